Context: an optimization exercise on an open-source flow, tuned for small area. The choices shown serve that exercise and are no tape-out recipe.
The RTL was checked by simulation tests, not by an equivalence proof against the original design.
The runs stand in the order in which they began. Some may have run side by side, so a run need not build on the results above it, and the first need not be the original design.
Some runs may be left out. An edit can pass the tests and still lose a function that they never use.
The clock cells of runs 9 to 13 come from the design's own scripts or RTL, not from TritonCTS.
The clock input has no modelled driver; a real chip could not lean on it and would need a root buffer or a full tree.
Power is estimated from default activity; no workload was simulated.

## flow/config.mk

```make
export PLATFORM = sky130hd
export DESIGN_NAME = spi_oled
export DESIGN_NICKNAME = spi_oled
export VERILOG_FILES = /design/flow/design.v
export SDC_FILE = /design/flow/constraint.sdc
export NUM_CORES = 4
export LEC_CHECK = 0
export CAP_MARGIN = 20
export CORE_MARGIN = 2
export CORE_UTILIZATION = 40
export SLEW_MARGIN = 20
export SYNTH_MEMORY_MAX_BITS = 16384
```

## flow/design.v

```verilog
module reverse_vector #( parameter
  WIDTH = 8
)(
  input [(WIDTH-1):0] in,
  output logic [(WIDTH-1):0] out
);
  integer i;
  always_comb begin
    for (i = 0; i < WIDTH ; i++) begin : gen_reverse
      out[i] = in[(WIDTH-1)-i];
    end  
  end  
endmodule
module edge_detect #(
  parameter [7:0] WIDTH = 1,                  
  parameter [0:0] REGISTER_OUTPUTS = 1'b0     
)(
  input clk,
  input anrst,
  input [WIDTH-1:0] in,
  output logic [WIDTH-1:0] rising,
  output logic [WIDTH-1:0] falling,
  output logic [WIDTH-1:0] both
);
logic [WIDTH-1:0] in_d;
always_ff @(posedge clk or negedge anrst) begin
  if ( ~anrst ) begin
    in_d[WIDTH-1:0] <= '0;
  end else begin
    in_d[WIDTH-1:0] <= in[WIDTH-1:0];
  end
end
logic [WIDTH-1:0] rising_comb;
logic [WIDTH-1:0] falling_comb;
logic [WIDTH-1:0] both_comb;
always_comb begin
  rising_comb[WIDTH-1:0] = {WIDTH{anrst}} & (in[WIDTH-1:0] & ~in_d[WIDTH-1:0]);
  falling_comb[WIDTH-1:0] = {WIDTH{anrst}} & (~in[WIDTH-1:0] & in_d[WIDTH-1:0]);
  both_comb[WIDTH-1:0] = {WIDTH{anrst}} & (rising_comb[WIDTH-1:0] | falling_comb[WIDTH-1:0]);
end
generate
  if( REGISTER_OUTPUTS==1'b0 ) begin
    always_comb begin
      rising[WIDTH-1:0] = rising_comb[WIDTH-1:0];
      falling[WIDTH-1:0] = falling_comb[WIDTH-1:0];
      both[WIDTH-1:0] = both_comb[WIDTH-1:0];
    end  
  end else begin
    always_ff @(posedge clk or negedge anrst) begin
      if( ~anrst ) begin
        rising[WIDTH-1:0] <= '0;
        falling[WIDTH-1:0] <= '0;
        both[WIDTH-1:0] <= '0;
      end else begin
        rising[WIDTH-1:0] <= rising_comb[WIDTH-1:0];
        falling[WIDTH-1:0] <= falling_comb[WIDTH-1:0];
        both[WIDTH-1:0] <= both_comb[WIDTH-1:0];
      end  
    end  
  end  
endgenerate
endmodule
module spi_master #(
  parameter CPOL = 0,                   
  parameter FREE_RUNNING_SPI_CLK = 0,   
  parameter [5:0] MOSI_DATA_WIDTH = 8,  
  parameter WRITE_MSB_FIRST = 1,        
  parameter [5:0] MISO_DATA_WIDTH = 8,  
  parameter READ_MSB_FIRST = 1          
)(
  input clk,                      
  input nrst,                     
  input spi_clk,                  
  input spi_wr_cmd,               
  input spi_rd_cmd,               
  output logic spi_busy,          
  input [MOSI_DATA_WIDTH-1:0] mosi_data,             
  output logic [MISO_DATA_WIDTH-1:0] miso_data,      
  output logic clk_pin,           
  output logic ncs_pin,       
  output logic mosi_pin,      
  output logic oe_pin,        
  input miso_pin,                 
  input			recv_dc,
  output	logic	spi_dc
);
localparam WRITE_SEQ_START = 2;
localparam WRITE_SEQ_END = WRITE_SEQ_START+2*MOSI_DATA_WIDTH;
localparam READ_SEQ_START = WRITE_SEQ_END;
localparam READ_SEQ_END = READ_SEQ_START+2*MISO_DATA_WIDTH;
logic spi_clk_rise;
logic spi_clk_fall;
edge_detect ed_spi_clk (
  .clk( clk ),
  .anrst( nrst ),
  .in( spi_clk ),
  .rising( spi_clk_rise ),
  .falling( spi_clk_fall ),
  .both(  )
);
logic spi_wr_cmd_rise;
logic spi_rd_cmd_rise;
edge_detect ed_cmds [1:0] (
  .clk( {2{clk}} ),
  .anrst( {2{nrst}} ),
  .in( {spi_wr_cmd,spi_rd_cmd} ),
  .rising( {spi_wr_cmd_rise,spi_rd_cmd_rise} ),
  .falling(  ),
  .both(  )
);
always@(posedge clk)
	if(~nrst)
		spi_dc <= 1'b0;
	else if(spi_wr_cmd)
		spi_dc <= recv_dc;
logic [MOSI_DATA_WIDTH-1:0] mosi_data_rev;
reverse_vector #(
  .WIDTH( MOSI_DATA_WIDTH )
) reverse_mosi_data (
  .in( mosi_data[MOSI_DATA_WIDTH-1:0] ),
  .out( mosi_data_rev[MOSI_DATA_WIDTH-1:0] )
);
logic clk_pin_before_inversion;                   
logic [7:0] sequence_cntr;
logic rd_nwr;                                 
logic [MOSI_DATA_WIDTH-1:0] mosi_data_buf;    
logic [MISO_DATA_WIDTH-1:0] miso_data_buf;    
always_ff @(posedge clk) begin
  if( ~nrst ) begin
    clk_pin_before_inversion <= CPOL;
    ncs_pin <= 1'b1;
    mosi_pin <= 1'b0;
    oe_pin <= 1'b0;
    sequence_cntr[7:0] <= 0;
    rd_nwr <= 0;
    mosi_data_buf[MOSI_DATA_WIDTH-1:0] <= 0;
    miso_data_buf[MISO_DATA_WIDTH-1:0] <= 0;
  end else begin
    if( FREE_RUNNING_SPI_CLK ) begin
      if ( spi_clk_rise ) begin
        clk_pin_before_inversion <= 1'b1;
      end
      if( spi_clk_fall ) begin
        clk_pin_before_inversion <= 1'b0;
      end
    end else begin   
      if ( ~ncs_pin ) begin
        if ( spi_clk_rise ) begin
          clk_pin_before_inversion <= 1'b1;
        end
        if( spi_clk_fall ) begin
          clk_pin_before_inversion <= 1'b0;
        end
      end else begin  
        clk_pin_before_inversion <= CPOL;
      end
    end  
    if( sequence_cntr[7:0]==0 && (spi_wr_cmd_rise || spi_rd_cmd_rise) ) begin
      if( spi_rd_cmd_rise ) begin
        rd_nwr <= 1'b1;
      end else begin
        rd_nwr <= 1'b0;
      end
      if( WRITE_MSB_FIRST ) begin
        mosi_data_buf[MOSI_DATA_WIDTH-1:0] <= mosi_data_rev[MOSI_DATA_WIDTH-1:0];
      end else begin
        mosi_data_buf[MOSI_DATA_WIDTH-1:0] <= mosi_data[MOSI_DATA_WIDTH-1:0];
      end
      sequence_cntr[7:0] <= sequence_cntr[7:0] + 1'b1;
    end
    if( sequence_cntr[7:0]==1 && spi_clk_rise ) begin
      ncs_pin <= 1'b0;
      oe_pin <= 1'b1;
      sequence_cntr[7:0] <= sequence_cntr[7:0] + 1'b1;
    end
    if( sequence_cntr[7:0]>=WRITE_SEQ_START && sequence_cntr[7:0]<WRITE_SEQ_END ) begin
      if ( spi_clk_rise ) begin
        sequence_cntr[7:0] <= sequence_cntr[7:0] + 1'b1;
      end
      if( spi_clk_fall ) begin
        mosi_pin <= mosi_data_buf[0];
        mosi_data_buf[MOSI_DATA_WIDTH-1:0] <= {1'b0,mosi_data_buf[MOSI_DATA_WIDTH-1:1]};
        sequence_cntr[7:0] <= sequence_cntr[7:0] + 1'b1;
      end
    end
    if( ~rd_nwr ) begin
      if( sequence_cntr[7:0]==WRITE_SEQ_END && spi_clk_fall ) begin
        ncs_pin <= 1'b1;
        mosi_pin <= 1'b0;
        oe_pin <= 1'b0;
        sequence_cntr[7:0] <= 0;
      end
    end else begin
      if( sequence_cntr[7:0]==WRITE_SEQ_END && spi_clk_fall ) begin
        mosi_pin <= 1'b0;
        oe_pin <= 1'b0;
        sequence_cntr[7:0] <= sequence_cntr[7:0] + 1'b1;
      end
      if( sequence_cntr[7:0]>=READ_SEQ_START && sequence_cntr[7:0]<READ_SEQ_END ) begin
          if ( spi_clk_rise ) begin
            miso_data_buf[MISO_DATA_WIDTH-1:0] <= {miso_pin,miso_data_buf[MOSI_DATA_WIDTH-1:1]};
            sequence_cntr[7:0] <= sequence_cntr[7:0] + 1'b1;
          end
          if( spi_clk_fall ) begin
            sequence_cntr[7:0] <= sequence_cntr[7:0] + 1'b1;
          end
      end
      if( sequence_cntr[7:0]==READ_SEQ_END && spi_clk_fall ) begin
          ncs_pin <= 1'b1;
          mosi_pin <= 1'b0;
          oe_pin <= 1'b0;
          sequence_cntr[7:0] <= 0;
      end
    end  
  end  
end  
logic [MISO_DATA_WIDTH-1:0] miso_data_buf_rev;
reverse_vector #(
  .WIDTH( MISO_DATA_WIDTH )
) reverse_miso_data (
  .in( miso_data_buf[MISO_DATA_WIDTH-1:0] ),
  .out( miso_data_buf_rev[MISO_DATA_WIDTH-1:0] )
);
always_comb begin
  if( CPOL ) begin
    clk_pin = ~clk_pin_before_inversion;
  end else begin
    clk_pin = clk_pin_before_inversion;
  end
  if( READ_MSB_FIRST ) begin
    miso_data[MISO_DATA_WIDTH-1:0] = miso_data_buf_rev[MISO_DATA_WIDTH-1:0];
  end else begin
    miso_data[MISO_DATA_WIDTH-1:0] = miso_data_buf[MISO_DATA_WIDTH-1:0];
  end
  spi_busy = (sequence_cntr[7:0] != 0);
end
endmodule
module myram(
	input		clk,
	input [9:0]	read_addr,
	output reg [7:0]	read_data
);
reg	[7:0]	memory	[1023:0];
initial $readmemh("xin.hex", memory);
always@(posedge clk)  	
	read_data<= memory[read_addr];
endmodule
module ssd1306_ctrl#(
	parameter CLK_FRE = 50
	) (
	input 			  clk,rst_n,
	output [9:0] read_addr,
	input  [7:0] read_data,
	output reg		  oled_rst,		 
	input 			  send_busy ,	
	output reg 		  send_en,
	output reg  	  send_dc,
	output reg [ 7:0] send_data
);
parameter	state_RESET = 3'd0,
				state_INIT  = 3'd1,
				state_WRITE = 3'd2,
				state_BUSY  = 3'd3;
parameter	DELAY_100MS = 5_000;
parameter OLED_CMD    = 0;			 
parameter OLED_DAT    = 1;			 
parameter	NUM_CMD_INIT = 27;	 
parameter	NUM_PAGR = 8;			 
parameter	NUM_PAGE_SEG = 128;	 
parameter	NUM_CMD_ADDR = 3;		 
localparam [27*8-1:0] init_cmd = {
	 8'hAE, 
	 8'h00, 
	 8'h10, 
	 8'h40, 
	 8'h81, 
	 8'hFF, 
	 8'hA1, 
	 8'hC8, 
	 8'hA6, 
	 8'hA8, 
	 8'h3f, 
	 8'hD3, 
	 8'h00, 
	 8'hd5, 
	 8'h80, 
	 8'hD9, 
	 8'hF1, 
	 8'hDA, 
	 8'h12, 
	 8'hDB, 
	 8'h40, 
	 8'h20, 
	 8'h02, 
	 8'h8D, 
	 8'h14, 
	 8'hA4, 
	 8'hAF }; 
localparam [3*8-1:0] set_cmd 	 = {8'hb0,8'h00,8'h10};  
reg	[2:0]		state_main,state_sub;
reg	[2:0]		state_save;
reg	[23:0]	cnt_delay;
reg	[10:0]	send_cnt;
reg	[2:0]		page_cnt;
assign read_addr = {page_cnt[2:0],send_cnt[6:0]};
always@(posedge clk or negedge rst_n) begin
	if(!rst_n)begin
		state_main <= 0;
		state_sub  <= 0;
		state_save <= 0;
		cnt_delay  <= 0;
		oled_rst   <= 0;
		send_en    <= 0;
		send_dc    <= 0;
		send_data  <= 0;
		send_cnt   <= 0;
		page_cnt   <= 0;
	end
	else case(state_main)
		state_RESET:
			case(state_sub)
				3'd0:
					if(cnt_delay == DELAY_100MS)begin
						oled_rst <= 'b0;
						cnt_delay <= 'd0;
						state_sub ++;
					end
					else begin 
						oled_rst <= 'b1;
						cnt_delay ++;
					end
				3'd1:
					if(cnt_delay == DELAY_100MS)begin
						oled_rst <= 'b1;
						cnt_delay <= 'd0;
						state_sub ++;
					end
					else  
						cnt_delay ++;
				3'd2:
					if(cnt_delay == DELAY_100MS)begin
						cnt_delay <= 'd0;
						state_sub <= 0;
						send_cnt <= 0;
						state_main ++;
					end
					else begin 
						cnt_delay ++;
					end
			endcase
		state_INIT:
			if(send_cnt == NUM_CMD_INIT) begin
				send_cnt <= 'd0;
				send_en  <= 'b0;
				state_main ++;
			end
			else if(!send_busy) begin	 
				send_en <= 'b1;
				send_dc <= OLED_CMD;
				send_data <= init_cmd[(NUM_CMD_INIT- 1 -send_cnt)*8 +: 8];
				send_cnt ++;
				state_save <= state_main;
				state_main <= state_BUSY;
			end
			else
				send_en <= 'b0;
		state_WRITE:
			case(state_sub)
				3'd0:		 
					if (send_cnt == NUM_CMD_ADDR) begin 
						send_en <= 0;
						send_cnt <=0;
						if(page_cnt == NUM_PAGR)begin 
							send_cnt <= 0;
							page_cnt <= 0;
							state_main ++;
							state_sub <= 0;
						end
						else
							state_sub ++;
					end
					else if(!send_busy) begin
						send_en <= 'b1;
						send_dc <= OLED_CMD;
						send_data <= (send_cnt=='d0) ? set_cmd[(NUM_CMD_ADDR- 1 -send_cnt)*8 +: 8] + page_cnt
						: set_cmd[(NUM_CMD_ADDR- 1 -send_cnt)*8 +: 8];
						send_cnt ++;
						state_save <= state_main;
						state_main <= state_BUSY;
					end
					else
						send_en <= 'b0;
				3'd1:		 
					if(send_cnt==NUM_PAGE_SEG) begin
						send_cnt <= 'd0;
						send_en  <= 'b0;
						page_cnt ++;
						state_sub <= 0;
					end
					else if(!send_busy) begin
						send_en <= 'b1;
						send_dc <= OLED_DAT;
						send_data <= read_data;
						send_cnt ++;
						state_save <= state_main;
						state_main <= state_BUSY;
					end
					else
						send_en <= 'b0;
			endcase
		state_BUSY:			 
			if(send_busy) state_main <= state_save;
		default : begin
			state_main <= 'd0;
			state_sub  <= 'd0;
		end
	endcase
end
endmodule
module spi_oled(
	input  clk,     
	input  rst_n,
	output oled_cs,		 
	output oled_sck,		 
	output oled_rst,		 
	output oled_dc,		 
	output oled_mosi		 
);
parameter 	CLK_FRE = 50;  
parameter 	SPI_FRE = 100;  
wire [9:0] read_addr;
wire [7:0] read_data;
myram myram_m0(
	.clk 	 	(clk			),
	.read_addr 	(read_addr		),
	.read_data 	(read_data		)
	);
wire send_busy,send_en,send_dc;
wire [7:0] send_data,recv_data;
ssd1306_ctrl#(
	.CLK_FRE (CLK_FRE	 )
	) 
ssd1306_ctrl_u0(
	.clk 	  		(clk 		),
	.rst_n 			(rst_n 		),
	.read_addr 		(read_addr	),
	.read_data 		(read_data	),
	.oled_rst 		(oled_rst 	),
	.send_busy	  	(send_busy 	),
	.send_en   		(send_en 	),
	.send_dc   		(send_dc 	),
	.send_data 		(send_data 	)
	);
parameter CLK_DIV = CLK_FRE * 50 / SPI_FRE;
reg [9:0] clk_delay;
reg spi_clk;
always@(posedge clk) clk_delay <= (!rst_n || clk_delay == CLK_DIV)? 0 : clk_delay + 'd1;
always@(posedge clk) spi_clk <= rst_n && clk_delay >= CLK_DIV / 2;
  spi_master #(
    .CPOL(0),                     
    .FREE_RUNNING_SPI_CLK(0),     
    .MOSI_DATA_WIDTH(8),          
    .WRITE_MSB_FIRST(1),          
    .MISO_DATA_WIDTH(8),          
    .READ_MSB_FIRST(1)            
  ) my_spi_master (
    .clk(clk),                    
    .nrst(rst_n),                  
    .spi_clk(spi_clk),            
    .spi_wr_cmd(send_en),      
    .spi_rd_cmd(1'b0),   
    .spi_busy(send_busy),          
    .mosi_data(send_data),        
    .miso_data(),        
    .clk_pin(oled_sck),            
    .ncs_pin(oled_cs),            
    .mosi_pin(oled_mosi),          
    .oe_pin(),              
    .miso_pin(1'b0),       
	 .recv_dc(send_dc),
	 .spi_dc(oled_dc)
  );
endmodule
```

## flow/xin.hex

```
00
00
00
00
00
00
00
00
00
00
00
00
00
00
00
00
00
00
00
00
00
00
00
00
00
00
00
00
00
00
00
00
00
00
00
00
00
00
00
00
00
00
00
00
00
00
00
00
00
00
00
00
00
00
00
00
00
00
00
00
00
00
00
00
00
00
00
00
00
00
00
00
00
00
00
00
00
00
00
00
00
00
00
00
00
00
00
00
00
00
00
00
00
00
00
00
00
00
00
00
00
00
00
00
00
00
00
00
00
00
00
00
00
00
00
00
00
00
00
00
00
00
00
00
00
00
00
00
00
00
00
00
00
00
00
00
00
00
00
00
00
00
00
00
00
00
00
00
00
00
00
00
00
00
00
80
C0
E0
F0
F0
F8
F8
FC
FC
FC
FC
FE
FE
FE
FE
FE
FE
FE
FC
FC
FC
FC
F8
F8
F0
F0
E0
E0
C0
80
00
00
00
00
00
80
C0
E0
E0
F0
F0
F8
F8
FC
FC
FC
FC
FC
FE
FE
FE
FE
FE
FE
FC
FC
FC
FC
F8
F8
F0
F0
E0
C0
80
00
00
00
00
00
00
00
00
00
00
00
00
00
00
00
00
00
00
00
00
00
00
00
00
00
00
00
00
00
00
00
00
00
00
00
00
00
00
00
00
00
00
00
00
00
00
00
00
00
00
00
00
00
00
00
00
00
00
00
00
E0
FC
FF
FF
FF
FF
FF
FF
FF
FF
FF
FF
FF
FF
FF
FF
FF
FF
FF
FF
FF
FF
FF
FF
FF
FF
FF
FF
FF
FF
FF
FF
FF
FF
FE
FC
FE
FF
FF
FF
FF
FF
FF
FF
FF
FF
FF
FF
FF
FF
FF
FF
FF
FF
FF
FF
FF
FF
FF
FF
FF
FF
FF
FF
FF
FF
FF
FF
FF
FC
E0
00
00
00
00
00
00
00
00
00
00
00
00
00
00
00
00
00
00
00
00
00
00
00
00
00
00
00
00
00
00
00
00
00
00
00
00
00
00
00
00
00
00
00
00
00
00
00
00
00
00
00
00
00
00
00
00
00
07
3F
FF
FF
FF
FF
FF
FF
FF
FF
FF
FF
FF
FF
FF
FF
FF
FF
FF
FF
FF
FF
FF
FF
FF
FF
FF
FF
FF
FF
FF
FF
FF
FF
FF
FF
FF
FF
FF
FF
FF
FF
FF
FF
FF
FF
FF
FF
FF
FF
FF
FF
FF
FF
FF
FF
FF
FF
FF
FF
FF
FF
FF
FF
FF
FF
FF
FF
FF
3F
07
00
00
00
00
00
00
00
00
00
00
00
00
00
00
00
00
00
00
00
00
00
00
00
00
00
00
00
00
00
00
00
00
00
00
00
00
00
00
00
00
00
00
00
00
00
00
00
00
00
00
00
00
00
00
00
00
00
00
00
00
03
07
0F
3F
7F
FF
FF
FF
FF
FF
FF
FF
FF
FF
FF
FF
FF
FF
FF
FF
FF
FF
FF
FF
FF
FF
FF
FF
FF
FF
FF
FF
FF
FF
FF
FF
FF
FF
FF
FF
FF
FF
FF
FF
FF
FF
FF
FF
FF
FF
FF
FF
FF
FF
FF
FF
FF
FF
FF
FF
7F
3F
1F
07
03
00
00
00
00
00
00
00
00
00
00
00
00
00
00
00
00
00
00
00
00
00
00
00
00
00
00
00
00
00
00
00
00
00
00
00
00
00
00
00
00
00
00
00
00
00
00
00
00
00
00
00
00
00
00
00
00
00
00
00
00
00
00
00
00
00
00
00
00
00
01
03
07
0F
0F
1F
3F
3F
7F
FF
FF
FF
FF
FF
FF
FF
FF
FF
FF
FF
FF
FF
FF
FF
FF
FF
FF
FF
FF
FF
FF
FF
FF
FF
FF
FF
FF
FF
FF
FF
FF
FF
FF
FF
7F
3F
3F
1F
0F
0F
07
03
01
00
00
00
00
00
00
00
00
00
00
00
00
00
00
00
00
00
00
00
00
00
00
00
00
00
00
00
00
00
00
00
00
00
00
00
00
00
00
00
00
00
00
00
00
00
00
00
00
00
00
00
00
00
00
00
00
00
00
00
00
00
00
00
00
00
00
00
00
00
00
00
00
00
00
00
00
00
00
00
00
00
00
00
00
00
00
01
01
03
03
07
07
0F
0F
1F
1F
1F
3F
3F
3F
7F
7F
7F
7F
3F
3F
1F
1F
1F
0F
0F
07
07
03
03
01
01
00
00
00
00
00
00
00
00
00
00
00
00
00
00
00
00
00
00
00
00
00
00
00
00
00
00
00
00
00
00
00
00
00
00
00
00
00
00
00
00
00
00
00
00
00
00
00
00
00
00
00
00
00
00
00
00
00
00
00
00
00
00
00
00
00
00
00
00
00
00
00
00
00
00
00
00
00
00
00
00
00
00
00
00
00
00
00
00
00
00
00
00
00
00
00
00
00
00
00
00
00
00
00
00
00
00
00
00
00
00
00
00
00
00
00
00
00
00
00
00
00
00
00
00
00
00
00
00
00
00
00
00
00
00
00
00
00
00
00
00
00
00
00
00
00
00
00
00
00
00
00
00
00
00
00
00
00
00
00
00
00
00
00
00
00
00
00
00
00
00
00
00
00
00
00
00
00
00
00
00
00
```

## flow/constraint.sdc

```tcl
create_clock -name core_clock -period 10.0 [get_ports {clk}]
set_input_delay 2.0000 -clock core_clock [delete_from_list [all_inputs] [get_ports {clk}]]
set_output_delay 2.0000 -clock core_clock [all_outputs]
set_load 0.01 [all_outputs]
```

## flow/run.sh

```bash
#!/bin/bash
# synth_recipe.tcl (not shown) runs the flow's synth.tcl, then flattens the netlist and writes it again
# the make line also repeats each setting of config.mk as NAME=value (left out here)
make -C /OpenROAD-flow-scripts/flow DESIGN_CONFIG=/design/flow/config.mk WORK_HOME=/design/flow/orfs CLKGATE_MAP_FILE= SYNTH_SCRIPT=/design/flow/synth_recipe.tcl finish
```

==> impl_metrics.ini, run 1 <==
[status]
status = timing/DRC/antenna clean

[placement]
number_of_port_buffers = 6
gp_congestion = 0.9329
hpwlAfterDp_um = 11480

[synthesis]
post_synth_num_cell_types = 73
count_of_state_elements_after_synthesis = 99
ys_async_sr_fraction_pct = 60.61
netlist.area_leader.share_pct = 23.29
synth_warnings = 6
synth_edf_count = 0
synth_cells = 797
synth_area_leader_cell = sky130_fd_sc_hd__dfrtp_1
netlist_top_cells_area = sky130_fd_sc_hd__dfrtp_1, sky130_fd_sc_hd__dfxtp_1, sky130_fd_sc_hd__ha_1, sky130_fd_sc_hd__nand2_1, sky130_fd_sc_hd__o21ai_0
post_synth_instance_area_sq_um = 6446
postSynth.topFlopCell = sky130_fd_sc_hd__dfrtp_1
ys_seq_area_share_pct = 35.40
syn_area_per_cell_sq_um = 8.088
mappedNetlistNets = 827

[worst_setup_path]
worst_path_max_delay_cell = sky130_fd_sc_hd__nand4_1
worst-path-max-fanout = 70
timing.reg2reg.worst_path_depth = 8
reg2reg_to = ssd1306_ctrl_u0.send_data[4]
worst_setup_end_kind = register
path_common_cell = sky130_fd_sc_hd__nand4_1
worst_setup_path_start_kind = input port
critical_path.startpoint = rst_n
cp.required_ns = 10.21
timing.reg2reg.setup_slack_ns = 6.36
rr_startpoint = ssd1306_ctrl_u0.send_cnt[0]
crit_path_cell_trace = buf_2 > buf_4 > nor4b_1 > nand4_1 > nand3_1 > nand4_1 > xor2_1 > nor2_1
timing.critical_path.slowest_cell_delay_ns = 0.71
worst-endpoint-arrival_ns = 4.99
criticalPathCategory = in -> reg
crit_end = my_spi_master.sequence_cntr[3]

[clock_network]
clk_root_buffer_cell = sky130_fd_sc_hd__clkbuf_16
cts_tree = yes
cts.sinks = 99
cts_repair_resize_count = 0
htree_num_levels = 3
cts_buffer_depth = 2
clk_latency_ns = 0.35
cts_made_buffers = 9
cts.hold.buffers_added = 0
cts_setup_buffers = 0
clkSlewWorstSetupHoldPaths_ns = 0.07

[finish]
seqCellArea_sq_um = 2282
drive_above_1_share_pct = 4.645
diodes = 0
fillers = 1559
multiInputGateArea_sq_um = 3860
finish.net_count = 800
syn2layout_area_growth_pct = 7.085

[timing]
hold_viol_final = 0
fin_clk_skew_ns = 0.005547
report.final.slew_viol_count = 0
final.min_clock_period_ns = 4.775
min_period_over_period_pct = 47.75
worst_slew_pin_slew_ns = 1.045
fin_tns_setup_ns = 0
grt_setup_unrepaired = false
max_freq_mhz = 209.4
max_slew_margin_pct = 30.16
setup_viol = 0

[routing]
drt_first_pass_iters = 7
drt-initial-drc-count = 592
detailroute.via_count = 5918
detail-route-antenna-nets = 0
drc = 0
routed_via_density = 5.972
detail_route.wl_per_cell_um = 16.44
route.final.wire_length_um = 16300

[floorplanning]
io_pins = 7
die_h_um = 130.9
floorplan.core_area_sq_um = 15830
die-area_sq_um = 17150
initial_util_pct = 40.73
core.rowCount = 46
floorplan.die.width_um = 130.9

[worst_hold_path]
timing.hold.worst.class = reg -> reg
holdPathStages = 0

[global_route]
gr-usage-all-layers_pct = 19.41
antenna_found_initial = 0
vias_in_the_first_global_route = 5474
grt_pass1_wl_um = 26810
largest_net_degree_at_the_start_of_global_routing = 71
grt_overflow_total = 0

[run]
max_cap_viols = 0
==> per-stage QoR <==
| step | cell area (sq um) | std cells | util (%) | hold slack, ns | setup slack [ns] |
|---|---|---|---|---|---|
| floorplan | 6446 | 797 | - | 0.3546 | 6.302 |
| finish | 6903 | 991 | 43.61 | 0.3892 | 5.225 |
| CTS | 6895 | 991 | 43.57 | 0.3875 | 5.170 |
| global placement | 6610 | 975 | 41.76 | 0.3785 | 4.966 |
| global route | 6903 | 991 | 43.61 | 0.4100 | 4.782 |
| detailed placement | 6610 | 975 | 41.76 | 0.3770 | 4.804 |
==> critical path, delay by kind of cell <==
| kind | cells | cell delay [ns] |
|---|---|---|
| and+or+nand+nor | 5 | 2.07 |
| buffers and inverters | 2 | 0.71 |
| xor gates and xnor gates | 1 | 0.18 |
==> area by class of cell <==
class	count	area share, %
multi-input cells	620	55.92
repair buffers	12	1.450
clock inverters	7	0.8700
well taps	216	3.915
clock buffers	9	3.263
inverters	28	1.523
flip-flops and latches	99	33.06
==> cells in the mapped netlist (7+ instances only) <==
cell / count
sky130_fd_sc_hd__a21oi_1: 43
sky130_fd_sc_hd__a22oi_1: 9
sky130_fd_sc_hd__a311oi_1: 9
sky130_fd_sc_hd__a31oi_1: 7
sky130_fd_sc_hd__and2_1: 7
sky130_fd_sc_hd__and3_1: 13
sky130_fd_sc_hd__clkbuf_1: 38
sky130_fd_sc_hd__dfrtp_1: 60
sky130_fd_sc_hd__dfxtp_1: 39
sky130_fd_sc_hd__ha_1: 28
sky130_fd_sc_hd__inv_1: 25
sky130_fd_sc_hd__nand2_1: 89
sky130_fd_sc_hd__nand2b_1: 13
sky130_fd_sc_hd__nand3_1: 26
sky130_fd_sc_hd__nand4_1: 16
sky130_fd_sc_hd__nor2_1: 77
sky130_fd_sc_hd__nor2b_1: 15
sky130_fd_sc_hd__nor3_1: 19
sky130_fd_sc_hd__nor4_1: 12
sky130_fd_sc_hd__o211ai_1: 9
sky130_fd_sc_hd__o21ai_0: 63
sky130_fd_sc_hd__o221ai_1: 7
sky130_fd_sc_hd__or3_1: 13
sky130_fd_sc_hd__xnor2_1: 24
sky130_fd_sc_hd__xor2_1: 20
==> logic make-up (layout without fill, tap and decap cells) <==
logic type,count (synthesis),in the layout,share of synthesized area [%]
simple gates,328,328,25.41
compound gates,211,211,21.51
flops,99,99,35.40
buf+inv,78,56,4.833
xor+xnor,44,44,5.978
fa+ha+maj,29,29,5.590
mux,8,8,1.281
==> layer usage <==
layer / global-route usage [%] / wire (um) / share of wire [%] / up-vias
met1: 26.47 / 7487 / 46 / 2839
met5: 0 / 0 / 0 / -
met2: 29.93 / 7477 / 46 / 218
li1: - / - / - / 2818
met4: 8.198 / 445 / 2.7 / 0
met3: 4.031 / 884 / 5.4 / 43
==> worst min path at each step <==
stage,from,endpoint
after floorplan,spi_clk,my_spi_master.ed_spi_clk.in_d
after global placement,spi_clk,my_spi_master.ed_spi_clk.in_d
after detailed placement,spi_clk,my_spi_master.ed_spi_clk.in_d
after CTS,spi_clk,my_spi_master.ed_spi_clk.in_d
after global routing,spi_clk,my_spi_master.ed_spi_clk.in_d
final,spi_clk,my_spi_master.ed_spi_clk.in_d
==> flip-flops by register name, summed over array words and instances, names as in the netlist, 3 cells and up <==
register,cells
ssd1306_ctrl_u0.page_cnt,3
ssd1306_ctrl_u0.state_save,3
ssd1306_ctrl_u0.send_cnt,11
ssd1306_ctrl_u0.cnt_delay,24
my_spi_master.sequence_cntr,8
ssd1306_ctrl_u0.send_data,8
clk_delay,10
ssd1306_ctrl_u0.state_sub,3
myram_m0.read_data,8
my_spi_master.mosi_data_buf,8
ssd1306_ctrl_u0.state_main,3
==> layout by cell type (no fill, tap or decap), types with 6 or more instances in the layout <==
| cell | n |
|---|---|
| sky130_fd_sc_hd__xor2_1 | 20 |
| sky130_fd_sc_hd__nor3_1 | 19 |
| sky130_fd_sc_hd__a21oi_1 | 43 |
| sky130_fd_sc_hd__and3_1 | 13 |
| sky130_fd_sc_hd__nand2_1 | 89 |
| sky130_fd_sc_hd__nand4_1 | 16 |
| sky130_fd_sc_hd__nor2b_1 | 15 |
| sky130_fd_sc_hd__o31ai_1 | 6 |
| sky130_fd_sc_hd__inv_1 | 25 |
| sky130_fd_sc_hd__nand3_1 | 26 |
| sky130_fd_sc_hd__o211ai_1 | 9 |
| sky130_fd_sc_hd__a22oi_1 | 9 |
| sky130_fd_sc_hd__a32oi_1 | 6 |
| sky130_fd_sc_hd__dfrtp_1 | 60 |
| sky130_fd_sc_hd__mux2i_1 | 6 |
| sky130_fd_sc_hd__and2_1 | 7 |
| sky130_fd_sc_hd__buf_4 | 6 |
| sky130_fd_sc_hd__xnor2_1 | 24 |
| sky130_fd_sc_hd__dfxtp_1 | 39 |
| sky130_fd_sc_hd__a31oi_1 | 7 |
| sky130_fd_sc_hd__nand2b_1 | 13 |
| sky130_fd_sc_hd__or3_1 | 13 |
| sky130_fd_sc_hd__o21ai_0 | 63 |
| sky130_fd_sc_hd__nor4_1 | 12 |
| sky130_fd_sc_hd__clkbuf_16 | 9 |
| sky130_fd_sc_hd__ha_1 | 28 |
| sky130_fd_sc_hd__a311oi_1 | 9 |
| sky130_fd_sc_hd__nor2_1 | 77 |
| sky130_fd_sc_hd__o221ai_1 | 7 |
Power of run 1 is not shown: the default activity estimate is doubtful for this run.
==> inputs of run 2 (changes only) <==
==> flow/design.v (replaced) <==
module spi_oled(
	input  clk,
	input  rst_n,
	output oled_cs,
	output oled_sck,
	output oled_rst,
	output oled_dc,
	output oled_mosi
);
reg [4:0] dv;
reg [3:0] sl;
reg [7:0] q;
reg [2:0] pg;
reg       rst_q;
wire gap    = sl[3];
wire dv_end = dv[4] & dv[3] & dv[0];           
wire q_inc  = gap & (dv == 5'd1);
wire su     = q[7] & ~(q[6] & q[5] & (|q[4:1]));  
wire win    = (q > 8'hB7 && q < 8'hCC) ||
              (q == 8'hB7 && ((sl == 4'd6 && dv >= 5'd6) || sl < 4'd6 || (gap && dv < 5'd2))) ||
              (q == 8'hCC && ((gap && dv >= 5'd2) || (!gap && sl > 4'd3) || (sl == 4'd3 && dv <= 5'd14)));
always @(posedge clk) begin
	if (!rst_n) begin
		dv    <= 5'd24;
		sl    <= 4'd1;
		q     <= 8'hA1;
		pg    <= 3'd0;
		rst_q <= 1'b0;
	end else begin
		dv <= dv_end ? 5'd0 : dv + 5'd1;
		if (dv_end) sl <= (sl == 4'd0) ? 4'd8 : sl - 4'd1;
		if (q_inc) begin
			if (q == 8'h7F) begin
				q  <= 8'hFD;
				pg <= pg + 3'd1;
			end else
				q <= q + 8'd1;
		end
		rst_q <= ~win;
	end
end
reg [7:0] cmd;
always @(*) begin
	case (q[4:0])
		5'd2: cmd = 8'hAE;
		5'd3: cmd = 8'h00;
		5'd4: cmd = 8'h10;
		5'd5: cmd = 8'h40;
		5'd6: cmd = 8'h81;
		5'd7: cmd = 8'hFF;
		5'd8: cmd = 8'hA1;
		5'd9: cmd = 8'hC8;
		5'd10: cmd = 8'hA6;
		5'd11: cmd = 8'hA8;
		5'd12: cmd = 8'h3F;
		5'd13: cmd = 8'hD3;
		5'd14: cmd = 8'h00;
		5'd15: cmd = 8'hD5;
		5'd16: cmd = 8'h80;
		5'd17: cmd = 8'hD9;
		5'd18: cmd = 8'hF1;
		5'd19: cmd = 8'hDA;
		5'd20: cmd = 8'h12;
		5'd21: cmd = 8'hDB;
		5'd22: cmd = 8'h40;
		5'd23: cmd = 8'h20;
		5'd24: cmd = 8'h02;
		5'd25: cmd = 8'h8D;
		5'd26: cmd = 8'h14;
		5'd27: cmd = 8'hA4;
		5'd28: cmd = 8'hAF;
		5'd29: cmd = {5'b10110, pg};
		5'd30: cmd = 8'h00;
		5'd31: cmd = 8'h10;
		default: cmd = 8'h00;
	endcase
end
localparam [767:0] TOPS = 768'b111111111111111111111111111111111111111111111111111111111111111111111111111111111111111111111111111111111111111111111111111111111111111111111111111111111111111111111111111111111111111111111111111111010101010010010000001111001110001101001100001100001011001011001010001010001010001010001001001001001001001001001001001001001010001010001010001010001010001011001011001100001100001101001101001110001111010000010001010010010001010000001111001110001101001101001100001100001011001011001010001010001010001010001001001001001001001001001001001001001001001010001010001010001010001011001011001100001100001101001110001111010000010010010101111111111111111111111111111111111111111111111111111111111111111111111111111111111111111111111111111111111111111111111111111111111111111111111111;
localparam [767:0] BOTS = 768'b000000000000000000000000000000000000000000000000000000000000000000000000000000000000000000000000000000000000000000000000000000000000000000000000000000000000000000000000000000000000000000000000000000011010011101011111100001100010100100100101100110100111101000101001101010101011101011101100101101101101101110101111101111110000110000110001110001110010110010110011110011110100110100110100110101110101110110110110110110110110110101110101110101110100110100110100110011110011110010110010110001110001110000110000101111101111101110101101101101101100101011101011101010101001101000100111100110100101100011100010100001011111011101011010000000000000000000000000000000000000000000000000000000000000000000000000000000000000000000000000000000000000000000000000000000000000000000000000;
wire [5:0] top = TOPS[q[6:0]*6 +: 6];
wire [5:0] bot = BOTS[q[6:0]*6 +: 6];
wire [5:0] row = {pg, sl[2:0]};
wire pix = (row >= top) && (row <= bot);
wire bit_out = q[7] ? cmd[sl[2:0]] : pix;
assign oled_cs   = su | (gap & ~(dv[4] | (dv[3] & dv[2])));
assign oled_sck  = ~su & ~gap & (dv[4] | (dv[3] & dv[2]));
assign oled_mosi = ~su & ~gap & bit_out;
assign oled_dc   = ~q[7];
assign oled_rst  = rst_q;
endmodule
removed: flow/xin.hex
==> run 2 against run 1 <==
Area after synthesis decreased by 53%. Die area shrank 52%. First-iteration DRC count is 58% lower. Maximum frequency decreased by 27%. Via count fell by 47%. Global-route usage up 2.9 points. Final cell count shrank 50%. Register-to-register slack improved by 1.3 ns. Still clean. Critical path depth up 5. Sequential share of layout area is 19 points lower. Critical endpoint is now oled_mosi. Hold slack improved by 0.17 ns. Clock-buffer cell count decreased by 5.
==> impl_metrics.ini, run 2 <==
[status]
status = timing/DRC/antenna clean

[timing]
hold_viol_final = 0
max_freq_mhz = 152.7
final.min_clock_period_ns = 6.550
grt_setup_unrepaired = false
setup_viol = 0
min_period_over_period_pct = 65.50
report.final.slew_viol_count = 0
fin_clk_skew_ns = 0.002351
worst_slew_pin_slew_ns = 0.8487
fin_tns_setup_ns = 0
max_slew_margin_pct = 43.34

[power]
combinationalPowerShare_pct = 9.7
p_sw_share_pct = 24.82
power_frac_clock_pct = 33.8
totalPowerFinal_uw = 161.9
switchingPower_uw = 40.18
worst_ir_drop_vdd_v = 0.00007208
power.density_cell_area_nw_per_um2 = 52.76
power_report.internal_total_uw = 121.7
sequentialPowerShare_pct = 56.5
power.leakage_nw = 1.170

[clock_network]
cts_tree = yes
clk_root_buffer_cell = sky130_fd_sc_hd__clkbuf_8
cts_buffer_depth = 2
clk_latency_ns = 0.26
cts_repair_resize_count = 0
htree_num_levels = 1
cts_made_buffers = 3
cts.hold.buffers_added = 0
cts.sinks = 21
cts_setup_buffers = 0
clkSlewWorstSetupHoldPaths_ns = 0.07

[global_route]
grtUsageMet1_pct = 31.89
global_route.usage.met3_pct = 3.422
grt_use_met2_pct = 34.33
antenna_found_initial = 0
vias_in_the_first_global_route = 2860
grt_pass1_wl_um = 15120
largest_net_degree_at_the_start_of_global_routing = 62
grt_most_used_layer = met2
grt_overflow_total = 0
gr-usage-all-layers_pct = 22.30

[placement]
number_of_port_buffers = 6
hpwlAfterDp_um = 6305
gp_congestion = 0.8894

[run]
max_cap_viols = 0

[worst_setup_path]
criticalPathCategory = reg -> out
worst-path-max-fanout = 19
worst_setup_path_start_kind = register
worst-endpoint-arrival_ns = 4.55
cp.required_ns = 8.00
worst_setup_end_kind = output port

[floorplanning]
initial_util_pct = 41.40
die-area_sq_um = 8217
io_pins = 7
floorplan.core_area_sq_um = 7253
die_h_um = 90.65
core.rowCount = 31
floorplan.die.width_um = 90.65

[synthesis]
synth_cells = 423
synth_warnings = 1
netlist_top_cells_area = sky130_fd_sc_hd__ha_1, sky130_fd_sc_hd__dfxtp_1, sky130_fd_sc_hd__a21oi_1, sky130_fd_sc_hd__nor2_1, sky130_fd_sc_hd__o21ai_0
ys_seq_area_share_pct = 14.00
synth_compound_area_share_pct = 32.38
post_synth_num_cell_types = 65
mappedNetlistNets = 459
ys_async_sr_fraction_pct = 0
count_of_state_elements_after_synthesis = 21
synth_edf_count = 0
synth_top_family_by_area = compound AO/OA/AOI/OAI gates
synth_common_cells = sky130_fd_sc_hd__a21oi_1, sky130_fd_sc_hd__nor2_1, sky130_fd_sc_hd__ha_1
synth_area_leader_cell = sky130_fd_sc_hd__ha_1
post_synth_instance_area_sq_um = 3003
postSynth.topFlopCell = sky130_fd_sc_hd__dfxtp_1
netlist.area_leader.share_pct = 14.17
yosys.area_share.adder_pct = 14.17
syn_area_per_cell_sq_um = 7.099
xor_xnor_share_of_the_synthesized_area_pct = 2.042
synth_simple_gate_area_share_pct = 22.67
synth.mux.area_fraction_pct = 6.750

[worst_hold_path]
timing.hold.worst.class = reg -> reg

[routing]
detailroute.via_count = 3138
route.final.wire_length_um = 9189
routed_via_density = 6.352
drt-initial-drc-count = 246
detail-route-antenna-nets = 0
drc = 0
detail_route.wl_per_cell_um = 18.60
drt_first_pass_iters = 5

[finish]
fillers = 758
final_cell_mix = sky130_fd_sc_hd__nor2_1, sky130_fd_sc_hd__a21oi_1, sky130_fd_sc_hd__ha_1, sky130_fd_sc_hd__o21ai_0, sky130_fd_sc_hd__nand2_1
syn2layout_area_growth_pct = 2.208
largest_reg_flops = 8
reg.largest.list = q x8, dv x5, sl x4
finish.net_count = 432
register_bank_with_the_most_flops = q
drive_above_1_share_pct = 5.063
diodes = 0
## run 2: cell families after synthesis
family                   after synthesis
AO/OA/AOI/OAI                        151
buffers and inverters                 55
multiplexers                          15
AND/OR/NAND/NOR                      140
flip-flops                            21
XOR/XNOR                               7
adder cells (fa/ha/maj)               34
## run 2: final cells by class
type / count / area [sq um] / area share [%]
Timing Repair Buffer: 9 / 82.58 / 2.691
Clock buffer: 4 / 45.04 / 1.468
Sequential cell: 21 / 422.9 / 13.78
Inverter: 14 / 52.55 / 1.712
Multi-Input combinational cell: 347 / 2342 / 76.31
Tap cell: 99 / 123.9 / 4.036
## run 2: worst max-delay path, cell delays in order (launching register included)
cell	delay, ns
sky130_fd_sc_hd__dfxtp_1	0.64
sky130_fd_sc_hd__ha_1	0.69
sky130_fd_sc_hd__inv_1	0.30
sky130_fd_sc_hd__ha_1	0.30
sky130_fd_sc_hd__mux4_2	0.47
sky130_fd_sc_hd__a211oi_1	0.26
sky130_fd_sc_hd__a21oi_1	0.07
sky130_fd_sc_hd__ha_1	0.32
sky130_fd_sc_hd__o21a_1	0.11
sky130_fd_sc_hd__o21a_1	0.16
sky130_fd_sc_hd__o21ai_0	0.15
sky130_fd_sc_hd__a21oi_1	0.10
sky130_fd_sc_hd__o32ai_1	0.13
sky130_fd_sc_hd__clkdlybuf4s50_1	0.59
## run 2: power groups by stage
stage	clock, mW	combinational, mW	sequential (mW)
global route	0.0608	0.0179	0.0921
CTS	0.0569	0.0156	0.0913
detailed placement	0	0.0155	0.0933
floorplan	0	0.0146	0.0896
finish	0.0547	0.0157	0.0915
global placement	0	0.0153	0.0932
## run 2: worst paths after layout
| kind | startpoint | endpoint | slack (ns) | cells past startpoint |
|---|---|---|---|---|
| setup / recovery | q[1] | oled_mosi | 3.45 | 13 |
| hold / removal | dv[0] | dv[0] | 0.56 | 1 |
| setup reg to reg | q[1] | pg[0] | 7.61 | 6 |
| hold reg to reg | dv[0] | dv[0] | 0.56 | 1 |
## run 2: layer usage
layer / vias to the layer above / wire [um]
li1: 1514 / -
met1: 1429 / 4163
met2: 167 / 4032
met3: 28 / 690
met4: 0 / 302
met5: - / 0
## run 2: metrics by stage
stage	instances	util [%]	setup WS (ns)	hold slack, ns	area, sq um
floorplan	423	-	4.741	0.4862	3003
global placement	490	41.69	3.961	0.5348	3024
detailed placement	490	41.69	3.782	0.5388	3024
CTS	494	42.32	3.456	0.5697	3069
global route	494	42.32	3.127	0.6123	3069
finish	494	42.32	3.450	0.5634	3069
==> inputs of run 3 (changes only) <==
==> flow/flow/run.sh (new file) <==
#!/bin/bash
set -e
bash standard.sh > standard.log 2>&1
==> flow/standard.sh (new file) <==
#!/bin/bash
# synth_recipe.tcl (not shown) runs the flow's synth.tcl, then flattens the netlist and writes it again
# the make line also repeats each setting of config.mk as NAME=value (left out here)
make -C /OpenROAD-flow-scripts/flow DESIGN_CONFIG=/design/flow/config.mk WORK_HOME=/design/flow/orfs CLKGATE_MAP_FILE= SYNTH_SCRIPT=/design/flow/synth_recipe.tcl "${@:-finish}"
removed: flow/run.sh
==> run 3 against run 2 <==
Area after synthesis unchanged. Final cell count unchanged. Setup slack stayed put. Non-clock buffer count did not move. Synthesized cell count unchanged. Largest cell class unchanged. Global-route usage stayed put. Via count unchanged. Core utilization did not move.
==> impl_metrics.ini, run 3 <==
[finish]
drive_above_1_share_pct = 5.063
diodes = 0
syn2layout_area_growth_pct = 2.208
postLayoutCoreUtil_pct = 42.32
largest_reg_flops = 8
finish.net_count = 432
reg.largest.list = q x8, dv x5, sl x4
register_bank_with_the_most_flops = q
final_cell_mix = sky130_fd_sc_hd__nor2_1, sky130_fd_sc_hd__a21oi_1, sky130_fd_sc_hd__ha_1, sky130_fd_sc_hd__o21ai_0, sky130_fd_sc_hd__nand2_1

[global_route]
antenna_found_initial = 0
largest_net_degree_at_the_start_of_global_routing = 62
vias_in_the_first_global_route = 2860
grt_pass1_wl_um = 15120
grt_overflow_total = 0
gr-usage-all-layers_pct = 22.30

[clock_network]
cts_setup_buffers = 0
cts_made_buffers = 3
cts_tree = yes
cts_buffer_depth = 2
htree_num_levels = 1
clkSlewWorstSetupHoldPaths_ns = 0.07
clk_latency_ns = 0.26
cts.hold.buffers_added = 0
cts.sinks = 21
clk_root_buffer_cell = sky130_fd_sc_hd__clkbuf_8
cts_repair_resize_count = 0

[worst_setup_path]
timing.critical_path.slowest_cell_delay_ns = 0.69
criticalPathCategory = reg -> out
worst_setup_end_kind = output port
worst-path-max-fanout = 19
path_common_cell = sky130_fd_sc_hd__ha_1
cp.required_ns = 8.00
worst_path_max_delay_cell = sky130_fd_sc_hd__ha_1
worst-endpoint-arrival_ns = 4.55
crit_path_cell_trace = ha_1 > inv_1 > ha_1 > mux4_2 > a211oi_1 > a21oi_1 > ha_1 > o21a_1 > o21a_1 > o21ai_0 > a21oi_1 > o32ai_1 > clkdlybuf4s50_1
path_buf_inv = 2
worst_setup_path_start_kind = register
timing.critical_path.max_delay_family = adder cells

[routing]
route.final.wire_length_um = 9189
routed_via_density = 6.352
detailroute.via_count = 3138
drt_first_pass_iters = 5
detail-route-antenna-nets = 0
detail_route.wl_per_cell_um = 18.60
drc = 0
drt-initial-drc-count = 246

[floorplanning]
floorplan.die.width_um = 90.65
core.rowCount = 31
die_h_um = 90.65
floorplan.core_area_sq_um = 7253
die-area_sq_um = 8217
initial_util_pct = 41.40
io_pins = 7

[synthesis]
synth_warnings = 1
ys_seq_area_share_pct = 14.00
synth_cells = 423
syn_area_per_cell_sq_um = 7.099
netlist.area_leader.share_pct = 14.17
ys_async_sr_fraction_pct = 0
postSynth.topFlopCell = sky130_fd_sc_hd__dfxtp_1
mappedNetlistNets = 459
count_of_state_elements_after_synthesis = 21
synth_common_cells = sky130_fd_sc_hd__a21oi_1, sky130_fd_sc_hd__nor2_1, sky130_fd_sc_hd__ha_1
post_synth_instance_area_sq_um = 3003
synth_edf_count = 0
netlist_top_cells_area = sky130_fd_sc_hd__ha_1, sky130_fd_sc_hd__dfxtp_1, sky130_fd_sc_hd__a21oi_1, sky130_fd_sc_hd__nor2_1, sky130_fd_sc_hd__o21ai_0
post_synth_num_cell_types = 65
synth_area_leader_cell = sky130_fd_sc_hd__ha_1

[status]
status = timing/DRC/antenna clean

[power]
power.density_cell_area_nw_per_um2 = 52.76
power_report.internal_total_uw = 121.7
combinationalPowerShare_pct = 9.7
switchingPower_uw = 40.18
p_sw_share_pct = 24.82
sequentialPowerShare_pct = 56.5
power_frac_clock_pct = 33.8
power.leakage_nw = 1.170
worst_ir_drop_vdd_v = 0.00007208

[timing]
grt_setup_unrepaired = false
setup_viol = 0
worst_slew_pin_slew_ns = 0.8487
report.final.slew_viol_count = 0
hold_viol_final = 0
min_period_over_period_pct = 65.50
fin_tns_setup_ns = 0
max_freq_mhz = 152.7
fin_clk_skew_ns = 0.002351
final.setup.worst_slack_ns = 3.450
final.min_clock_period_ns = 6.550
max_slew_margin_pct = 43.34

[placement]
gp_congestion = 0.8894
number_of_port_buffers = 6
hpwlAfterDp_um = 6305
dpl_worst_slack_ns = 3.782

[run]
max_cap_viols = 0

[worst_hold_path]
timing.hold.worst.class = reg -> reg
## run 3: layer usage
layer / routed length (um) / global-route usage (%) / share of wire (%) / vias to the layer above
met1: 4163 / 31.89 / 45 / 1429
met4: 302 / 6.923 / 3.3 / 0
li1: - / - / - / 1514
met5: 0 / 0 / 0 / -
met2: 4032 / 34.33 / 44 / 167
met3: 690 / 3.422 / 7.5 / 28
## run 3: power by group through the flow
| stage | registers [mW] | clock network, mW | logic [mW] |
|---|---|---|---|
| 2_1_floorplan | 0.0896 | 0 | 0.0146 |
| 3_3_place_gp | 0.0932 | 0 | 0.0153 |
| 5_1_grt | 0.0921 | 0.0608 | 0.0179 |
| 4_1_cts | 0.0913 | 0.0569 | 0.0156 |
| 3_5_place_dp | 0.0933 | 0 | 0.0155 |
| 6_report | 0.0915 | 0.0547 | 0.0157 |
## run 3: worst paths after layout
check	slack, ns	cells past startpoint	end	start
setup reg to reg	7.61	6	pg[0]	q[1]
hold reg to reg	0.56	1	dv[0]	dv[0]
hold / removal	0.56	1	dv[0]	dv[0]
setup / recovery	3.45	13	oled_mosi	q[1]
## run 3: area by class of cell
cell class,count,area [sq um]
inverter,14,52.55
sequential,21,422.9
tap,99,123.9
multi-input combinational,347,2342
fill,758,4184
clock buffer,4,45.04
timing repair buffer,9,82.58
## run 3: logic make-up after synthesis
logic type | synth area share (%)
AO/OA/AOI/OAI | 32.38
AND/OR/NAND/NOR | 22.67
multiplexers | 6.750
buffers and inverters | 8.000
flip-flops | 14.00
XOR/XNOR | 2.042
adder cells (fa/ha/maj) | 14.17
## run 3: metrics by stage
step           hold slack [ns]  cell area, sq um  power, mW  cells
6_report                0.5634              3069     0.1619    494
3_3_place_gp            0.5348              3024     0.1085    490
5_1_grt                 0.6123              3069     0.1708    494
3_5_place_dp            0.5388              3024     0.1088    490
4_1_cts                 0.5697              3069     0.1639    494
2_1_floorplan           0.4862              3003     0.1042    423
==> inputs of run 4 (changes only) <==
==> flow/flow/run.sh (replaced) <==
#!/bin/bash
# Layout flow: the standard synthesis, then the combinational logic between the
# (untouched) flip-flops is re-optimised for area with ABC's deepsyn and checked
# equivalent, then the standard ORFS flow continues from the new netlist.
set -euo pipefail
W=$PWD
R=$W/orfs/results/$FLOW_PLATFORM/spi_oled/base
YOSYS=$(command -v yosys || echo "$FLOW_HOME/../tools/install/yosys/bin/yosys")
LIB=$FLOW_HOME/platforms/$FLOW_PLATFORM/lib/sky130_fd_sc_hd__tt_025C_1v80.lib

# 1. standard synthesis (same registers, names and cell types as the standard flow's)
bash standard.sh "$R/1_2_yosys.v" > $W/flow_synth.log 2>&1
cp "$R/1_2_yosys.v" "$W/1_2_yosys.standard.v"

# 2. area re-optimisation of the logic between the flip-flops
DU=""
for c in $(cat $W/flow/dont_use.txt); do DU="$DU -dont_use $c"; done
for f in post check; do
  sed -e "s#@LIB@#$LIB#g" -e "s#@IN@#$W/1_2_yosys.standard.v#g" -e "s#@OUT@#$W/1_2_yosys.post.v#g" \
      -e "s#@DU@#$DU#g" -e "s#@ABC@#$W/flow/deep.abc#g" $W/flow/$f.ys > $W/$f.ys
done
if "$YOSYS" -s $W/post.ys > $W/flow_post_synth.log 2>&1 && \
   "$YOSYS" -s $W/check.ys > $W/flow_post_check.log 2>&1; then
  cp $W/1_2_yosys.post.v "$R/1_2_yosys.v"
  touch "$R/1_2_yosys.v"
else
  echo "post-synthesis optimisation failed; keeping the standard netlist"
fi

# 3. the rest of the standard flow, from the new netlist
bash standard.sh > $W/flow_layout.log 2>&1
==> flow/flow/check.ys (new file) <==
# the new netlist must be well formed and do what the standard synthesis does
read_liberty -lib @LIB@
read_verilog @OUT@
hierarchy -top spi_oled
check -assert
design -reset
read_liberty -ignore_miss_func @LIB@
read_verilog @IN@
rename spi_oled gold
read_verilog @OUT@
rename spi_oled gate
flatten gold gate
delete t:$scopeinfo
opt_clean
rename -hide w:_*
opt_clean
equiv_make gold gate equiv
hierarchy -top equiv
equiv_simple -seq 2
equiv_induct
equiv_status -assert
==> flow/flow/deep.abc (new file) <==
strash
&get -n
&deepsyn -T 60
&put
&get -n
&dch -f
&nf -R 1000
&put
topo
==> flow/flow/dont_use.txt (new file) <==
sky130_fd_sc_hd__lpflow_bleeder_1 sky130_fd_sc_hd__lpflow_clkbufkapwr_1 sky130_fd_sc_hd__lpflow_clkbufkapwr_16 sky130_fd_sc_hd__lpflow_clkbufkapwr_2 sky130_fd_sc_hd__lpflow_clkbufkapwr_4 sky130_fd_sc_hd__lpflow_clkbufkapwr_8 sky130_fd_sc_hd__lpflow_clkinvkapwr_1 sky130_fd_sc_hd__lpflow_clkinvkapwr_16 sky130_fd_sc_hd__lpflow_clkinvkapwr_2 sky130_fd_sc_hd__lpflow_clkinvkapwr_4 sky130_fd_sc_hd__lpflow_clkinvkapwr_8 sky130_fd_sc_hd__lpflow_decapkapwr_12 sky130_fd_sc_hd__lpflow_decapkapwr_3 sky130_fd_sc_hd__lpflow_decapkapwr_4 sky130_fd_sc_hd__lpflow_decapkapwr_6 sky130_fd_sc_hd__lpflow_decapkapwr_8 sky130_fd_sc_hd__lpflow_inputiso0n_1 sky130_fd_sc_hd__lpflow_inputiso0p_1 sky130_fd_sc_hd__lpflow_inputiso1n_1 sky130_fd_sc_hd__lpflow_inputiso1p_1 sky130_fd_sc_hd__lpflow_inputisolatch_1 sky130_fd_sc_hd__lpflow_isobufsrc_1 sky130_fd_sc_hd__lpflow_isobufsrc_16 sky130_fd_sc_hd__lpflow_isobufsrc_2 sky130_fd_sc_hd__lpflow_isobufsrc_4 sky130_fd_sc_hd__lpflow_isobufsrc_8 sky130_fd_sc_hd__lpflow_isobufsrckapwr_16 sky130_fd_sc_hd__lpflow_lsbuf_lh_hl_isowell_tap_1 sky130_fd_sc_hd__lpflow_lsbuf_lh_hl_isowell_tap_2 sky130_fd_sc_hd__lpflow_lsbuf_lh_hl_isowell_tap_4 sky130_fd_sc_hd__lpflow_lsbuf_lh_isowell_4 sky130_fd_sc_hd__lpflow_lsbuf_lh_isowell_tap_1 sky130_fd_sc_hd__lpflow_lsbuf_lh_isowell_tap_2 sky130_fd_sc_hd__lpflow_lsbuf_lh_isowell_tap_4 sky130_fd_sc_hd__probe_p_8 sky130_fd_sc_hd__probec_p_8 
==> flow/flow/post.ys (new file) <==
read_liberty -ignore_miss_func @LIB@
read_verilog @IN@
hierarchy -top spi_oled
setattr -mod -set keep_hierarchy 1 sky130_fd_sc_hd__df*
flatten
delete t:$scopeinfo
opt -purge
abc -script @ABC@ -liberty @LIB@ @DU@
opt_clean -purge
hilomap -singleton -hicell sky130_fd_sc_hd__conb_1 HI -locell sky130_fd_sc_hd__conb_1 LO
insbuf -buf sky130_fd_sc_hd__buf_1 A X
select -module spi_oled
stat -liberty @LIB@
write_verilog -noattr -nohex -nodec -selected @OUT@
==> run 4 against run 3 <==
Power up 0.28%. Register-to-register slack worse by 0.62 ns. Core utilization up 4.2 points. Final cell count down 35%. Routed wire length down 39%. Area after synthesis down 43%. Combinational power down 11%. Maximum frequency up 4.4%. Synthesized cell count down 38%. Critical endpoint unchanged. Largest cell class unchanged. Largest power group unchanged. Highest routed layer unchanged.
==> impl_metrics.ini, run 4 <==
[timing]
hold_viol_final = 0
max_freq_mhz = 159.4
fin_tns_setup_ns = 0
report.final.slew_viol_count = 0
fin_clk_skew_ns = 0.001635
min_period_over_period_pct = 62.75
grt_setup_unrepaired = false
max_slew_margin_pct = 45.47
final.min_clock_period_ns = 6.275
setup_viol = 0
worst_slew_pin_slew_ns = 0.8168

[synthesis]
mappedNetlistNets = 264
synth_cells = 262
synth_warnings = 1
post_synth_instance_area_sq_um = 1719
syn_area_per_cell_sq_um = 6.562

[clock_network]
cts_buffer_depth = 2
cts_tree = yes
cts_setup_buffers = 0
clkSlewWorstSetupHoldPaths_ns = 0.08
cts.hold.buffers_added = 0
cts_made_buffers = 3
clk_latency_ns = 0.26
cts.sinks = 21
htree_num_levels = 1
clk_root_buffer_cell = sky130_fd_sc_hd__clkbuf_8
cts_repair_resize_count = 0

[routing]
drc = 0
routed_via_density = 6.661
detail_route.wl_per_cell_um = 17.42
route.final.wire_length_um = 5610
detail-route-antenna-nets = 0
detailroute.via_count = 2145
drt_first_pass_iters = 5
drt-initial-drc-count = 368

[floorplanning]
core.rowCount = 23
die_h_um = 69.56
die-area_sq_um = 4839
initial_util_pct = 42.37
io_pins = 7
floorplan.core_area_sq_um = 4058
floorplan.die.width_um = 69.56

[placement]
number_of_port_buffers = 6
hpwlAfterDp_um = 3919
gp_congestion = 0.9668

[worst_setup_path]
crit_path_cell_trace = and2_0 > o21ai_0 > and3_1 > o21ai_0 > xor2_1 > a311oi_1 > o21ai_0 > a2111oi_0 > nor4b_1 > nand2_1 > a21oi_1 > clkdlybuf4s50_1
crit_end = oled_mosi
worst-endpoint-arrival_ns = 4.27
path_common_cell = sky130_fd_sc_hd__o21ai_0
timing.reg2reg.worst_path_depth = 8
criticalPathCategory = reg -> out
rr_startpoint = q[3]
worst_setup_path_start_kind = register
worst-path-max-fanout = 23
worst_path_max_delay_cell = sky130_fd_sc_hd__dfxtp_1
reg2reg_to = pg[1]
critical_path.startpoint = q[3]
worst_setup_end_kind = output port
timing.critical_path.slowest_cell_delay_ns = 0.81
timing.reg2reg.setup_slack_ns = 6.99
cp.required_ns = 8.00

[finish]
fillers = 420
layout_commonest_cell = sky130_fd_sc_hd__nand2_1
final_cell_mix = sky130_fd_sc_hd__nand2_1, sky130_fd_sc_hd__o21ai_0, sky130_fd_sc_hd__nor2_1, sky130_fd_sc_hd__a21oi_1, sky130_fd_sc_hd__dfxtp_1
largest_reg_flops = 8
reg.largest.list = q x8, dv x5, sl x4
postLayoutCoreUtil_pct = 46.50
syn2layout_area_growth_pct = 9.753
drive_above_1_share_pct = 1.103
finish.net_count = 275
diodes = 0
register_bank_with_the_most_flops = q

[run]
max_cap_viols = 0

[worst_hold_path]
timing.hold.worst.class = reg -> reg

[power]
worst_ir_drop_vdd_v = 0.00005913
power.leakage_nw = 0.6265
power.density_cell_area_nw_per_um2 = 86.06

[global_route]
largest_net_degree_at_the_start_of_global_routing = 25
grt_pass1_wl_um = 9177
vias_in_the_first_global_route = 1864
antenna_found_initial = 0
grt_overflow_total = 0
gr-usage-all-layers_pct = 23.13

[status]
status = timing/DRC/antenna clean
==> run 4: final cells by class <==
class | count | area, sq um | area share, %
repair buffers | 6 | 60.06 | 3.183
inverters | 8 | 30.03 | 1.592
flip-flops and latches | 21 | 420.4 | 22.28
clock buffers | 4 | 45.04 | 2.387
multi-input cells | 233 | 1269 | 67.24
well taps | 50 | 62.56 | 3.316
==> run 4: power by group <==
part / total [mW] / switching, mW / internal (mW) / leakage, nW
logic: 0.0140 / 0.00744 / 0.00652 / 0.433
clock network: 0.0569 / 0.0284 / 0.0285 / 0.0228
registers: 0.0916 / 0.00513 / 0.0864 / 0.171
==> run 4: metrics by stage <==
step	cells	total power, mW	cell area, sq um	setup slack (ns)	hold WS, ns
6_report	322	0.1624	1887	3.725	0.5342
5_1_grt	322	0.1709	1887	3.513	0.5918
4_1_cts	322	0.1648	1887	3.905	0.5397
3_5_place_dp	318	0.1072	1842	4.205	0.5172
3_3_place_gp	318	0.1072	1842	4.045	0.5101
2_1_floorplan	262	0.1021	1719	5.345	0.4743
==> run 4: worst min-delay path by stage <==
| stage | start | end | slack [ns] | cells past startpoint |
|---|---|---|---|---|
| 2_1_floorplan | dv[0] | dv[0] | 0.47 | 1 |
| 3_3_place_gp | dv[0] | dv[0] | 0.51 | 1 |
| 3_5_place_dp | dv[0] | dv[0] | 0.52 | 1 |
| 4_1_cts | dv[0] | dv[0] | 0.54 | 1 |
| 5_1_grt | dv[0] | dv[0] | 0.59 | 1 |
| 6_report | dv[0] | dv[0] | 0.53 | 1 |
==> run 4: metal layers <==
metal  routed length [um]  track usage, %  vias up
met5                    0               0        -
met4                  228           11.98        0
met3                  539           4.506       28
met2                 2377           33.76      145
met1                 2465           32.11      949
li1                     -               -     1023
==> run 4: worst max-delay path, delay by kind of cell (launching register included) <==
kind,cells,cell delay (ns)
buffers and inverters,1,0.55
AO/OA/AOI/OAI,6,0.94
AND/OR/NAND/NOR,4,1.34
flip-flops,1,0.81
XOR/XNOR,1,0.37
==> inputs of run 5 (changes only) <==
==> flow/design.v (replaced) <==
module spi_oled(
	input  clk,
	input  rst_n,
	output oled_cs,
	output oled_sck,
	output oled_rst,
	output oled_dc,
	output oled_mosi
);
reg [4:0] dv;
reg [3:0] sl;
reg [7:0] q;
reg [2:0] pg;
reg       rst_q;
wire gap    = sl[3];
wire dv_end = dv[4] & dv[3] & dv[0];           
wire q_inc  = gap & (dv == 5'd1);
wire su     = (q >= 8'hA6) && (q < 8'hE7);
wire data   = (q >= 8'h05) && (q <= 8'h84);
wire win    = (q > 8'hBC && q < 8'hD1) ||
              (q == 8'hBC && ((sl == 4'd6 && dv >= 5'd6) || sl < 4'd6 || (gap && dv < 5'd2))) ||
              (q == 8'hD1 && ((gap && dv >= 5'd2) || (!gap && sl > 4'd3) || (sl == 4'd3 && dv <= 5'd14)));
always @(posedge clk) begin
	if (!rst_n) begin
		dv    <= 5'd24;
		sl    <= 4'd1;
		q     <= 8'hA6;
		pg    <= 3'd0;
		rst_q <= 1'b0;
	end else begin
		dv <= dv_end ? 5'd0 : dv + 5'd1;
		if (dv_end) sl <= (sl == 4'd0) ? 4'd8 : sl - 4'd1;
		if (q_inc) begin
			if (q == 8'h84) begin
				q  <= 8'h02;
				pg <= pg + 3'd1;
			end else
				q <= q + 8'd1;
		end
		rst_q <= ~win;
	end
end
localparam [255:0] CMDS = 256'b0001010010001101000000100010000001000000110110110001001011011010111100011101100110000000110101010000000011010011001111111010100010100110110010001010000111111111100000010100000000010000000000001010111000000000000000000001000000000000101100001010111110100100;
wire [7:0] cmd  = CMDS[q[4:0]*8 +: 8] | ((q[4:0] == 5'd2) ? {5'd0, pg} : 8'd0);
localparam [383:0] LO = 384'b111111111111111111111111111111111111111111111111111111000000000000000000000000000000000000000000000000000000000000000000000000000000000000000000000000000000000000000000000000000000000000000000000000000000000000000000000000000000000000000000000000000000000000000000000000000000000001000010000011000100000101000111001001001011010000111111111111111111111111111111111111111111111111111111;
localparam [383:0] HI = 384'b000000000000000000000000000000000000000000000000000000000001000100000111001001001011001101001111010001010010010100010101010111011000011001011010011011011100011101011101011110011111100000100000100001100001100010100010100010100011100011100011100011100011100011100010100010100010100001100001100000011111011110011101011011011001010101000000000000000000000000000000000000000000000000000000;
wire [5:0] row = {pg, sl[2:0]};
wire [6:0] u   = q[6:0];                        
wire [5:0] lo_r = LO[row*6 +: 6];
wire [5:0] hi_r = HI[row*6 +: 6];
wire       s   = u[6];
wire [5:0] m   = s ? u[5:0] : ~u[5:0];
wire [6:0] ad  = {1'b0, m} + {6'd0, ~s};      
wire fix = (row == 6'd9 && u == 7'd49) || (row == 6'd36 && u == 7'd94) || (row == 6'd54 && u == 7'd66);
wire pix = (({1'b0, lo_r} <= ad) && (ad <= {1'b0, hi_r})) ^ fix;
wire bit_out = data ? pix : cmd[sl[2:0]];
assign oled_cs   = su | (gap & ~(dv[4] | (dv[3] & dv[2])));
assign oled_sck  = ~su & ~gap & (dv[4] | (dv[3] & dv[2]));
assign oled_mosi = ~su & ~gap & bit_out;
assign oled_dc   = data;
assign oled_rst  = rst_q;
endmodule
--- a/flow/flow/run.sh
+++ b/flow/flow/run.sh
@@ -28,4 +28,5 @@
 fi
 
 # 3. the rest of the standard flow, from the new netlist
+export BUFFER_PORTS_ARGS="-buffer_cell sky130_fd_sc_hd__buf_1"
 bash standard.sh > $W/flow_layout.log 2>&1
==> run 5 against run 4 <==
Clock skew grew 0.0013 ns. Register-to-register slack better by 0.44 ns. Combinational power grew about 10%. Clock-buffer cell count unchanged. Sequential share of layout area grew 1.3 points. Hold slack barely moved. Flip-flop and latch count stayed put.
==> impl_metrics.ini, run 5 <==
[status]
status = timing/DRC/antenna clean

[worst_setup_path]
crit_path_cell_trace = clkinv_1 > nand2_1 > a21boi_0 > a21oi_1 > nor3_1 > nor4_1 > a21boi_0 > o221ai_1 > nand2_1 > a31oi_1 > nor3_1 > buf_1
worst_path_max_delay_cell = sky130_fd_sc_hd__dfxtp_1
cp.required_ns = 8.00
worst-endpoint-arrival_ns = 3.04
worst_setup_path_start_kind = register
criticalPathCategory = reg -> out
worst-path-max-fanout = 18
worst_setup_end_kind = output port
timing.critical_path.slowest_cell_delay_ns = 0.71

[floorplanning]
initial_util_pct = 41.38
floorplan.core_area_sq_um = 4000
die-area_sq_um = 4669
io_pins = 7
die_h_um = 68.33
floorplan.die.width_um = 68.33
core.rowCount = 23

[clock_network]
cts_setup_buffers = 0
cts_repair_resize_count = 0
cts_tree = yes
clk_latency_ns = 0.26
cts.sinks = 21
cts_buffer_depth = 2
clk_root_buffer_cell = sky130_fd_sc_hd__clkbuf_8
cts_made_buffers = 3
cts.hold.buffers_added = 0
htree_num_levels = 1
clkSlewWorstSetupHoldPaths_ns = 0.07

[power]
worst_ir_drop_vdd_v = 0.00009642
power_frac_clock_pct = 33.8
power.density_cell_area_nw_per_um2 = 91.46
sequentialPowerShare_pct = 56.7
switchingPower_uw = 41.77
p_sw_share_pct = 25.58
power.leakage_nw = 0.5760
combinationalPowerShare_pct = 9.5
power_report.internal_total_uw = 121.5

[timing]
hold_viol_final = 0
report.final.slew_viol_count = 0
max_freq_mhz = 198.4
fin_tns_setup_ns = 0
final.min_clock_period_ns = 5.041
min_period_over_period_pct = 50.41
setup_viol = 0
grt_setup_unrepaired = false
max_slew_margin_pct = 37.73
worst_slew_pin_slew_ns = 0.9327
fin_clk_skew_ns = 0.002983

[placement]
gp_congestion = 0.8677
hpwlAfterDp_um = 3196
number_of_port_buffers = 6
place.detailed.instances = 289

[finish]
reg.largest.list = q x8, dv x5, sl x4
layout.cells.non_filler = 293
largest_reg_flops = 8
drive_above_1_share_pct = 1.235
final_cell_mix = sky130_fd_sc_hd__nand2_1, sky130_fd_sc_hd__nor2_1, sky130_fd_sc_hd__o21ai_0, sky130_fd_sc_hd__a21oi_1, sky130_fd_sc_hd__dfxtp_1
diodes = 0
register_bank_with_the_most_flops = q
postLayoutCoreUtil_pct = 44.64
finish.net_count = 246
syn2layout_area_growth_pct = 7.861
fillers = 421

[global_route]
vias_in_the_first_global_route = 1633
grt_pass1_wl_um = 8066
largest_net_degree_at_the_start_of_global_routing = 28
antenna_found_initial = 0
gr-usage-all-layers_pct = 22.51
grt_overflow_total = 0

[synthesis]
synth_cells = 233
mappedNetlistNets = 235
post_synth_instance_area_sq_um = 1655
synth_warnings = 1
syn_area_per_cell_sq_um = 7.104

[routing]
drt-initial-drc-count = 341
routed_via_density = 6.263
detailroute.via_count = 1835
route.final.wire_length_um = 4646
drc = 0
detail_route.wl_per_cell_um = 15.86
detail-route-antenna-nets = 0
drt_first_pass_iters = 5

[run]
max_cap_viols = 0

[worst_hold_path]
timing.hold.worst.class = reg -> reg
==> run 5: critical path: cells and delay by family (launching register included) <==
| family | cells | cell delay, ns |
|---|---|---|
| compound gates | 5 | 0.76 |
| buf+inv | 2 | 0.55 |
| flops | 1 | 0.71 |
| simple gates | 5 | 0.76 |
==> run 5: final cells by class <==
| class | instances | area [sq um] | share of cell area [%] |
|---|---|---|---|
| Tap cell | 50 | 62.56 | 3.504 |
| Clock buffer | 4 | 45.04 | 2.523 |
| Sequential cell | 21 | 420.4 | 23.55 |
| Multi-Input combinational cell | 205 | 1209 | 67.69 |
| Inverter | 7 | 26.28 | 1.472 |
| Timing Repair Buffer | 6 | 22.52 | 1.261 |
==> run 5: power by group through the flow <==
| stage | logic [mW] | registers, mW | clock network, mW |
|---|---|---|---|
| after detailed placement | 0.0153 | 0.0943 | 0 |
| after global routing | 0.0177 | 0.0934 | 0.0614 |
| after global placement | 0.0154 | 0.0944 | 0 |
| after floorplan | 0.0118 | 0.0927 | 0 |
| after CTS | 0.0154 | 0.0924 | 0.0574 |
| final | 0.0154 | 0.0927 | 0.0552 |
==> run 5: path summary, 6_finish.rpt <==
| path | start | to | slack [ns] | cells after the start |
|---|---|---|---|---|
| max | sl[0] | oled_mosi | 4.96 | 12 |
| min | dv[0] | dv[0] | 0.53 | 1 |
| max reg2reg | q[1] | q[7] | 7.43 | 7 |
| min reg2reg | dv[0] | dv[0] | 0.53 | 1 |
==> run 5: routing by layer <==
layer	track usage, %	part of all wire, %
met1	33.83	50
met2	32.65	42
met4	8.250	2.3
met3	2.467	5.7
met5	0	0
==> run 5: through the flow <==
| step | worst slack [ns] | power, mW | cell area [sq um] | hold WS [ns] |
|---|---|---|---|---|
| after floorplan | 5.806 | 0.1044 | 1655 | 0.4662 |
| after global placement | 5.234 | 0.1098 | 1740 | 0.5118 |
| after detailed placement | 5.287 | 0.1096 | 1740 | 0.5173 |
| after CTS | 4.987 | 0.1652 | 1785 | 0.5341 |
| after global routing | 4.539 | 0.1725 | 1785 | 0.5869 |
| final | 4.959 | 0.1633 | 1785 | 0.5344 |
==> inputs of run 6 (changes only) <==
--- a/flow/config.mk
+++ b/flow/config.mk
@@ -8,5 +8,7 @@
 export CAP_MARGIN = 20
 export CORE_MARGIN = 2
 export CORE_UTILIZATION = 40
+export CTS_BUF_LIST = sky130_fd_sc_hd__clkbuf_4
+export CTS_CLUSTER_DIAMETER = 200
+export CTS_CLUSTER_SIZE = 30
 export SLEW_MARGIN = 20
-export SYNTH_MEMORY_MAX_BITS = 16384
==> run 6 against run 5 <==
Critical endpoint unchanged. Clock power fell by 21%. Synthesized cell count stayed put. Via count is 1.4% higher. Largest power group unchanged.
==> impl_metrics.ini, run 6 <==
[routing]
route.final.wire_length_um = 4638
routed_via_density = 6.348
drt_first_pass_iters = 5
drc = 0
detailroute.via_count = 1860
detail_route.wl_per_cell_um = 15.83
drt-initial-drc-count = 380
detail-route-antenna-nets = 0

[clock_network]
cts_buffer_depth = 2
cts_made_buffers = 3
clk_root_buffer_cell = sky130_fd_sc_hd__clkbuf_4
cts.hold.buffers_added = 0
cts.sinks = 21
htree_num_levels = 1
cts_tree = yes
cts_setup_buffers = 0
clk_latency_ns = 0.30
clkSlewWorstSetupHoldPaths_ns = 0.11
cts_repair_resize_count = 0

[power]
power.density_cell_area_nw_per_um2 = 85.75
power.leakage_nw = 0.5716
totalPowerFinal_uw = 151.8
worst_ir_drop_vdd_v = 0.00009021

[floorplanning]
initial_util_pct = 41.38
floorplan.die.width_um = 68.33
core.rowCount = 23
floorplan.core_area_sq_um = 4000
die-area_sq_um = 4669
die_h_um = 68.33
io_pins = 7

[worst_setup_path]
timing.reg2reg.setup_slack_ns = 7.43
rr_startpoint = q[1]
criticalPathCategory = reg -> out
reg2reg_to = q[7]
worst_setup_path_start_kind = register
timing.reg2reg.worst_path_depth = 7
worst-endpoint-arrival_ns = 3.11
cp.required_ns = 8.00
worst_setup_end_kind = output port
worst-path-max-fanout = 18

[timing]
final.min_clock_period_ns = 5.106
grt_setup_unrepaired = false
fin_tns_setup_ns = 0
setup_viol = 0
hold_slack_ns = 0.5480
report.final.slew_viol_count = 0
min_period_over_period_pct = 51.06
max_freq_mhz = 195.9
max_slew_margin_pct = 38.91
fin_clk_skew_ns = 0.0006939
worst_slew_pin_slew_ns = 0.9152
hold_viol_final = 0

[finish]
reg.largest.list = q x8, dv x5, sl x4
finish.net_count = 246
register_bank_with_the_most_flops = q
diodes = 0
drive_above_1_share_pct = 1.646
largest_reg_flops = 8
fillers = 425
final_cell_mix = sky130_fd_sc_hd__nand2_1, sky130_fd_sc_hd__nor2_1, sky130_fd_sc_hd__o21ai_0, sky130_fd_sc_hd__a21oi_1, sky130_fd_sc_hd__dfxtp_1
syn2layout_area_growth_pct = 6.954

[worst_hold_path]
hold-path-endpoint = dv[0]
holdPathStages = 1
holdCritStartpoint = dv[0]
timing.hold.worst.class = reg -> reg

[placement]
gp_congestion = 0.8677
hpwlAfterDp_um = 3196
number_of_port_buffers = 6

[synthesis]
mappedNetlistNets = 235
syn_area_per_cell_sq_um = 7.104
synth_warnings = 1
post_synth_instance_area_sq_um = 1655
synth_cells = 233

[global_route]
grt_most_used_layer = met1
grtUsageMet1_pct = 33.73
grt_overflow_total = 0
vias_in_the_first_global_route = 1639
grt_use_met2_pct = 32.65
gr-usage-all-layers_pct = 22.07
antenna_found_initial = 0
grt_pass1_wl_um = 8017
largest_net_degree_at_the_start_of_global_routing = 28
global_route.usage.met3_pct = 1.974

[status]
status = timing/DRC/antenna clean

[run]
max_cap_viols = 0
-- run 6: final cells by class --
type / count / area [sq um] / share of cell area (%)
inverter: 7 / 26.28 / 1.484
timing repair buffer: 6 / 22.52 / 1.272
multi-input combinational: 205 / 1209 / 68.27
clock buffer: 4 / 30.03 / 1.696
sequential: 21 / 420.4 / 23.75
tap: 50 / 62.56 / 3.534
-- run 6: worst max path at each step --
stage | endpoint | cells past startpoint | slack (ns) | from
floorplan | oled_mosi | 10 | 5.81 | sl[1]
global placement | oled_mosi | 12 | 5.23 | sl[0]
detailed placement | oled_mosi | 12 | 5.29 | sl[0]
CTS | oled_mosi | 12 | 4.93 | sl[0]
global route | oled_mosi | 12 | 4.47 | sl[0]
finish | oled_mosi | 12 | 4.89 | sl[0]
-- run 6: critical path, cell delays in order, from the launching register on --
cell	delay, ns
sky130_fd_sc_hd__dfxtp_1	0.72
sky130_fd_sc_hd__clkinv_1	0.42
sky130_fd_sc_hd__nand2_1	0.22
sky130_fd_sc_hd__a21boi_0	0.13
sky130_fd_sc_hd__a21oi_1	0.16
sky130_fd_sc_hd__nor3_1	0.06
sky130_fd_sc_hd__nor4_1	0.35
sky130_fd_sc_hd__a21boi_0	0.14
sky130_fd_sc_hd__o221ai_1	0.20
sky130_fd_sc_hd__nand2_1	0.07
sky130_fd_sc_hd__a31oi_1	0.13
sky130_fd_sc_hd__nor3_1	0.06
sky130_fd_sc_hd__buf_1	0.13
-- run 6: layer usage --
layer  share of wire [%]  wire (um)
met4                 2.1         99
met5                   0          0
met1                  48       2238
met3                 7.8        360
met2                  42       1939
-- run 6: through the flow --
| step | utilization [%] | cell area (sq um) | setup WS (ns) | instances |
|---|---|---|---|---|
| after global placement | 43.51 | 1740 | 5.234 | 289 |
| after floorplan | - | 1655 | 5.806 | 233 |
| after detailed placement | 43.51 | 1740 | 5.287 | 289 |
| after global routing | 44.26 | 1770 | 4.475 | 293 |
| after CTS | 44.26 | 1770 | 4.928 | 293 |
| final | 44.26 | 1770 | 4.894 | 293 |
-- run 6: report_power, final --
part	switching (mW)	leakage, nW	internal, mW
Sequential	0.00623	0.171	0.0865
Combinational	0.00872	0.382	0.00665
Clock	0.0254	0.0184	0.0183
==> inputs of run 7 (changes only) <==
==> flow/flow/run.sh (replaced) <==
#!/bin/bash
set -euo pipefail
W=$PWD
R=$W/orfs/results/$FLOW_PLATFORM/spi_oled/base
YOSYS=$(command -v yosys || echo "$FLOW_HOME/../tools/install/yosys/bin/yosys")
LIB=$FLOW_HOME/platforms/$FLOW_PLATFORM/lib/sky130_fd_sc_hd__tt_025C_1v80.lib

# 1. standard synthesis (same registers, names and cell types as the standard flow's)
bash standard.sh "$R/1_2_yosys.v" > $W/flow_synth.log 2>&1
cp "$R/1_2_yosys.v" "$W/1_2_yosys.standard.v"

# 2. area re-optimisation of the logic between the flip-flops
DU=""
for c in $(cat $W/flow/dont_use.txt); do DU="$DU -dont_use $c"; done
SEEDS="1 2 3 4"
for s in $SEEDS; do
  sed -e "s#@SEED@#$s#g" $W/flow/deep.abc > $W/deep_$s.abc
  for f in post check; do
    sed -e "s#@LIB@#$LIB#g" -e "s#@IN@#$W/1_2_yosys.standard.v#g" -e "s#@OUT@#$W/1_2_yosys.post_$s.v#g" \
        -e "s#@DU@#$DU#g" -e "s#@ABC@#$W/deep_$s.abc#g" $W/flow/$f.ys > $W/${f}_$s.ys
  done
  ( "$YOSYS" -s $W/post_$s.ys > $W/flow_post_synth_$s.log 2>&1 && \
    "$YOSYS" -s $W/check_$s.ys > $W/flow_post_check_$s.log 2>&1 && \
    grep "Chip area" $W/flow_post_synth_$s.log | tail -1 | awk -v s=$s '{print $NF, s}' > $W/area_$s.txt ) || true &
done
wait
BEST=$(cat $W/area_*.txt 2>/dev/null | sort -g | head -1 | awk '{print $2}')
if [[ -n "$BEST" ]]; then
  echo "using seed $BEST"; cat $W/area_*.txt
  cp $W/1_2_yosys.post_$BEST.v "$R/1_2_yosys.v"
  touch "$R/1_2_yosys.v"
else
  echo "post-synthesis optimisation failed; keeping the standard netlist"
fi

# 3. the rest of the standard flow, from the new netlist
export BUFFER_PORTS_ARGS="-buffer_cell sky130_fd_sc_hd__buf_1"
export CTS_ARGS="-sink_clustering_enable -repair_clock_nets -sink_clustering_size 30 -sink_clustering_max_diameter 200 -buf_list sky130_fd_sc_hd__clkbuf_4 -dont_use_dummy_load"
bash standard.sh > $W/flow_layout.log 2>&1
==> flow/flow/deep.abc (replaced) <==
strash
&get -n
&deepsyn -T 90 -S @SEED@
&put
&get -n
&dch -f
&nf -R 1000
&put
topo
==> flow/config.mk (replaced) <==
export PLATFORM = sky130hd
export DESIGN_NAME = spi_oled
export DESIGN_NICKNAME = spi_oled
export VERILOG_FILES = /design/flow/design.v
export SDC_FILE = /design/flow/constraint.sdc
export NUM_CORES = 4
export LEC_CHECK = 0
export CAP_MARGIN = 20
export CORE_MARGIN = 2
export CORE_UTILIZATION = 60
export SLEW_MARGIN = 20
==> run 7 against run 6 <==
Still clean on timing, DRC and antenna. Critical path depth is 1 higher. Setup slack worse by 0.15 ns. Global-route usage is 7.1 points higher. Critical endpoint unchanged. Highest routed layer unchanged.
==> impl_metrics.ini, run 7 <==
[status]
status = timing/DRC/antenna clean

[timing]
setup_viol = 0
hold_viol_final = 0
report.final.slew_viol_count = 0
final.min_clock_period_ns = 5.256
max_freq_mhz = 190.3
fin_tns_setup_ns = 0
fin_clk_skew_ns = 0.003113
max_slew_margin_pct = 54.14
worst_slew_pin_slew_ns = 0.6869
min_period_over_period_pct = 52.56
grt_setup_unrepaired = false

[routing]
detail-route-antenna-nets = 0
detail_route.wl_per_cell_um = 16.75
drt_first_pass_iters = 5
drt-initial-drc-count = 199
route.final.wire_length_um = 4574
drc = 0
routed_via_density = 7.037
detailroute.via_count = 1921

[power]
power.density_cell_area_nw_per_um2 = 82.18
worst_ir_drop_vdd_v = 0.00008154
power.leakage_nw = 0.5796

[global_route]
grt_overflow_total = 0
vias_in_the_first_global_route = 1642
grt_pass1_wl_um = 7686
antenna_found_initial = 0
largest_net_degree_at_the_start_of_global_routing = 25
gr-usage-all-layers_pct = 29.18

[run]
max_cap_viols = 0

[finish]
finish.net_count = 247
layout_commonest_cell = sky130_fd_sc_hd__o21ai_0
largest_reg_flops = 8
fillers = 235
drive_above_1_share_pct = 1.235
register_bank_with_the_most_flops = q
layout.cells.non_filler = 273
reg.largest.list = q x8, dv x5, sl x4
final_cell_mix = sky130_fd_sc_hd__o21ai_0, sky130_fd_sc_hd__a21oi_1, sky130_fd_sc_hd__nand2_1, sky130_fd_sc_hd__dfxtp_1, sky130_fd_sc_hd__nor2_1
postLayoutCellArea_sq_um = 1722
diodes = 0
postLayoutCoreUtil_pct = 68.25
syn2layout_area_growth_pct = 5.038

[worst_setup_path]
timing.reg2reg.worst_path_depth = 9
worst_setup_path_start_kind = register
rr_startpoint = sl[3]
worst-endpoint-arrival_ns = 3.26
cp.required_ns = 8.00
worst-path-max-fanout = 20
reg2reg_to = q[7]
timing.reg2reg.setup_slack_ns = 7.48
worst_setup_end_kind = output port
criticalPathCategory = reg -> out

[worst_hold_path]
timing.hold.worst.class = reg -> reg
holdPathStages = 1
hold-path-endpoint = dv[0]
holdCritStartpoint = dv[0]

[floorplanning]
die_h_um = 56.27
initial_util_pct = 64.98
die-area_sq_um = 3166
floorplan.die.width_um = 56.27
floorplan.core_area_sq_um = 2522
core.rowCount = 18
io_pins = 7

[synthesis]
post_synth_instance_area_sq_um = 1639
mappedNetlistNets = 236
synth_warnings = 1
synth_cells = 234
syn_area_per_cell_sq_um = 7.005

[clock_network]
htree_num_levels = 1
clk_root_buffer_cell = sky130_fd_sc_hd__clkbuf_4
clkSlewWorstSetupHoldPaths_ns = 0.11
cts_setup_buffers = 0
cts.sinks = 21
clk_latency_ns = 0.30
cts_repair_resize_count = 0
cts_made_buffers = 3
cts_buffer_depth = 2
cts_tree = yes
cts.hold.buffers_added = 0

[placement]
hpwlAfterDp_um = 3194
post_dp_cell_area_sq_um = 1699
place.detailed.instances = 270
gp_congestion = 0.9884
number_of_port_buffers = 6
## run 7: how the worst max path moves through the flow
stage / cells past startpoint / slack, ns / to / startpoint
floorplan: 12 / 5.58 / oled_mosi / sl[1]
global placement: 13 / 5.30 / oled_mosi / sl[0]
detailed placement: 13 / 5.14 / oled_mosi / sl[0]
CTS: 13 / 4.80 / oled_mosi / sl[0]
global route: 13 / 4.42 / oled_mosi / sl[0]
finish: 13 / 4.74 / oled_mosi / sl[0]
## run 7: routing by layer
metal	routed length, um	GRT usage (%)	up-vias
met1	2042	43.41	870
met2	2120	46.55	112
li1	-	-	931
met5	0	0	-
met3	357	1.843	8
met4	54	6.122	0
## run 7: layout make-up
class                      instances  area (sq um)  share of cell area [%]
clock buffer                       3         22.52                   1.308
inverter                           8         30.03                   1.744
multi-input combinational        205          1189                   69.04
sequential                        21         420.4                   24.42
tap                               30         37.54                   2.180
timing repair buffer               6         22.52                   1.308
## run 7: through the flow
stage | setup slack, ns | total power [mW] | hold slack (ns)
after floorplan | 5.576 | 0.1000 | 0.4599
after global placement | 5.298 | 0.1036 | 0.4875
after detailed placement | 5.140 | 0.1044 | 0.5021
after CTS | 4.799 | 0.1406 | 0.5357
after global routing | 4.420 | 0.1478 | 0.5765
final | 4.744 | 0.1415 | 0.5341
## run 7: critical path, stage by stage (launching register included)
cell and delay, ns:
sky130_fd_sc_hd__dfxtp_1 0.76, sky130_fd_sc_hd__nor2b_1 0.21, sky130_fd_sc_hd__nand3_1 0.16, sky130_fd_sc_hd__nand3_1 0.09, sky130_fd_sc_hd__a21oi_1 0.25, sky130_fd_sc_hd__clkinv_1 0.10
sky130_fd_sc_hd__a221oi_1 0.29, sky130_fd_sc_hd__a21oi_1 0.06, sky130_fd_sc_hd__o221ai_1 0.20, sky130_fd_sc_hd__a21oi_1 0.09, sky130_fd_sc_hd__o22ai_1 0.16, sky130_fd_sc_hd__a21oi_1 0.08
sky130_fd_sc_hd__nor4_1 0.28, sky130_fd_sc_hd__buf_1 0.19
## run 7: power breakdown
group	internal, mW	total [mW]	switching [mW]
Clock	0.0140	0.0385	0.0245
Sequential	0.0861	0.0911	0.00504
Combinational	0.00495	0.0118	0.00689
Total	0.105	0.141	0.0364
==> inputs of run 8 (changes only) <==
--- a/flow/flow/run.sh
+++ b/flow/flow/run.sh
@@ -35,5 +35,5 @@
 
 # 3. the rest of the standard flow, from the new netlist
 export BUFFER_PORTS_ARGS="-buffer_cell sky130_fd_sc_hd__buf_1"
-export CTS_ARGS="-sink_clustering_enable -repair_clock_nets -sink_clustering_size 30 -sink_clustering_max_diameter 200 -buf_list sky130_fd_sc_hd__clkbuf_4 -dont_use_dummy_load"
+export CTS_ARGS="-sink_clustering_enable -repair_clock_nets -sink_clustering_size 30 -sink_clustering_max_diameter 200 -root_buf sky130_fd_sc_hd__clkbuf_4 -buf_list sky130_fd_sc_hd__clkbuf_2 -dont_use_dummy_load"
 bash standard.sh > $W/flow_layout.log 2>&1
==> run 8 against run 7 <==
Register-to-register slack is essentially flat. Non-clock buffer count is the same. Sequential power is essentially flat. Setup slack is the same. Hold slack is the same. Synthesized cell count is the same. Flip-flop and latch count is the same. Critical path depth is the same. Critical path type unchanged.
==> impl_metrics.ini, run 8 <==
[clock_network]
htree_num_levels = 1
cts_buffer_depth = 2
clk_latency_ns = 0.30
clkSlewWorstSetupHoldPaths_ns = 0.11
cts_repair_resize_count = 0
cts_tree = yes
clk_root_buffer_cell = sky130_fd_sc_hd__clkbuf_4
cts_made_buffers = 3
cts_setup_buffers = 0
cts.sinks = 21
cts.hold.buffers_added = 0

[timing]
final.min_clock_period_ns = 5.256
min_period_over_period_pct = 52.56
setup_viol = 0
final.setup.worst_slack_ns = 4.744
fin_tns_setup_ns = 0
report.final.slew_viol_count = 0
fin_clk_skew_ns = 0.003113
worst_slew_pin_slew_ns = 0.6869
hold_viol_final = 0
max_slew_margin_pct = 54.14
grt_setup_unrepaired = false
max_freq_mhz = 190.3
hold_slack_ns = 0.5341

[synthesis]
post_synth_instance_area_sq_um = 1639
mappedNetlistNets = 236
syn_area_per_cell_sq_um = 7.005
synth_cells = 234
synth_warnings = 1

[placement]
gp_congestion = 0.9884
dpl_worst_slack_ns = 5.140
post_dp_cell_area_sq_um = 1699
number_of_port_buffers = 6
hpwlAfterDp_um = 3194

[finish]
finish.net_count = 247
largest_reg_flops = 8
fillers = 235
reg.largest.list = q x8, dv x5, sl x4
diodes = 0
drive_above_1_share_pct = 1.235
postLayoutCellArea_sq_um = 1722
final_cell_mix = sky130_fd_sc_hd__o21ai_0, sky130_fd_sc_hd__a21oi_1, sky130_fd_sc_hd__nand2_1, sky130_fd_sc_hd__dfxtp_1, sky130_fd_sc_hd__nor2_1
syn2layout_area_growth_pct = 5.038
layout_commonest_cell = sky130_fd_sc_hd__o21ai_0
postLayoutCoreUtil_pct = 68.25
register_bank_with_the_most_flops = q

[worst_setup_path]
cp.required_ns = 8.00
path_common_cell = sky130_fd_sc_hd__a21oi_1
timing.reg2reg.worst_path_depth = 9
worst-path-max-fanout = 20
crit_cells = 13
worst_setup_end_kind = output port
reg2reg_to = q[7]
worst-endpoint-arrival_ns = 3.26
path_buf_inv = 2
rr_startpoint = sl[3]
worst_setup_path_start_kind = register
crit_path_cell_trace = nor2b_1 > nand3_1 > nand3_1 > a21oi_1 > clkinv_1 > a221oi_1 > a21oi_1 > o221ai_1 > a21oi_1 > o22ai_1 > a21oi_1 > nor4_1 > buf_1
timing.critical_path.slowest_cell_delay_ns = 0.76
criticalPathCategory = reg -> out
worst_path_max_delay_cell = sky130_fd_sc_hd__dfxtp_1
timing.critical_path.max_delay_family = compound AO/OA/AOI/OAI gates
timing.reg2reg.setup_slack_ns = 7.48

[power]
power.leakage_nw = 0.5796
power.density_cell_area_nw_per_um2 = 82.18
worst_ir_drop_vdd_v = 0.00008154

[worst_hold_path]
holdPathStages = 1
holdCritStartpoint = dv[0]
hold-path-endpoint = dv[0]
timing.hold.worst.class = reg -> reg

[routing]
detailroute.via_count = 1921
detail_route.wl_per_cell_um = 16.75
detail-route-antenna-nets = 0
route.final.wire_length_um = 4574
drc = 0
routed_via_density = 7.037
drt-initial-drc-count = 199
drt_first_pass_iters = 5

[floorplanning]
die-area_sq_um = 3166
floorplan.core_area_sq_um = 2522
floorplan.die.width_um = 56.27
initial_util_pct = 64.98
core.rowCount = 18
io_pins = 7
die_h_um = 56.27

[status]
status = timing/DRC/antenna clean

[run]
max_cap_viols = 0

[global_route]
antenna_found_initial = 0
gr-usage-all-layers_pct = 29.18
grt_overflow_total = 0
largest_net_degree_at_the_start_of_global_routing = 25
grt_pass1_wl_um = 7686
vias_in_the_first_global_route = 1642
## run 8: power by group
part / internal (mW) / switching [mW] / leakage [nW] / total (mW)
logic: 0.00495 / 0.00689 / 0.395 / 0.0118
clock network: 0.0140 / 0.0245 / 0.0138 / 0.0385
registers: 0.0861 / 0.00504 / 0.171 / 0.0911
## run 8: final cells by class
cell class	instances	area, sq um	area share (%)
Clock buffer	3	22.52	1.308
Inverter	8	30.03	1.744
Multi-Input combinational cell	205	1189	69.04
Sequential cell	21	420.4	24.42
Tap cell	30	37.54	2.180
Timing Repair Buffer	6	22.52	1.308
## run 8: per-layer routing
layer | GRT usage [%] | vias to the layer above | part of all wire (%)
met3 | 1.843 | 8 | 7.8
met4 | 6.122 | 0 | 1.2
met5 | 0 | - | 0
met2 | 46.55 | 112 | 46
met1 | 43.41 | 870 | 45
li1 | - | 931 | -
## run 8: metrics by stage
stage,power (mW),instances
after floorplan,0.1000,234
after CTS,0.1406,273
final,0.1415,273
after global placement,0.1036,270
after global routing,0.1478,273
after detailed placement,0.1044,270
## run 8: worst max path at each step
| stage | start | endpoint | slack, ns |
|---|---|---|---|
| detailed placement | sl[0] | oled_mosi | 5.14 |
| finish | sl[0] | oled_mosi | 4.74 |
| CTS | sl[0] | oled_mosi | 4.80 |
| global route | sl[0] | oled_mosi | 4.42 |
| global placement | sl[0] | oled_mosi | 5.30 |
| floorplan | sl[1] | oled_mosi | 5.58 |
==> inputs of run 9 (changes only) <==
--- a/flow/flow/run.sh
+++ b/flow/flow/run.sh
@@ -35,5 +35,5 @@
 
 # 3. the rest of the standard flow, from the new netlist
 export BUFFER_PORTS_ARGS="-buffer_cell sky130_fd_sc_hd__buf_1"
-export CTS_ARGS="-sink_clustering_enable -repair_clock_nets -sink_clustering_size 30 -sink_clustering_max_diameter 200 -root_buf sky130_fd_sc_hd__clkbuf_4 -buf_list sky130_fd_sc_hd__clkbuf_2 -dont_use_dummy_load"
+export POST_CTS_TCL=$W/flow/post_cts.tcl
 bash standard.sh > $W/flow_layout.log 2>&1
==> flow/flow/deep.abc (replaced) <==
strash
&get -n
&deepsyn -T 60 -S @SEED@
&put
if -K 6
mfs2 -W 50 -M 5000
strash
&get -n
&deepsyn -T 60 -S @SEED@
&put
if -K 6
mfs2 -W 50 -M 5000
strash
&get -n
&deepsyn -T 60 -S @SEED@
&put
&get -n
&dch -f
&nf -R 1000
&put
topo
==> flow/flow/post_cts.tcl (new file) <==
# Replace the clock tree TritonCTS built by a single clock buffer next to the
# flip-flops: the clock port then drives one buffer, which drives every register.
set cts_bufs [get_cells -quiet clkbuf_*]
if { [llength $cts_bufs] > 0 } {
  remove_buffers $cts_bufs
}
set block [ord::get_db_block]
# dummy loads CTS may have added for balancing are not needed any more
foreach inst [$block getInsts] {
  if { [string match clkload* [$inst getName]] } {
    odb::dbInst_destroy $inst
  }
}
set clk_net [$block findNet clk]
set sx 0; set sy 0; set n 0
foreach it [$clk_net getITerms] {
  set loc [[$it getInst] getLocation]
  set sx [expr {$sx + [lindex $loc 0]}]
  set sy [expr {$sy + [lindex $loc 1]}]
  incr n
}
set dbu [$block getDbUnitsPerMicron]
set x [expr {$sx / double($n) / $dbu}]
set y [expr {$sy / double($n) / $dbu}]
puts "clock loads: $n, buffer at $x $y"
insert_buffer -buffer_cell sky130_fd_sc_hd__clkbuf_16 -net clk -buffer_name clkbuf_0_clk -location [list $x $y]
detailed_placement
check_placement -verbose
estimate_parasitics -placement
--- a/flow/config.mk
+++ b/flow/config.mk
@@ -7,5 +7,5 @@
 export LEC_CHECK = 0
 export CAP_MARGIN = 20
 export CORE_MARGIN = 2
-export CORE_UTILIZATION = 60
+export CORE_UTILIZATION = 40
 export SLEW_MARGIN = 20
==> run 9 against run 8 <==
Via count is 6.2% lower. Clock skew is 0.00063 ns lower. First-iteration DRC count is 20% higher. Still clean on timing, DRC and antenna. Critical endpoint unchanged. Area after synthesis is 0.69% lower. Clock power is 1% higher. Largest power group unchanged. Critical path depth is 3 lower. Hold slack worse by 0.0036 ns.
==> impl_metrics.ini, run 9 <==
[clock_network]
clk_latency_ns = 0.15
cts.sinks = 21
clkSlewWorstSetupHoldPaths_ns = 0.08

[floorplanning]
initial_util_pct = 40.99
die_h_um = 67.79
core.rowCount = 23
floorplan.core_area_sq_um = 3971
floorplan.die.width_um = 67.79
die-area_sq_um = 4595
io_pins = 7

[routing]
detailroute.via_count = 1801
drc = 0
detail-route-antenna-nets = 0
routed_via_density = 6.168
detail_route.wl_per_cell_um = 15.55
route.final.wire_length_um = 4540
drt_first_pass_iters = 6
drt-initial-drc-count = 239

[finish]
register_bank_with_the_most_flops = q
diodes = 0
final_cell_mix = sky130_fd_sc_hd__a21oi_1, sky130_fd_sc_hd__o21ai_0, sky130_fd_sc_hd__nor2_1, sky130_fd_sc_hd__nand2_1, sky130_fd_sc_hd__dfxtp_1
layout_commonest_cell = sky130_fd_sc_hd__a21oi_1
reg.largest.list = q x8, dv x5, sl x4
syn2layout_area_growth_pct = 5.765
fillers = 422
layout.cells.non_filler = 292
drive_above_1_share_pct = 0.8264
finish.net_count = 246
largest_reg_flops = 8

[global_route]
antenna_found_initial = 0
gr-usage-all-layers_pct = 22.38
grt_overflow_total = 0
grt_use_met2_pct = 34.93
grt_most_used_layer = met2
grt_pass1_wl_um = 7472
global_route.usage.met3_pct = 1.667
vias_in_the_first_global_route = 1547
grtUsageMet1_pct = 33.91
largest_net_degree_at_the_start_of_global_routing = 27

[timing]
min_period_over_period_pct = 50.15
setup_viol = 0
hold_viol_final = 0
worst_slew_pin_slew_ns = 0.8812
fin_tns_setup_ns = 0
grt_setup_unrepaired = false
max_slew_margin_pct = 41.18
final.min_clock_period_ns = 5.015
report.final.slew_viol_count = 0
fin_clk_skew_ns = 0.002480
max_freq_mhz = 199.4

[power]
power_report.internal_total_uw = 112.6
combinationalPowerShare_pct = 10.7
power.leakage_nw = 0.5448
worst_ir_drop_vdd_v = 0.0001131
power.density_cell_area_nw_per_um2 = 87.37
totalPowerFinal_uw = 150.4
power_frac_clock_pct = 25.9
switchingPower_uw = 37.84
p_sw_share_pct = 25.16
sequentialPowerShare_pct = 63.4

[status]
status = timing/DRC/antenna clean

[worst_setup_path]
crit_path_cell_trace = o21ai_0 > o21a_1 > a211oi_1 > xnor2_1 > a211o_1 > a21oi_1 > o221ai_1 > nand3_1 > o21ai_0 > a21oi_1
criticalPathCategory = reg -> out
worst-path-max-fanout = 26
worst_setup_path_start_kind = register
worst-endpoint-arrival_ns = 3.01
timing.critical_path.slowest_cell_delay_ns = 0.90
cp.required_ns = 8.00
path_buf_inv = 0
timing.critical_path.max_delay_family = compound AO/OA/AOI/OAI gates
worst_path_max_delay_cell = sky130_fd_sc_hd__dfxtp_1
worst_setup_end_kind = output port

[placement]
number_of_port_buffers = 6
gp_congestion = 0.8660
hpwlAfterDp_um = 3190
place.detailed.instances = 298

[worst_hold_path]
timing.hold.worst.class = reg -> reg

[synthesis]
synth_cells = 241
syn_area_per_cell_sq_um = 6.754
mappedNetlistNets = 243
post_synth_instance_area_sq_um = 1628
synth_warnings = 1

[run]
max_cap_viols = 0
-- run 9: metal layers --
layer  wire [um]  part of all wire (%)
met5           0                     0
met1        2223                    49
met4          42                  0.93
met3         222                   4.9
met2        2051                    45
-- run 9: power by group through the flow --
stage	Combinational (mW)	Clock, mW	Sequential, mW
6_report	0.0161	0.0389	0.0954
5_1_grt	0.0187	0.0436	0.0963
3_5_place_dp	0.0176	0	0.0970
3_3_place_gp	0.0175	0	0.0970
2_1_floorplan	0.0135	0	0.0944
-- run 9: worst reg2reg max path, delay by kind of cell (launching register included) --
kind             cells  cell delay, ns
flip-flops           1            0.35
XOR/XNOR             1            0.17
AND/OR/NAND/NOR      6            1.97
-- run 9: final cells by class, without the clock buffers --
class	count	area, sq um	share of cell area, %
multi-input cells	214	1191	69.19
well taps	50	62.56	3.634
inverters	6	22.52	1.308
flip-flops and latches	21	420.4	24.42
-- run 9: path summary, 6_finish.rpt --
kind | slack, ns | endpoint | from | cells after the start
worst max-delay path | 4.99 | oled_mosi | sl[1] | 10
worst min-delay path | 0.53 | dv[0] | dv[0] | 1
worst max register to register | 7.42 | pg[2] | dv[4] | 7
worst min register to register | 0.53 | dv[0] | dv[0] | 1
-- run 9: stage by stage --
stage | cell area [sq um] | util (%) | hold slack (ns) | setup WS [ns]
2_1_floorplan | 1628 | - | 0.4664 | 5.598
3_3_place_gp | 1720 | 43.32 | 0.5030 | 5.188
3_5_place_dp | 1720 | 43.32 | 0.5096 | 5.115
5_1_grt | 1722 | 43.35 | 0.5752 | 4.740
6_report | 1722 | 43.35 | 0.5305 | 4.985
==> inputs of run 10 (changes only) <==
==> flow/flow/deep.abc (replaced) <==
strash
&get -n
&deepsyn -T 240 -S @SEED@
&put
if -K 6
mfs2 -W 50 -M 5000
strash
&get -n
&deepsyn -T 240 -S @SEED@
&put
if -K 6
mfs2 -W 50 -M 5000
strash
&get -n
&deepsyn -T 240 -S @SEED@
&put
&get -n
&dch -f
&nf -R 1000
&put
topo
--- a/flow/flow/post_cts.tcl
+++ b/flow/flow/post_cts.tcl
@@ -1,15 +1,38 @@
 # Replace the clock tree TritonCTS built by a single clock buffer next to the
 # flip-flops: the clock port then drives one buffer, which drives every register.
-set cts_bufs [get_cells -quiet clkbuf_*]
-if { [llength $cts_bufs] > 0 } {
-  remove_buffers $cts_bufs
+# Bypass and delete them one by one (remove_buffers would also take out the
+# port buffers).
+proc bypass_buffer { inst } {
+  set in_net "NULL"
+  set out_net "NULL"
+  foreach it [$inst getITerms] {
+    set n [$it getNet]
+    if { $n == "NULL" } { continue }
+    if { [$it isInputSignal] } { set in_net $n }
+    if { [$it isOutputSignal] } { set out_net $n }
+  }
+  if { $out_net != "NULL" } {
+    foreach it [$out_net getITerms] {
+      if { [$it getInst] != $inst } {
+        $it disconnect
+        $it connect $in_net
+      }
+    }
+  }
+  odb::dbInst_destroy $inst
+  if { $out_net != "NULL" } { odb::dbNet_destroy $out_net }
 }
 set block [ord::get_db_block]
-# dummy loads CTS may have added for balancing are not needed any more
+set cts_cells {}
 foreach inst [$block getInsts] {
-  if { [string match clkload* [$inst getName]] } {
-    odb::dbInst_destroy $inst
+  set name [$inst getName]
+  if { [string match clkbuf_* $name] || [string match clkload* $name] } {
+    lappend cts_cells $name
   }
+}
+foreach name $cts_cells {
+  puts "removing clock tree cell $name"
+  bypass_buffer [$block findInst $name]
 }
 set clk_net [$block findNet clk]
 set sx 0; set sy 0; set n 0
==> run 10 against run 9 <==
Critical path depth grew 4. Maximum frequency fell by 4.2%. Flip-flop and latch count unchanged. Core utilization rose by 1.8 points. First-iteration DRC count grew 12%. Die area fell by 2.6%. Still clean. Sequential share of layout area rose by 0.45 points.
==> impl_metrics.ini, run 10 <==
[routing]
drt-initial-drc-count = 268
drt_first_pass_iters = 6
detail_route.wl_per_cell_um = 16.07
route.final.wire_length_um = 4643
drc = 0
detail-route-antenna-nets = 0
detailroute.via_count = 1808
routed_via_density = 6.256

[worst_setup_path]
timing.reg2reg.setup_slack_ns = 7.43
worst-path-max-fanout = 27
worst_setup_end_kind = output port
criticalPathCategory = reg -> out
timing.reg2reg.worst_path_depth = 10
worst_setup_path_start_kind = register
reg2reg_to = q[7]
cp.required_ns = 8.00
worst-endpoint-arrival_ns = 3.23
rr_startpoint = sl[3]

[worst_hold_path]
holdPathStages = 1
hold-path-endpoint = dv[0]
holdCritStartpoint = dv[0]
timing.hold.worst.class = reg -> reg

[clock_network]
cts.sinks = 21
clk_latency_ns = 0.15
clkSlewWorstSetupHoldPaths_ns = 0.09

[global_route]
vias_in_the_first_global_route = 1538
antenna_found_initial = 0
largest_net_degree_at_the_start_of_global_routing = 28
grt_overflow_total = 0
gr-usage-all-layers_pct = 23.81
grt_pass1_wl_um = 7617

[timing]
grt_setup_unrepaired = false
final.min_clock_period_ns = 5.235
worst_slew_pin_slew_ns = 0.8923
fin_tns_setup_ns = 0
fin_clk_skew_ns = 0.006263
min_period_over_period_pct = 52.35
report.final.slew_viol_count = 0
max_slew_margin_pct = 40.43
max_freq_mhz = 191.0
setup_viol = 0
hold_viol_final = 0

[floorplanning]
die-area_sq_um = 4476
io_pins = 7
core.rowCount = 22
floorplan.die.width_um = 66.91
initial_util_pct = 42.28
die_h_um = 66.91
floorplan.core_area_sq_um = 3744

[finish]
diodes = 0
register_bank_with_the_most_flops = q
layout.cells.non_filler = 289
final_cell_mix = sky130_fd_sc_hd__nand2_1, sky130_fd_sc_hd__a21oi_1, sky130_fd_sc_hd__nor2_1, sky130_fd_sc_hd__o21ai_0, sky130_fd_sc_hd__dfxtp_1
layout_commonest_cell = sky130_fd_sc_hd__nand2_1
largest_reg_flops = 8
postLayoutCellArea_sq_um = 1690
reg.largest.list = q x8, dv x5, sl x4
drive_above_1_share_pct = 0.4149
finish.net_count = 245
syn2layout_area_growth_pct = 6.798

[placement]
hpwlAfterDp_um = 3348
gp_congestion = 0.9507
post_dp_cell_area_sq_um = 1665
number_of_port_buffers = 6
place.detailed.instances = 288

[power]
power_report.internal_total_uw = 109.5
power_frac_clock_pct = 27.7
totalPowerFinal_uw = 143.8
switchingPower_uw = 34.32
power.leakage_nw = 0.5984
worst_ir_drop_vdd_v = 0.0001190
sequentialPowerShare_pct = 63.5
combinationalPowerShare_pct = 8.8
p_sw_share_pct = 23.86
power.density_cell_area_nw_per_um2 = 85.09

[synthesis]
synth_warnings = 1
post_synth_instance_area_sq_um = 1583
syn_area_per_cell_sq_um = 6.764
mappedNetlistNets = 236
synth_cells = 234

[status]
status = timing/DRC/antenna clean

[run]
max_cap_viols = 0
## run 10: area by class of cell, without the clock buffers
cell class	instances	area, sq um
Inverter	7	26.28
Multi-Input combinational cell	206	1136
Fill cell	427	2053
Timing Repair Buffer	6	22.52
Sequential cell	21	420.4
Tap cell	48	60.06
## run 10: per-layer routing
layer / GRT usage (%) / up-vias / part of all wire, %
li1: - / 904 / -
met1: 35.69 / 835 / 49
met2: 37.00 / 67 / 44
met3: 2.196 / 2 / 6.8
met4: 4.337 / 0 / 0.71
met5: 0 / - / 0
## run 10: critical path, cell delays in order (launching register included)
cell,delay (ns)
sky130_fd_sc_hd__dfxtp_1,0.91
sky130_fd_sc_hd__nand2_1,0.28
sky130_fd_sc_hd__nor2_1,0.30
sky130_fd_sc_hd__nor2_1,0.07
sky130_fd_sc_hd__clkinv_1,0.07
sky130_fd_sc_hd__a21oi_1,0.10
sky130_fd_sc_hd__o31ai_1,0.09
sky130_fd_sc_hd__a21oi_1,0.09
sky130_fd_sc_hd__a21oi_1,0.14
sky130_fd_sc_hd__o21ai_0,0.10
sky130_fd_sc_hd__a41oi_1,0.17
sky130_fd_sc_hd__a21oi_1,0.07
sky130_fd_sc_hd__o31a_1,0.32
sky130_fd_sc_hd__nor3_1,0.20
sky130_fd_sc_hd__buf_1,0.17
## run 10: power groups by stage
stage	Sequential (mW)	Clock, mW	Combinational [mW]
6_report	0.0913	0.0399	0.0126
5_1_grt	0.0918	0.0446	0.0143
3_5_place_dp	0.0932	0	0.0127
2_1_floorplan	0.0918	0	0.00951
3_3_place_gp	0.0933	0	0.0127
## run 10: worst max-delay path by stage
stage | endpoint | cells past startpoint | slack (ns) | from
global route | oled_mosi | 14 | 4.41 | sl[1]
detailed placement | oled_mosi | 14 | 5.00 | sl[1]
global placement | oled_mosi | 14 | 5.04 | sl[1]
finish | oled_mosi | 14 | 4.77 | sl[1]
floorplan | oled_mosi | 13 | 5.48 | sl[1]
## run 10: metrics by stage
| stage | utilization (%) | setup slack, ns | hold slack (ns) |
|---|---|---|---|
| 6_report | 45.15 | 4.765 | 0.5135 |
| 5_1_grt | 45.15 | 4.409 | 0.5788 |
| 3_3_place_gp | 44.49 | 5.040 | 0.4950 |
| 3_5_place_dp | 44.49 | 5.004 | 0.5032 |
| 2_1_floorplan | - | 5.479 | 0.4599 |
==> inputs of run 11 (changes only) <==
--- a/flow/flow/run.sh
+++ b/flow/flow/run.sh
@@ -14,7 +14,8 @@
 for c in $(cat $W/flow/dont_use.txt); do DU="$DU -dont_use $c"; done
 SEEDS="1 2 3 4"
 for s in $SEEDS; do
-  sed -e "s#@SEED@#$s#g" $W/flow/deep.abc > $W/deep_$s.abc
+  MAPPER=nf; if (( s % 2 == 0 )); then MAPPER=amap; fi
+  sed -e "s#@SEED@#$s#g" $W/flow/deep_$MAPPER.abc > $W/deep_$s.abc
   for f in post check; do
     sed -e "s#@LIB@#$LIB#g" -e "s#@IN@#$W/1_2_yosys.standard.v#g" -e "s#@OUT@#$W/1_2_yosys.post_$s.v#g" \
         -e "s#@DU@#$DU#g" -e "s#@ABC@#$W/deep_$s.abc#g" $W/flow/$f.ys > $W/${f}_$s.ys
==> flow/flow/deep_amap.abc (new file) <==
strash
&get -n
&deepsyn -T 600 -S @SEED@
&put
if -K 6
mfs2 -W 50 -M 5000
strash
&get -n
&deepsyn -T 600 -S @SEED@
&put
if -K 6
mfs2 -W 50 -M 5000
strash
&get -n
&deepsyn -T 600 -S @SEED@
&put
dch -f
amap
topo
==> flow/flow/deep_nf.abc (new file) <==
strash
&get -n
&deepsyn -T 600 -S @SEED@
&put
if -K 6
mfs2 -W 50 -M 5000
strash
&get -n
&deepsyn -T 600 -S @SEED@
&put
if -K 6
mfs2 -W 50 -M 5000
strash
&get -n
&deepsyn -T 600 -S @SEED@
&put
&get -n
&dch -f
&nf -R 1000
&put
topo
removed: flow/flow/deep.abc
==> run 11 against run 10 <==
Flip-flop and latch count unchanged. Via count increased by 6.7%. Critical path depth increased by 2. Register-to-register slack got worse by 0.13 ns. Hold slack got worse by 0.059 ns. Design area decreased by 1.6%. Global-route usage increased by 1.8 points. Final cell count increased by 6.6%. First-iteration DRC count increased by 12%. Core utilization about the same. Sequential power decreased by 3.0%. Area after synthesis decreased by 1.7%.
==> impl_metrics.ini, run 11 <==
[worst_setup_path]
worst_setup_path_start_kind = register
worst-path-max-fanout = 9
worst-endpoint-arrival_ns = 3.42
worst_setup_end_kind = output port
cp.required_ns = 8.00
criticalPathCategory = reg -> out

[routing]
met2WireLength_um = 2111
highest_layer = met4
met1Wirelength_um = 2140
drt_first_pass_iters = 8
routed_via_density = 6.263
detailroute.via_count = 1929
detail-route-antenna-nets = 0
detail_route.wl_per_cell_um = 15.90
route.final.wire_length_um = 4897
drc = 0
drt-initial-drc-count = 301
met3WireLength_um = 543

[finish]
drive_above_1_share_pct = 0.3846
fillers = 417
register_bank_with_the_most_flops = q
largest_reg_flops = 8
postLayoutCoreUtil_pct = 45.12
postLayoutCellArea_sq_um = 1664
layout_commonest_cell = sky130_fd_sc_hd__nor2_1
diodes = 0
seqCellArea_sq_um = 420.4
syn2layout_area_growth_pct = 6.913
multiInputGateArea_sq_um = 1012
final_cell_mix = sky130_fd_sc_hd__nor2_1, sky130_fd_sc_hd__clkinv_1, sky130_fd_sc_hd__nand2_1, sky130_fd_sc_hd__a21oi_1, sky130_fd_sc_hd__dfxtp_1
finish.net_count = 264
reg.largest.list = q x8, dv x5, sl x4

[placement]
post_dp_cell_area_sq_um = 1639
hpwlAfterDp_um = 3742
dpl_worst_slack_ns = 4.805
gp_congestion = 0.9890
number_of_port_buffers = 6

[timing]
worst_slew_pin_slew_ns = 0.6388
setup_viol = 0
final.min_clock_period_ns = 5.420
max_freq_mhz = 184.5
fin_clk_skew_ns = 0.002832
report.final.slew_viol_count = 0
grt_setup_unrepaired = false
hold_slack_ns = 0.4548
max_slew_margin_pct = 57.02
min_period_over_period_pct = 54.20
hold_viol_final = 0
final.setup.worst_slack_ns = 4.580
fin_tns_setup_ns = 0

[clock_network]
clkSlewWorstSetupHoldPaths_ns = 0.09
cts.sinks = 21
clk_latency_ns = 0.15

[global_route]
grt_pass1_wl_um = 8328
largest_net_degree_at_the_start_of_global_routing = 22
grt_overflow_total = 0
antenna_found_initial = 0
vias_in_the_first_global_route = 1717
gr-usage-all-layers_pct = 25.63

[synthesis]
syn_area_per_cell_sq_um = 6.152
mappedNetlistNets = 255
synth_cells = 253
post_synth_instance_area_sq_um = 1556
synth_warnings = 1

[power]
worst_ir_drop_vdd_v = 0.0001203
power.density_cell_area_nw_per_um2 = 85.00
power.leakage_nw = 0.5894

[floorplanning]
io_pins = 7
floorplan.die.width_um = 66.38
initial_util_pct = 42.20
die-area_sq_um = 4406
die_h_um = 66.38
floorplan.core_area_sq_um = 3689
core.rowCount = 22

[run]
max_cap_viols = 0

[worst_hold_path]
timing.hold.worst.class = reg -> reg

[status]
status = timing/DRC/antenna clean
-- run 11: power by group --
group | switching [mW] | internal (mW) | leakage, nW
clock network | 0.0220 | 0.0183 | 0.0123
registers | 0.00257 | 0.0860 | 0.171
logic | 0.00838 | 0.00421 | 0.406
total | 0.0330 | 0.108 | 0.589
-- run 11: critical path, cell delays in order (launching register included) --
cell                       delay, ns
sky130_fd_sc_hd__dfxtp_1        0.53
sky130_fd_sc_hd__clkinv_1       0.33
sky130_fd_sc_hd__nor2_1         0.37
sky130_fd_sc_hd__clkinv_1       0.25
sky130_fd_sc_hd__nor2_1         0.18
sky130_fd_sc_hd__nor2_1         0.08
sky130_fd_sc_hd__clkinv_1       0.06
sky130_fd_sc_hd__a21oi_1        0.03
sky130_fd_sc_hd__nor3_1         0.14
sky130_fd_sc_hd__nor2_1         0.08
sky130_fd_sc_hd__a222oi_1       0.31
sky130_fd_sc_hd__nor2_1         0.09
sky130_fd_sc_hd__o22a_1         0.18
sky130_fd_sc_hd__nor4b_1        0.30
sky130_fd_sc_hd__nor2_1         0.09
sky130_fd_sc_hd__nor2_1         0.10
sky130_fd_sc_hd__buf_1          0.15
-- run 11: path summary, 6_finish.rpt --
kind	start	endpoint	slack, ns	cells past startpoint
setup reg to reg	q[0]	pg[2]	7.30	8
hold reg to reg	dv[0]	dv[0]	0.45	1
setup / recovery	sl[0]	oled_mosi	4.58	16
hold / removal	dv[0]	dv[0]	0.45	1
-- run 11: metrics by stage --
| step | instances | total power [mW] |
|---|---|---|
| 3_5_place_dp | 307 | 0.1030 |
| 5_1_grt | 308 | 0.1469 |
| 6_report | 308 | 0.1414 |
| 2_1_floorplan | 253 | 0.09903 |
| 3_3_place_gp | 307 | 0.1034 |
-- run 11: layout make-up, without the clock buffers --
cell class | count | area share, %
Multi-Input combinational cell | 199 | 60.83
Sequential cell | 21 | 25.26
Timing Repair Buffer | 6 | 1.353
Inverter | 33 | 7.444
Tap cell | 48 | 3.609
-- run 11: metal layers --
metal | track usage, % | up-vias
met3 | 2.215 | 18
met2 | 39.75 | 141
met5 | 0 | -
met4 | 4.337 | 0
li1 | - | 930
met1 | 38.77 | 840
==> inputs of run 12 (changes only) <==
--- a/flow/flow/run.sh
+++ b/flow/flow/run.sh
@@ -12,7 +12,7 @@
 # 2. area re-optimisation of the logic between the flip-flops
 DU=""
 for c in $(cat $W/flow/dont_use.txt); do DU="$DU -dont_use $c"; done
-SEEDS="1 2 3 4"
+SEEDS="5 6 7 8"
 for s in $SEEDS; do
   MAPPER=nf; if (( s % 2 == 0 )); then MAPPER=amap; fi
   sed -e "s#@SEED@#$s#g" $W/flow/deep_$MAPPER.abc > $W/deep_$s.abc
==> run 12 against run 11 <==
Sequential share of layout area decreased by 0.47 points. Area after synthesis increased by 2.0%. Routed wire length increased by 4.4%. Final cell count increased by 2.3%. Setup slack improved by 0.11 ns. Synthesized cell count increased by 2.8%. Flip-flop and latch count unchanged. Die area increased by 1.9%. Clock power about the same. Register-to-register slack got worse by 0.27 ns. Critical path type unchanged. Critical endpoint unchanged. Largest cell class unchanged.
==> impl_metrics.ini, run 12 <==
[status]
status = timing/DRC/antenna clean

[synthesis]
syn_area_per_cell_sq_um = 6.107
mappedNetlistNets = 262
post_synth_instance_area_sq_um = 1588
synth_cells = 260
synth_warnings = 1

[run]
max_cap_viols = 0

[global_route]
grt_overflow_total = 0
antenna_found_initial = 0
vias_in_the_first_global_route = 1780
grt_pass1_wl_um = 8576
largest_net_degree_at_the_start_of_global_routing = 22
gr-usage-all-layers_pct = 26.57

[worst_setup_path]
timing.critical_path.max_delay_family = compound AO/OA/AOI/OAI gates
critical_path.startpoint = sl[0]
rr_startpoint = sl[3]
timing.critical_path.slowest_cell_delay_ns = 0.52
worst-endpoint-arrival_ns = 3.31
worst_setup_end_kind = output port
path_buf_inv = 2
cp.required_ns = 8.00
criticalPathCategory = reg -> out
worst-path-max-fanout = 13
crit_path_cell_trace = clkinv_1 > nor2_1 > a211oi_1 > o31ai_1 > a21o_1 > o31ai_1 > o211ai_1 > o21ai_0 > o21ai_0 > a31oi_1 > nor2_1 > nor2b_1 > nor3_1 > buf_1
worst_path_max_delay_cell = sky130_fd_sc_hd__dfxtp_1
worst_setup_path_start_kind = register

[routing]
detail_route.wl_per_cell_um = 16.23
drt_first_pass_iters = 7
route.final.wire_length_um = 5113
routed_via_density = 6.200
drt-initial-drc-count = 231
drc = 0
detailroute.via_count = 1953
detail-route-antenna-nets = 0

[power]
worst_ir_drop_vdd_v = 0.00008028
power.density_cell_area_nw_per_um2 = 83.59
power.leakage_nw = 0.5518

[floorplanning]
floorplan.core_area_sq_um = 3744
initial_util_pct = 42.41
die_h_um = 67.01
io_pins = 7
core.rowCount = 22
floorplan.die.width_um = 67.01
die-area_sq_um = 4490

[finish]
largest_reg_flops = 8
register_bank_with_the_most_flops = q
final_cell_mix = sky130_fd_sc_hd__nor2_1, sky130_fd_sc_hd__clkinv_1, sky130_fd_sc_hd__o21ai_0, sky130_fd_sc_hd__nand2_1, sky130_fd_sc_hd__dfxtp_1
layout_commonest_cell = sky130_fd_sc_hd__nor2_1
drive_above_1_share_pct = 0.3745
finish.net_count = 271
diodes = 0
reg.largest.list = q x8, dv x5, sl x4
syn2layout_area_growth_pct = 6.777

[worst_hold_path]
holdCritStartpoint = dv[0]
timing.hold.worst.class = reg -> reg

[timing]
report.final.slew_viol_count = 0
setup_viol = 0
fin_tns_setup_ns = 0
max_freq_mhz = 188.4
fin_clk_skew_ns = 0.001398
final.min_clock_period_ns = 5.309
final.setup.worst_slack_ns = 4.691
grt_setup_unrepaired = false
worst_slew_pin_slew_ns = 0.8722
max_slew_margin_pct = 41.12
min_period_over_period_pct = 53.09
hold_viol_final = 0

[clock_network]
clk_latency_ns = 0.15
clkSlewWorstSetupHoldPaths_ns = 0.09
cts.sinks = 21

[placement]
hpwlAfterDp_um = 3889
number_of_port_buffers = 6
dpl_worst_slack_ns = 4.906
gp_congestion = 1.061
-- run 12: routing by layer --
metal / vias to the layer above / GRT usage (%) / part of all wire [%] / wire length [um]
li1: 955 / - / - / -
met1: 860 / 37.58 / 44 / 2231
met2: 116 / 39.85 / 44 / 2231
met3: 22 / 3.547 / 9.3 / 474
met4: 0 / 11.48 / 3.4 / 176
met5: - / 0 / 0 / 0
-- run 12: where the power goes --
part	internal (mW)	switching, mW	leakage [nW]
clock	0.0183	0.0222	0.0123
sequential	0.0860	0.00214	0.171
combinational	0.00394	0.00913	0.368
-- run 12: area by class of cell, without the clock buffers --
class,count,area (sq um)
Timing Repair Buffer,6,22.52
Tap cell,48,60.06
Sequential cell,21,420.4
Multi-Input combinational cell,205,1040
Fill cell,445,2048
Inverter,34,127.6
-- run 12: path summary, 6_finish.rpt --
kind         cells past startpoint  slack, ns         to
max                             14       4.69  oled_mosi
min                              1       0.43      dv[0]
max reg2reg                      9       7.03      pg[2]
min reg2reg                      1       0.43      dv[0]
-- run 12: through the flow --
step	hold slack [ns]	power, mW	area, sq um	utilization, %	std cells
3_3_place_gp	0.4121	0.1028	1670	44.62	314
2_1_floorplan	0.4006	0.09898	1588	-	260
6_report	0.4341	0.1417	1695	45.29	315
3_5_place_dp	0.4182	0.1028	1670	44.62	314
5_1_grt	0.4508	0.1479	1695	45.29	315
==> inputs of run 13 (changes only) <==
--- a/flow/flow/run.sh
+++ b/flow/flow/run.sh
@@ -12,9 +12,9 @@
 # 2. area re-optimisation of the logic between the flip-flops
 DU=""
 for c in $(cat $W/flow/dont_use.txt); do DU="$DU -dont_use $c"; done
-SEEDS="5 6 7 8"
+SEEDS="2 4 11 12 13 14 15 16"
 for s in $SEEDS; do
-  MAPPER=nf; if (( s % 2 == 0 )); then MAPPER=amap; fi
+  MAPPER=amap
   sed -e "s#@SEED@#$s#g" $W/flow/deep_$MAPPER.abc > $W/deep_$s.abc
   for f in post check; do
     sed -e "s#@LIB@#$LIB#g" -e "s#@IN@#$W/1_2_yosys.standard.v#g" -e "s#@OUT@#$W/1_2_yosys.post_$s.v#g" \
==> flow/flow/deep_amap.abc (replaced) <==
strash
&get -n
&deepsyn -T 800 -S @SEED@
&put
if -K 6
mfs2 -W 50 -M 5000
strash
&get -n
&deepsyn -T 800 -S @SEED@
&put
if -K 6
mfs2 -W 50 -M 5000
strash
&get -n
&deepsyn -T 800 -S @SEED@
&put
dch -f
amap
topo
removed: flow/flow/deep_nf.abc
==> run 13 against run 12 <==
Hold slack better by 0.021 ns. Sequential power is 0.6% higher. Via count is 1.2% lower. Synthesized cell count is 2.7% lower. Critical endpoint unchanged.
==> impl_metrics.ini, run 13 <==
[status]
status = timing/DRC/antenna clean

[global_route]
largest_net_degree_at_the_start_of_global_routing = 22
vias_in_the_first_global_route = 1717
grt_pass1_wl_um = 8328
grt_overflow_total = 0
antenna_found_initial = 0
gr-usage-all-layers_pct = 25.63

[placement]
hpwlAfterDp_um = 3742
gp_congestion = 0.9890
number_of_port_buffers = 6

[floorplanning]
die-area_sq_um = 4406
core.rowCount = 22
io_pins = 7
initial_util_pct = 42.20
floorplan.die.width_um = 66.38
floorplan.core_area_sq_um = 3689
die_h_um = 66.38

[worst_setup_path]
critical_path.startpoint = sl[0]
rr_startpoint = q[0]
worst_setup_end_kind = output port
timing.reg2reg.worst_path_depth = 8
worst-endpoint-arrival_ns = 3.42
criticalPathCategory = reg -> out
worst_setup_path_start_kind = register
cp.required_ns = 8.00
worst-path-max-fanout = 9
timing.reg2reg.setup_slack_ns = 7.30

[run]
max_cap_viols = 0

[finish]
diodes = 0
largest_reg_flops = 8
fillers = 417
postLayoutCoreUtil_pct = 45.12
syn2layout_area_growth_pct = 6.913
final_cell_mix = sky130_fd_sc_hd__nor2_1, sky130_fd_sc_hd__clkinv_1, sky130_fd_sc_hd__nand2_1, sky130_fd_sc_hd__a21oi_1, sky130_fd_sc_hd__dfxtp_1
finish.net_count = 264
register_bank_with_the_most_flops = q
drive_above_1_share_pct = 0.3846
reg.largest.list = q x8, dv x5, sl x4
layout_commonest_cell = sky130_fd_sc_hd__nor2_1

[timing]
fin_clk_skew_ns = 0.002832
worst_slew_pin_slew_ns = 0.6388
max_freq_mhz = 184.5
max_slew_margin_pct = 57.02
grt_setup_unrepaired = false
report.final.slew_viol_count = 0
final.min_clock_period_ns = 5.420
setup_viol = 0
hold_viol_final = 0
min_period_over_period_pct = 54.20
fin_tns_setup_ns = 0

[synthesis]
mappedNetlistNets = 255
synth_cells = 253
post_synth_instance_area_sq_um = 1556
syn_area_per_cell_sq_um = 6.152
synth_warnings = 1

[clock_network]
cts.sinks = 21
clkSlewWorstSetupHoldPaths_ns = 0.09
clk_latency_ns = 0.15

[routing]
detail_route.wl_per_cell_um = 15.90
route.final.wire_length_um = 4897
drt-initial-drc-count = 301
detailroute.via_count = 1929
detail-route-antenna-nets = 0
routed_via_density = 6.263
drt_first_pass_iters = 8
drc = 0

[power]
power.leakage_nw = 0.5894
worst_ir_drop_vdd_v = 0.0001203
power.density_cell_area_nw_per_um2 = 85.00

[worst_hold_path]
holdCritStartpoint = dv[0]
holdPathStages = 1
timing.hold.worst.class = reg -> reg
## run 13: changes by cell type in the layout (fill, tap and decap cells not counted), moves of 3 or more
cell	before	now
sky130_fd_sc_hd__a21oi_1	13	21
sky130_fd_sc_hd__o21ai_0	25	18
sky130_fd_sc_hd__nand3_1	4	0
sky130_fd_sc_hd__or3_1	0	4
sky130_fd_sc_hd__a211oi_1	5	2
sky130_fd_sc_hd__nor2_1	71	68
sky130_fd_sc_hd__o21a_1	0	3
sky130_fd_sc_hd__o221ai_1	1	4
## run 13: per-layer routing
metal / share of wire [%] / vias up / routed length, um / global-route usage, %
met5: 0 / - / 0 / 0
met4: 2.0 / 0 / 100 / 4.337
met3: 11 / 18 / 543 / 2.215
met2: 43 / 141 / 2111 / 39.75
met1: 44 / 840 / 2140 / 38.77
li1: - / 930 / - / -
## run 13: final timing paths
path	to
setup reg to reg	pg[2]
hold / removal	dv[0]
hold reg to reg	dv[0]
setup / recovery	oled_mosi
## run 13: final cells by class, without the clock buffers
| class | count | area (sq um) | area share, % |
|---|---|---|---|
| inverter | 33 | 123.9 | 7.444 |
| multi-input combinational | 199 | 1012 | 60.83 |
| sequential | 21 | 420.4 | 25.26 |
| tap | 48 | 60.06 | 3.609 |
| timing repair buffer | 6 | 22.52 | 1.353 |
## run 13: stage by stage
| stage | instances | power (mW) | hold slack, ns | area (sq um) | setup WS (ns) |
|---|---|---|---|---|---|
| 2_1_floorplan | 253 | 0.09903 | 0.4173 | 1556 | 5.561 |
| 3_3_place_gp | 307 | 0.1034 | 0.4330 | 1639 | 4.793 |
| 3_5_place_dp | 307 | 0.1030 | 0.4398 | 1639 | 4.805 |
| 5_1_grt | 308 | 0.1469 | 0.4694 | 1664 | 4.300 |
| 6_report | 308 | 0.1414 | 0.4548 | 1664 | 4.580 |
## run 13: report_power, final
group	switching [mW]	internal (mW)	total, mW
Sequential	0.00257	0.0860	0.0886
Combinational	0.00838	0.00421	0.0126
Clock	0.0220	0.0183	0.0403
Total	0.0330	0.108	0.141
## run 13: worst max-delay path: stages (launching register included)
cell                       delay (ns)
sky130_fd_sc_hd__dfxtp_1         0.53
sky130_fd_sc_hd__clkinv_1        0.33
sky130_fd_sc_hd__nor2_1          0.37
sky130_fd_sc_hd__clkinv_1        0.25
sky130_fd_sc_hd__nor2_1          0.18
sky130_fd_sc_hd__nor2_1          0.08
sky130_fd_sc_hd__clkinv_1        0.06
sky130_fd_sc_hd__a21oi_1         0.03
sky130_fd_sc_hd__nor3_1          0.14
sky130_fd_sc_hd__nor2_1          0.08
sky130_fd_sc_hd__a222oi_1        0.31
sky130_fd_sc_hd__nor2_1          0.09
sky130_fd_sc_hd__o22a_1          0.18
sky130_fd_sc_hd__nor4b_1         0.30
sky130_fd_sc_hd__nor2_1          0.09
sky130_fd_sc_hd__nor2_1          0.10
sky130_fd_sc_hd__buf_1           0.15

-- what the ideal ports hide --
The results above use ideal ports. As a check the final layouts listed here were re-extracted and re-timed, cells and wires unchanged. Step 1, drivers: a clkbuf_16 drives clk and a buf_2 each remaining input, both assumed. Step 2, shift: input delay + t, output delay - t, t = (earliest + latest rising clock arrival at the registers) / 2. This alone moves slack from input paths to output paths. Three values: ideal, step 1, step 2; two values: the first two.
| run | shift t [ns] | setup slack, ns | hold WS [ns] | worst setup path at the end | worst slew at a driven data input, ns |
|---|---|---|---|---|---|
| run 1 | 0.388 | 5.225 / 5.241 / 4.853 | 0.389 / 0.389 / 0.389 | input to register | 0.03 |
| run 2 | 0.278 | 3.450 / 3.428 / 3.706 | 0.563 / 0.563 / 0.563 | register to output | 0.03 |
| run 3 | 0.278 | 3.450 / 3.428 / 3.706 | 0.563 / 0.563 / 0.563 | register to output | 0.03 |
| run 4 | 0.289 | 3.725 / 3.700 / 3.989 | 0.534 / 0.534 / 0.534 | register to output | 0.03 |
| run 5 | 0.285 | 4.959 / 4.934 / 5.219 | 0.534 / 0.534 / 0.534 | register to output | 0.03 |
| run 6 | 0.327 | 4.894 / 4.873 / 5.199 | 0.548 / 0.548 / 0.548 | register to output | 0.03 |
| run 7 | 0.318 | 4.744 / 4.723 / 5.041 | 0.534 / 0.534 / 0.534 | register to output | 0.03 |
| run 8 | 0.318 | 4.744 / 4.723 / 5.041 | 0.534 / 0.534 / 0.534 | register to output | 0.03 |
| run 9 | 0.174 | 4.985 / 4.956 / 5.131 | 0.531 / 0.531 / 0.531 | register to output | 0.31 |
| run 10 | 0.179 | 4.765 / 4.734 / 4.914 | 0.514 / 0.514 / 0.514 | register to output | 0.03 |
| run 11 | 0.176 | 4.580 / 4.552 / 4.729 | 0.455 / 0.455 / 0.455 | register to output | 0.03 |
| run 12 | 0.175 | 4.691 / 4.665 / 4.840 | 0.434 / 0.434 / 0.434 | register to output | 0.03 |
| run 13 | 0.176 | 4.580 / 4.552 / 4.729 | 0.455 / 0.455 / 0.455 | register to output | 0.03 |
After both steps setup and hold are still met in every run listed. The setup slack of run 1, which loses most, moves by +0.016 ns with the drivers and by -0.372 ns with both steps.
